What follows belongs to an exercise in optimizing a design on an open flow for a short achievable clock period and few clock cycles; a production flow would make more cautious choices. Only simulation tests tie the RTL to the original design; equivalence was not proved. Order is by start time. A run may have started before the one above it ended, and the first run may already hold edits. The series may have gaps, and a smaller design here may also do less where the tests do not look. Power figures rest on the tool's default switching activity, not on a simulated workload.

**design/flow/design.v**
```verilog
`timescale 1ns / 1ps
module alu(
    input [31:0] alu_a,
    input [31:0] alu_b,
    input [3:0] alu_op,
    output reg [31:0] alu_out,
    output beq_sig,
    output bgez_sig,
    output bgtz_sig,
    output blez_sig,
    output bltz_sig,
    output bne_sig
);
    parameter A_NOP = 4'd00;
    parameter A_ADD = 4'd01;
    parameter A_SUB = 4'd02;
    parameter A_AND = 4'd03;
    parameter A_OR = 4'd04;
    parameter A_XOR = 4'd05;
    parameter A_NOR = 4'd06;
    parameter A_SLT = 4'd07;
    parameter A_SLTU = 4'd08;
    parameter A_SLL = 4'd09;
    parameter A_SRA = 4'd10;
    parameter A_SRL = 4'd11;
    parameter A_LUI = 4'd12;
    always @(*)
    begin
        case (alu_op)
            A_ADD: alu_out = alu_a + alu_b;
            A_SUB: alu_out = alu_a - alu_b;
            A_AND: alu_out = alu_a & alu_b;
            A_OR: alu_out = alu_a | alu_b;
            A_XOR: alu_out = alu_a ^ alu_b;
            A_NOR: alu_out = ~(alu_a | alu_b);
            A_SLT: alu_out = ($signed(alu_a) < $signed(alu_b)) ? 32'd1 : 32'd0;
            A_SLTU: alu_out = (alu_a < alu_b) ? 32'd1 : 32'd0;
            A_SLL: alu_out = alu_b << alu_a[4:0];
            A_SRA: alu_out = $signed(alu_b) >>> alu_a[4:0];
            A_SRL: alu_out = alu_b >> alu_a[4:0];
            A_LUI: alu_out = {alu_b[15:0], 16'b0};
            default: alu_out = 32'h0;
        endcase
    end
    assign beq_sig = alu_a == alu_b;
    assign bgez_sig = $signed(alu_a) >= 0;
    assign bgtz_sig = $signed(alu_a) > 0;
    assign blez_sig = $signed(alu_a) <= 0;
    assign bltz_sig = $signed(alu_a) < 0;
    assign bne_sig = alu_a != alu_b;
endmodule
`timescale 1ns / 1ps
module control(
    input [5:0] op,
    input [5:0] funct,
    input [4:0] rt,
    output reg branch,
    output reg mem_to_reg,
    output reg [3:0] alu_control,
    output reg mem_write,
    output reg alu_src,
    output reg alu_shift_shamt,
    output reg reg_write,
    output reg jump,
    output reg jump_reg,
    output reg reg_dst,
    output reg [2:0] branch_type,
    output reg [2:0] load_type,
    output reg [1:0] store_type
);
    parameter BRANCH_BEQ = 3'd0;
    parameter BRANCH_BGEZ = 3'd1; 
    parameter BRANCH_BGTZ = 3'd2;
    parameter BRANCH_BLEZ = 3'd3;
    parameter BRANCH_BLTZ = 3'd4;
    parameter BRANCH_BNE = 3'd5;
    parameter LOAD_LB = 3'd0;
    parameter LOAD_LBU = 3'd1;
    parameter LOAD_LH = 3'd2;
    parameter LOAD_LHU = 3'd3;
    parameter LOAD_LW = 3'd4;
    parameter STORE_SB = 2'd0;
    parameter STORE_SH = 2'd1;
    parameter STORE_SW = 2'd2;
    parameter A_NOP = 4'd00;
    parameter A_ADD = 4'd01;
    parameter A_SUB = 4'd02;
    parameter A_AND = 4'd03;
    parameter A_OR = 4'd04;
    parameter A_XOR = 4'd05;
    parameter A_NOR = 4'd06;
    parameter A_SLT = 4'd07;
    parameter A_SLTU = 4'd08;
    parameter A_SLL = 4'd09;
    parameter A_SRA = 4'd10;
    parameter A_SRL = 4'd11;
    parameter A_LUI = 4'd12;
    always @(*)
    begin
        branch = 1'b0;
        mem_to_reg = 1'b0;
        alu_control = 4'd0;
        mem_write = 1'b0;
        alu_src = 1'b0;
        alu_shift_shamt = 1'b0;
        reg_write = 1'b0;
        jump = 1'b0;
        jump_reg = 1'b0;
        reg_dst = 1'b0;
        branch_type = 3'd0;
        load_type = 3'd0;
        store_type = 2'd0;
        case(op)
            6'h0:
            begin
                reg_dst = 1'b1;
                reg_write = 1'b1;
                case(funct)
                    6'h20:  
                        alu_control = A_ADD;
                    6'h21:  
                        alu_control = A_ADD;
                    6'h24:  
                        alu_control = A_AND;
                    6'h27:  
                        alu_control = A_XOR;
                    6'h25:  
                        alu_control = A_OR;
                    6'h0:  
                    begin
                        alu_shift_shamt = 1'b1;
                        alu_control = A_SLL;
                    end
                    6'h4:  
                        alu_control = A_SLL;
                    6'h3:  
                    begin
                        alu_shift_shamt = 1'b1;
                        alu_control = A_SRA;
                    end
                    6'h7:  
                        alu_control = A_SRA;
                    6'h2:  
                    begin
                        alu_shift_shamt = 1'b1;
                        alu_control = A_SRL;
                    end 
                    6'h6:  
                        alu_control = A_SRL;
                    6'h22:  
                        alu_control = A_SUB;
                    6'h23:  
                        alu_control = A_SUB;
                    6'h26:  
                        alu_control = A_XOR;
                    6'h2a:  
                        alu_control = A_SLT;
                    6'h2b:  
                        alu_control = A_SLTU;
                    6'h8:  
                        jump_reg = 1'b1;
						  default:
								alu_control = A_NOP;
                endcase
            end
            6'h8:  
            begin
                alu_src = 1'b1;
                reg_write = 1'b1;
                alu_control = A_ADD;
            end
            6'h9:  
            begin
                alu_src = 1'b1;
                reg_write = 1'b1;
                alu_control = A_ADD;
            end
            6'hc:  
            begin
                alu_src = 1'b1;
                reg_write = 1'b1;
                alu_control = A_AND;
            end
            6'hd:  
            begin
                alu_src = 1'b1;
                reg_write = 1'b1;
                alu_control = A_OR;
            end
            6'he:  
            begin
                alu_src = 1'b1;
                reg_write = 1'b1;
                alu_control = A_XOR;
            end
            6'ha:  
            begin
                alu_src = 1'b1;
                reg_write = 1'b1;
                alu_control = A_SLT;
            end
            6'hb:  
            begin
                alu_src = 1'b1;
                reg_write = 1'b1;
                alu_control = A_SLTU;
            end
            6'h4:  
            begin
                branch = 1'b1;
                branch_type = BRANCH_BEQ;
            end
            6'h1:
            begin
                if (rt == 1)  
                begin
                    branch = 1'b1;
                    branch_type = BRANCH_BGEZ;
                end
                else if (rt == 0)  
                begin
                    branch = 1'b1;
                    branch_type = BRANCH_BLTZ;
                end
            end
            6'h7:  
            begin
                branch = 1'b1;
                branch_type = BRANCH_BGTZ;
            end
            6'h6:  
            begin
                branch = 1'b1;
                branch_type = BRANCH_BLEZ;
            end
            6'h5:  
            begin
                branch = 1'b1;
                branch_type = BRANCH_BNE;
            end
            6'h20:  
            begin
                mem_to_reg = 1'b1;
                reg_write = 1'b1;
                alu_src = 1'b1;
                alu_control = A_ADD;
                load_type = LOAD_LB;
            end
            6'h24:  
            begin
                mem_to_reg = 1'b1;
                reg_write = 1'b1;
                alu_src = 1'b1;
                alu_control = A_ADD;
                load_type = LOAD_LBU;
            end
            6'h21:  
            begin
                mem_to_reg = 1'b1;
                reg_write = 1'b1;
                alu_src = 1'b1;
                alu_control = A_ADD;
                load_type = LOAD_LH;
            end
            6'h25:  
            begin
                mem_to_reg = 1'b1;
                reg_write = 1'b1;
                alu_src = 1'b1;
                alu_control = A_ADD;
                load_type = LOAD_LHU;
            end
            6'h23:  
            begin
                mem_to_reg = 1'b1;
                reg_write = 1'b1;
                alu_src = 1'b1;
                alu_control = A_ADD;
                load_type = LOAD_LW;
            end
            6'h28:  
            begin
                mem_write = 1'b1;
                alu_control = A_ADD;
                alu_src = 1'b1;
                store_type = STORE_SB;
            end
            6'h29:  
            begin
                mem_write = 1'b1;
                alu_control = A_ADD;
                alu_src = 1'b1;
                store_type = STORE_SH;
            end
            6'h2b:  
            begin
                mem_write = 1'b1;
                alu_control = A_ADD;
                alu_src = 1'b1;
                store_type = STORE_SW;
            end
            6'h2:  
            begin
                jump = 1'b1;
            end
				default:
				begin
				end
        endcase
    end
endmodule
`timescale 1ns / 1ps
module forwarding_alu(
    input [4:0] id_ex_rs,
    input [4:0] id_ex_rt,
    input [4:0] ex_mem_rd,
    input [4:0] mem_wb_rd,
    input ex_mem_reg_write,
    input mem_wb_reg_write,
    input [31:0] reg_a_data,
    input [31:0] reg_b_data,
    input [31:0] ex_mem_alu_result,
    input [31:0] mem_wb_data,
    output reg [31:0] alu_src_a,
    output reg [31:0] alu_src_b_reg
);
    wire bypass_a_from_mem;
    wire bypass_a_from_wb;
    wire bypass_b_from_mem;
    wire bypass_b_from_wb;
    wire [1:0] forward_a;
    wire [1:0] forward_b;
    function [1:0] forward_sig;
        input ex_mem_forward_sig;
        input mem_wb_forward_sig;
        begin
            if (ex_mem_forward_sig)
                forward_sig = 2'b10;
            else if (mem_wb_forward_sig)
                forward_sig = 2'b01;
            else forward_sig = 2'b00;
        end
    endfunction
    assign bypass_a_from_mem = (id_ex_rs == ex_mem_rd) && (id_ex_rs != 5'd0) && (ex_mem_reg_write == 1'b1);
    assign bypass_b_from_mem = (id_ex_rt == ex_mem_rd) && (id_ex_rt != 5'd0) && (ex_mem_reg_write == 1'b1);
    assign bypass_a_from_wb = (id_ex_rs == mem_wb_rd) && (id_ex_rs != 5'd0) && (mem_wb_reg_write == 1'b1);
    assign bypass_b_from_wb = (id_ex_rt == mem_wb_rd) && (id_ex_rt != 5'd0) && (mem_wb_reg_write == 1'b1);
    assign forward_a = forward_sig(bypass_a_from_mem, bypass_a_from_wb);
    assign forward_b = forward_sig(bypass_b_from_mem, bypass_b_from_wb);
    always @(*)
        case (forward_a)
            2'b00: alu_src_a = reg_a_data;
            2'b01: alu_src_a = mem_wb_data;
            2'b10: alu_src_a = ex_mem_alu_result;
            default: alu_src_a = reg_a_data;
        endcase
    always @(*)
        case (forward_b)
            2'b00: alu_src_b_reg = reg_b_data;
            2'b01: alu_src_b_reg = mem_wb_data;
            2'b10: alu_src_b_reg = ex_mem_alu_result;
            default: alu_src_b_reg = reg_b_data;
        endcase
endmodule
`timescale 1ns / 1ps
module flush_control(
    input branch_taken,
    input jump_taken,
    output flush_if,
    output flush_id,
    output flush_ex
);
    assign flush_if = (jump_taken || branch_taken) ? 1'b1 : 1'b0;
    assign flush_id = (jump_taken || branch_taken) ? 1'b1 : 1'b0;
    assign flush_ex = (jump_taken || branch_taken) ? 1'b1 : 1'b0;
endmodule
`timescale 1ns / 1ps
module split_word_load(
    input [31:0] original_data,
    input [2:0] load_type,
    input [1:0] addr_low_two_bits,
    output reg [31:0] split_data
);
    parameter LOAD_LB = 3'd0;
    parameter LOAD_LBU = 3'd1;
    parameter LOAD_LH = 3'd2;
    parameter LOAD_LHU = 3'd3;
    parameter LOAD_LW = 3'd4;
    always @(*)
    begin
        case(load_type)
            LOAD_LB:
            begin
                if (addr_low_two_bits == 2'b00)
                    split_data = $signed(original_data[7:0]);
                else if (addr_low_two_bits == 2'b01)
                    split_data = $signed(original_data[15:8]);
                else if (addr_low_two_bits == 2'b10)
                    split_data = $signed(original_data[23:16]);
                else
                    split_data = $signed(original_data[31:24]);
            end    
            LOAD_LBU:
            begin
                if (addr_low_two_bits == 2'b00)
                    split_data = original_data[7:0];
                else if (addr_low_two_bits == 2'b01)
                    split_data = original_data[15:8];
                else if (addr_low_two_bits == 2'b10)
                    split_data = original_data[23:16];
                else
                    split_data = original_data[31:24];
            end
            LOAD_LH:
            begin
                if (addr_low_two_bits == 2'b00)
                    split_data = $signed(original_data[15:0]);
                else     
                    split_data = $signed(original_data[31:16]);
            end
            LOAD_LHU:
            begin
                if (addr_low_two_bits == 2'b00)
                    split_data = original_data[15:0];
                else
                    split_data = original_data[31:15];
            end
            LOAD_LW:
                split_data = original_data;
            default: split_data = 32'b0;
        endcase
    end
endmodule
`timescale 1ns / 1ps
module split_word_store(
    input [31:0] original_data,
    input [31:0] whole_piece_read,   
    input [1:0] store_type,
    input [1:0] addr_low_two_bits,
    output reg [31:0] split_data
);
    parameter STORE_SB = 2'd0;
    parameter STORE_SH = 2'd1;
    parameter STORE_SW = 2'd2;
    always @(*)
    begin
        case(store_type)
            STORE_SB:
            begin
                if (addr_low_two_bits == 2'b00)
                    split_data = {whole_piece_read[31:8], original_data[7:0]};
                else if (addr_low_two_bits == 2'b01)
                    split_data = {whole_piece_read[31:16], original_data[7:0], whole_piece_read[7:0]};
                else if (addr_low_two_bits == 2'b10)
                    split_data = {whole_piece_read[31:24], original_data[7:0], whole_piece_read[15:0]};
                else     
                    split_data = {original_data[7:0], whole_piece_read[23:0]};
            end
            STORE_SH:
            begin
                if (addr_low_two_bits == 2'b00)
                    split_data = {whole_piece_read[31:16], original_data[15:0]};
                else  
                    split_data = {original_data[15:0], whole_piece_read[31:16]};
            end
            STORE_SW:
                split_data = original_data;
            default:
                split_data = original_data;
        endcase
    end
endmodule
`timescale 1ns / 1ps
module reg_file(
	input clk,
	input rst_n,
	input [4:0] rAddr,
	output [31:0] rDout,
	input [4:0] rAddr2,
	output [31:0] rDout2,
	input [4:0] wAddr,
	input [31:0] wIn,
	input wEna
);
	reg [31:0] data [31:0];
	integer i;
	assign rDout = (rAddr)? ((wEna && rAddr == wAddr) ? wIn : data[rAddr]) : 32'b0;
	assign rDout2 = (rAddr2) ? ((wEna && rAddr2 == wAddr) ? wIn : data[rAddr2]) : 32'b0;
	always @(posedge clk or negedge rst_n)
	begin
		if (~rst_n)
		begin
			for (i = 0; i < 32; i = i + 1)
			begin
				data[i] <= 32'h00000000;
			end
		end
		else if (wEna)
		begin
			if (wAddr != 5'd0) data[wAddr] <= wIn;
		end
	end
endmodule
`timescale 1ns / 1ps
module if_stage(
    input clk,
    input rst_n,
    input jump_taken,
    input branch_taken,
    input [31:0] pc_jump,
    input [31:0] pc_branch,
	 input flush_if,
	 input stall,
    output [7:0] imem_addr,
    input [31:0] imem_rdata,
    output reg [31:0] if_id_instruction,
    output reg [31:0] if_id_pc_next
);
    reg [31:0] pc;
    wire [31:0] instruction;
    always @(posedge clk or negedge rst_n)
        if (~rst_n) pc <= 32'b0;
        else
        begin
            if (jump_taken) pc <= pc_jump;
            else if (branch_taken) pc <= pc_branch;
            else if (stall) pc <= pc;
            else pc <= pc + 32'h4;
        end
    assign imem_addr = pc[9:2];
    assign instruction = imem_rdata;
    always @(posedge clk or negedge rst_n)
    begin
        if (~rst_n)
        begin
            if_id_pc_next <= 32'b0;
            if_id_instruction <= 32'b0;
        end
        else if (flush_if)
		  begin
            if_id_pc_next <= 32'b0;
            if_id_instruction <= 32'b0;
		  end
        else if (stall)
        begin
            if_id_pc_next <= if_id_pc_next;
            if_id_instruction <= if_id_instruction;
        end
        else
        begin
            if_id_pc_next <= pc + 32'h4;
            if_id_instruction <= instruction;
        end
    end
endmodule
`timescale 1ns / 1ps
module id_stage(
    input clk,
    input rst_n,
    input [31:0] if_id_instruction,
    input [31:0] if_id_pc_next,
	 input flush_id,
    output reg [4:0] id_ex_rs,
    output reg [4:0] id_ex_rt,
    output reg [4:0] id_ex_rd,
    output reg [31:0] id_ex_imm_sign_extended,
    output reg [4:0] id_ex_shamt,
    output reg [31:0] id_ex_pc_next,
    output reg [3:0] id_ex_ctrl_alu_control,
    output reg id_ex_ctrl_alu_src,
    output reg id_ex_ctrl_alu_shift_shamt,
    output reg id_ex_ctrl_branch,
    output reg id_ex_ctrl_jump,
    output reg id_ex_ctrl_jump_reg,
    output reg [2:0] id_ex_ctrl_load_type,
    output reg [1:0] id_ex_ctrl_store_type,
    output reg [2:0] id_ex_ctrl_branch_type,
    output reg id_ex_ctrl_mem_to_reg,
    output reg id_ex_ctrl_mem_write,
    output reg id_ex_ctrl_reg_dst,
    output reg id_ex_ctrl_reg_write,
    output stall
);
    wire [4:0] rs;
    wire [4:0] rt;
    wire [4:0] rd;
    wire [5:0] op;
    wire [5:0] funct;
    wire [4:0] shamt;
    wire branch;
    wire mem_to_reg;
    wire [3:0] alu_control;
    wire mem_write;
    wire alu_src;
    wire alu_shift_shamt;
    wire reg_write;
    wire jump;
    wire jump_reg;
    wire reg_dst;
    wire [2:0] branch_type;
    wire [2:0] load_type;
    wire [1:0] store_type;
    reg [31:0] imm_sign_extended;
    assign rs = if_id_instruction[25:21];
    assign rt = if_id_instruction[20:16];
    assign rd = if_id_instruction[15:11];
    assign op = if_id_instruction[31:26];
    assign funct = if_id_instruction[5:0];
    assign shamt = if_id_instruction[10:6];
    control CPU_CONTROL(
        op,
        funct,
        rt,
        branch,
        mem_to_reg,
        alu_control,
        mem_write,
        alu_src,
        alu_shift_shamt,
        reg_write,
        jump,
        jump_reg,
        reg_dst,
        branch_type,
        load_type,
        store_type
    );
    always @(*)
        if (if_id_instruction[15] == 1'b1) imm_sign_extended = 32'hffff0000 + if_id_instruction[15:0];
        else imm_sign_extended = 32'h00000000 + if_id_instruction[15:0];
    assign stall = (id_ex_ctrl_mem_to_reg) && (id_ex_rt == rs || id_ex_rt == rt);
    always @(posedge clk or negedge rst_n)
    begin
        if (~rst_n)
        begin
            id_ex_ctrl_alu_control <= 3'b0;
            id_ex_ctrl_reg_dst <= 1'b0;
            id_ex_ctrl_alu_src <= 1'b0;
            id_ex_ctrl_reg_write <= 1'b0;
            id_ex_ctrl_mem_to_reg <= 1'b0;
            id_ex_ctrl_mem_write <= 1'b0;
            id_ex_ctrl_jump <= 1'b0;
            id_ex_ctrl_branch <= 1'b0;
            id_ex_ctrl_jump_reg <= 1'b0;
            id_ex_ctrl_alu_shift_shamt <= 1'b0;
            id_ex_ctrl_store_type <= 2'b0;
            id_ex_ctrl_load_type <= 2'b0;
            id_ex_ctrl_branch_type <= 2'b0;
            id_ex_imm_sign_extended <= 32'b0;
            id_ex_pc_next <= 32'b0;
            id_ex_rd <= 5'b0;
            id_ex_rt <= 5'b0;
            id_ex_rs <= 5'b0;
            id_ex_shamt <= 5'b0;
        end
        else if (flush_id)
        begin
            id_ex_ctrl_alu_control <= 3'b0;
            id_ex_ctrl_reg_dst <= 1'b0;
            id_ex_ctrl_alu_src <= 1'b0;
            id_ex_ctrl_reg_write <= 1'b0;
            id_ex_ctrl_mem_to_reg <= 1'b0;
            id_ex_ctrl_mem_write <= 1'b0;
            id_ex_ctrl_jump <= 1'b0;
            id_ex_ctrl_branch <= 1'b0;
            id_ex_ctrl_jump_reg <= 1'b0;
            id_ex_ctrl_alu_shift_shamt <= 1'b0;
            id_ex_ctrl_store_type <= 2'b0;
            id_ex_ctrl_load_type <= 2'b0;
            id_ex_ctrl_branch_type <= 2'b0;
            id_ex_imm_sign_extended <= 32'b0;
            id_ex_pc_next <= 32'b0;
            id_ex_rd <= 5'b0;
            id_ex_rt <= 5'b0;
            id_ex_rs <= 5'b0;
            id_ex_shamt <= 5'b0;
        end
        else if (stall)
        begin
            id_ex_ctrl_alu_control <= 3'b0;
            id_ex_ctrl_reg_dst <= 1'b0;
            id_ex_ctrl_alu_src <= 1'b0;
            id_ex_ctrl_reg_write <= 1'b0;
            id_ex_ctrl_mem_to_reg <= 1'b0;
            id_ex_ctrl_mem_write <= 1'b0;
            id_ex_ctrl_jump <= 1'b0;
            id_ex_ctrl_branch <= 1'b0;
            id_ex_ctrl_jump_reg <= 1'b0;
            id_ex_ctrl_alu_shift_shamt <= 1'b0;
            id_ex_ctrl_store_type <= 2'b0;
            id_ex_ctrl_load_type <= 2'b0;
            id_ex_ctrl_branch_type <= 2'b0;
            id_ex_imm_sign_extended <= 32'b0;
            id_ex_pc_next <= 32'b0;
            id_ex_rd <= 5'b0;
            id_ex_rt <= 5'b0;
            id_ex_rs <= 5'b0;
            id_ex_shamt <= 5'b0;
        end
        else 
        begin
            id_ex_ctrl_alu_control <= alu_control;
            id_ex_ctrl_reg_dst <= reg_dst;
            id_ex_ctrl_alu_src <= alu_src;
            id_ex_ctrl_reg_write <= reg_write;
            id_ex_ctrl_mem_to_reg <= mem_to_reg;
            id_ex_ctrl_mem_write <= mem_write;
            id_ex_ctrl_jump <= jump;
            id_ex_ctrl_branch <= branch;
            id_ex_ctrl_jump_reg <= jump_reg;
            id_ex_ctrl_alu_shift_shamt <= alu_shift_shamt;
            id_ex_ctrl_store_type <= store_type;
            id_ex_ctrl_load_type <= load_type;
            id_ex_ctrl_branch_type <= branch_type;
            id_ex_imm_sign_extended <= imm_sign_extended;
            id_ex_pc_next <= if_id_pc_next;
            id_ex_rd <= rd;
            id_ex_rt <= rt;
            id_ex_rs <= rs;
            id_ex_shamt <= shamt;
        end
    end
endmodule
`timescale 1ns / 1ps
module ex_stage(
    input clk,
    input rst_n,
    input [4:0] id_ex_rs,
    input [4:0] id_ex_rt,
    input [4:0] id_ex_rd,
    input [31:0] id_ex_imm_sign_extended,
    input [4:0] id_ex_shamt,
    input [31:0] id_ex_reg_a_data,
    input [31:0] id_ex_reg_b_data,
    input [31:0] id_ex_pc_next,
    input [3:0] id_ex_ctrl_alu_control,
    input id_ex_ctrl_alu_src,
    input id_ex_ctrl_alu_shift_shamt,
    input id_ex_ctrl_branch,
    input id_ex_ctrl_jump,
    input id_ex_ctrl_jump_reg,
    input [2:0] id_ex_ctrl_load_type,
    input [1:0] id_ex_ctrl_store_type,
    input [2:0] id_ex_ctrl_branch_type,
    input id_ex_ctrl_mem_to_reg,
    input id_ex_ctrl_mem_write,
    input id_ex_ctrl_reg_dst,
    input id_ex_ctrl_reg_write,
    input [31:0] mem_wb_data,
    input [4:0] mem_wb_rd,
    input mem_wb_ctrl_reg_write,
	 input flush_ex,
    output reg ex_mem_alu_beq_sig,
    output reg ex_mem_alu_bgez_sig,
    output reg ex_mem_alu_bgtz_sig,
    output reg ex_mem_alu_blez_sig,
    output reg ex_mem_alu_bltz_sig,
    output reg ex_mem_alu_bne_sig,
    output reg [31:0] ex_mem_alu_out,
    output reg ex_mem_ctrl_branch,
    output reg [2:0] ex_mem_ctrl_branch_type,
    output reg ex_mem_ctrl_jump,
    output reg ex_mem_ctrl_jump_reg,
    output reg [2:0] ex_mem_ctrl_load_type,
    output reg ex_mem_ctrl_mem_to_reg,
    output reg ex_mem_ctrl_mem_write,
    output reg ex_mem_ctrl_reg_write,
    output reg [1:0] ex_mem_ctrl_store_type,
    output reg [31:0] ex_mem_pc_branch,
    output reg [31:0] ex_mem_pc_jump,
    output reg [4:0] ex_mem_rd,
    output reg [31:0] ex_mem_reg_b_data
);
    wire [31:0] alu_src_a_reg;
    wire [31:0] alu_src_b_reg;
    wire [4:0] write_reg_dst;
	 wire [31:0] alu_src_a;
	 wire [31:0] alu_src_b;
	 wire [31:0] alu_out;
    forwarding_alu CPU_ALU_FORWARDING(
        id_ex_rs,
        id_ex_rt,
        ex_mem_rd,
        mem_wb_rd,
        ex_mem_ctrl_reg_write,
        mem_wb_ctrl_reg_write,
        id_ex_reg_a_data, 
        id_ex_reg_b_data, 
        ex_mem_alu_out, 
        mem_wb_data, 
        alu_src_a_reg,
        alu_src_b_reg
    );
    assign alu_src_a = (id_ex_ctrl_alu_shift_shamt) ? id_ex_shamt : alu_src_a_reg;
    assign alu_src_b = (id_ex_ctrl_alu_src) ? id_ex_imm_sign_extended : alu_src_b_reg;
    alu CPU_ALU(
        alu_src_a, 
        alu_src_b, 
        id_ex_ctrl_alu_control, 
        alu_out, 
        alu_beq_sig,
        alu_bgez_sig,
        alu_bgtz_sig,
        alu_blez_sig,
        alu_bltz_sig,
        alu_bne_sig
    );
    assign write_reg_dst = (id_ex_ctrl_reg_dst) ? id_ex_rd : id_ex_rt; 
    always @(posedge clk or negedge rst_n)
    begin
        if (~rst_n)
        begin
            ex_mem_ctrl_reg_write <= 1'b0;
            ex_mem_ctrl_mem_to_reg <= 1'b0;
            ex_mem_ctrl_mem_write <= 1'b0;
            ex_mem_ctrl_jump <= 1'b0;
            ex_mem_ctrl_jump_reg <= 1'b0;
            ex_mem_ctrl_branch <= 1'b0;
            ex_mem_ctrl_branch_type <= 3'd0;
            ex_mem_ctrl_load_type <= 3'd0;
            ex_mem_ctrl_store_type <= 2'd0;
            ex_mem_alu_out <= 32'b0;
            ex_mem_reg_b_data <= 32'b0;
            ex_mem_pc_branch <= 32'd0;
            ex_mem_pc_jump <= 32'd0;   
            ex_mem_rd <= 5'd0;
            ex_mem_alu_beq_sig <= 1'b0;
            ex_mem_alu_bgez_sig <= 1'b0;
            ex_mem_alu_bgtz_sig <= 1'b0;
            ex_mem_alu_blez_sig <= 1'b0;
            ex_mem_alu_bltz_sig <= 1'b0;
            ex_mem_alu_bne_sig <= 1'b0;
        end 
        else if (flush_ex)
        begin
            ex_mem_ctrl_reg_write <= 1'b0;
            ex_mem_ctrl_mem_to_reg <= 1'b0;
            ex_mem_ctrl_mem_write <= 1'b0;
            ex_mem_ctrl_jump <= 1'b0;
            ex_mem_ctrl_jump_reg <= 1'b0;
            ex_mem_ctrl_branch <= 1'b0;
            ex_mem_ctrl_branch_type <= 3'd0;
            ex_mem_ctrl_load_type <= 3'd0;
            ex_mem_ctrl_store_type <= 2'd0;
            ex_mem_alu_out <= 32'b0;
            ex_mem_reg_b_data <= 32'b0;
            ex_mem_pc_branch <= 32'd0;
            ex_mem_pc_jump <= 32'd0;   
            ex_mem_rd <= 5'd0;
            ex_mem_alu_beq_sig <= 1'b0;
            ex_mem_alu_bgez_sig <= 1'b0;
            ex_mem_alu_bgtz_sig <= 1'b0;
            ex_mem_alu_blez_sig <= 1'b0;
            ex_mem_alu_bltz_sig <= 1'b0;
            ex_mem_alu_bne_sig <= 1'b0;
        end
		  else
        begin
            ex_mem_ctrl_reg_write <= id_ex_ctrl_reg_write;
            ex_mem_ctrl_mem_to_reg <= id_ex_ctrl_mem_to_reg;
            ex_mem_ctrl_mem_write <= id_ex_ctrl_mem_write;
            ex_mem_ctrl_jump <= id_ex_ctrl_jump;
            ex_mem_ctrl_jump_reg <= id_ex_ctrl_jump_reg;
            ex_mem_ctrl_branch <= id_ex_ctrl_branch;
            ex_mem_ctrl_branch_type <= id_ex_ctrl_branch_type;
            ex_mem_ctrl_load_type <= id_ex_ctrl_load_type;
            ex_mem_ctrl_store_type <= id_ex_ctrl_store_type;
            ex_mem_alu_out <= alu_out;
            ex_mem_reg_b_data <= alu_src_b_reg;
            ex_mem_pc_branch <= id_ex_pc_next + (id_ex_imm_sign_extended << 2);
            ex_mem_pc_jump <= 
            (id_ex_ctrl_jump_reg) ? alu_src_a : {id_ex_pc_next[31:28], id_ex_imm_sign_extended[25:0], 2'b00};
            ex_mem_rd <= write_reg_dst;
            ex_mem_alu_beq_sig <= alu_beq_sig;
            ex_mem_alu_bgez_sig <= alu_bgez_sig;
            ex_mem_alu_bgtz_sig <= alu_bgtz_sig;
            ex_mem_alu_blez_sig <= alu_blez_sig;
            ex_mem_alu_bltz_sig <= alu_bltz_sig;
            ex_mem_alu_bne_sig <= alu_bne_sig;
        end
    end
endmodule
`timescale 1ns / 1ps
module mem_stage(
    input clk,
    input rst_n,
    input ex_mem_alu_beq_sig,
    input ex_mem_alu_bgez_sig,
    input ex_mem_alu_bgtz_sig,
    input ex_mem_alu_blez_sig,
    input ex_mem_alu_bltz_sig,
    input ex_mem_alu_bne_sig,
    input [31:0] ex_mem_alu_out,
    input ex_mem_ctrl_branch,
    input [2:0] ex_mem_ctrl_branch_type,
    input ex_mem_ctrl_jump,
    input ex_mem_ctrl_jump_reg,
    input [2:0] ex_mem_ctrl_load_type,
    input ex_mem_ctrl_mem_to_reg,
    input ex_mem_ctrl_mem_write,
    input ex_mem_ctrl_reg_write,
    input [1:0] ex_mem_ctrl_store_type,
    input [31:0] ex_mem_pc_branch,
    input [31:0] ex_mem_pc_jump,
    input [4:0] ex_mem_rd,
    input [31:0] ex_mem_reg_b_data,
    output reg branch_taken,
    output jump_taken,
    output reg [2:0] mem_wb_ctrl_load_type,
    output reg mem_wb_ctrl_reg_write,
	 output reg mem_wb_ctrl_mem_to_reg,
    output reg [31:0] mem_wb_data,
    output reg [4:0] mem_wb_rd,
    output reg [1:0] mem_wb_low_two_bits,
    output [7:0] dmem_addr,
    output [31:0] dmem_wdata,
    output dmem_we,
    input [31:0] dmem_rdata
);
    parameter BRANCH_BEQ = 3'd0;
    parameter BRANCH_BGEZ = 3'd1; 
    parameter BRANCH_BGTZ = 3'd2;
    parameter BRANCH_BLEZ = 3'd3;
    parameter BRANCH_BLTZ = 3'd4;
    parameter BRANCH_BNE = 3'd5;
    wire [31:0] data_mem_read;
    wire [31:0] split_data_write;
    split_word_store split_word_store_module(
        ex_mem_reg_b_data,
        data_mem_read,
        ex_mem_ctrl_store_type,
        ex_mem_alu_out[1:0],
        split_data_write
    );
    assign dmem_addr = ex_mem_alu_out[9:2];
    assign dmem_wdata = split_data_write;
    assign dmem_we = ex_mem_ctrl_mem_write;
    assign data_mem_read = dmem_rdata;
    always @(*)
    begin
        case(ex_mem_ctrl_branch_type)
            BRANCH_BEQ:
                branch_taken = ex_mem_ctrl_branch && ex_mem_alu_beq_sig;
            BRANCH_BGEZ:
                branch_taken = ex_mem_ctrl_branch && ex_mem_alu_bgez_sig;
            BRANCH_BGTZ:
                branch_taken = ex_mem_ctrl_branch && ex_mem_alu_bgtz_sig;
            BRANCH_BLEZ:
                branch_taken = ex_mem_ctrl_branch && ex_mem_alu_blez_sig;
            BRANCH_BLTZ:
                branch_taken = ex_mem_ctrl_branch && ex_mem_alu_bltz_sig;
            BRANCH_BNE:
                branch_taken = ex_mem_ctrl_branch && ex_mem_alu_bne_sig;
            default:
                branch_taken = 1'b0;
		  endcase
    end
    assign jump_taken = ex_mem_ctrl_jump || ex_mem_ctrl_jump_reg;
    always @(posedge clk or negedge rst_n)
    begin
        if (~rst_n)
        begin
            mem_wb_ctrl_reg_write <= 1'b0;
            mem_wb_ctrl_load_type <= 1'b0;
				mem_wb_ctrl_mem_to_reg <= 1'b0;
            mem_wb_low_two_bits <= 2'b00;
            mem_wb_data <= 32'b0;
            mem_wb_rd <= 5'b0;
        end
        else
        begin
            mem_wb_ctrl_reg_write <= ex_mem_ctrl_reg_write;
            mem_wb_ctrl_load_type <= ex_mem_ctrl_load_type;
				mem_wb_ctrl_mem_to_reg <= ex_mem_ctrl_mem_to_reg;
            mem_wb_low_two_bits <= ex_mem_alu_out[1:0];
            mem_wb_data <= (ex_mem_ctrl_mem_to_reg) ? data_mem_read : ex_mem_alu_out;
            mem_wb_rd <= ex_mem_rd;
        end
    end
endmodule
`timescale 1ns / 1ps
module wb_stage(
    input [2:0] mem_wb_ctrl_load_type,
    input mem_wb_ctrl_reg_write,
	 input mem_wb_ctrl_mem_to_reg,
    input [4:0] mem_wb_rd,
    input [31:0] mem_wb_data,
    input [1:0] mem_wb_low_two_bits,
    output final_reg_write,
    output [31:0] final_data_reg_write,
    output [4:0] final_dst_reg_write
);
	 wire [31:0] load_data_splited;
    split_word_load split_word_load_module(
        mem_wb_data,
        mem_wb_ctrl_load_type,
        mem_wb_low_two_bits,
        load_data_splited
    );
    assign final_reg_write = mem_wb_ctrl_reg_write;
	 assign final_dst_reg_write = mem_wb_rd;
	 assign final_data_reg_write = (mem_wb_ctrl_mem_to_reg) ? load_data_splited : mem_wb_data; 
endmodule
`timescale 1ns / 1ps
module CPU(
	 input clk,
	 input rst_n,
	 output [7:0] imem_addr,
	 input [31:0] imem_rdata,
	 output [7:0] dmem_addr,
	 output [31:0] dmem_wdata,
	 output dmem_we,
	 input [31:0] dmem_rdata
);
	 wire jump_taken;
	 wire branch_taken;
	 wire [31:0] if_id_instruction;
	 wire [31:0] if_id_pc_next;
	 wire [4:0] id_ex_rs;
	 wire [4:0] id_ex_rt;
	 wire [4:0] id_ex_rd;
	 wire [31:0] id_ex_imm_sign_extended;
	 wire [4:0] id_ex_shamt;
	 reg [31:0] id_ex_reg_a_data;
	 reg [31:0] id_ex_reg_b_data;
	 wire [31:0] id_ex_pc_next;
	 wire [3:0] id_ex_ctrl_alu_control;
	 wire id_ex_ctrl_alu_src;
	 wire id_ex_ctrl_alu_shift_shamt;
	 wire id_ex_ctrl_branch;
	 wire id_ex_ctrl_jump;
	 wire id_ex_ctrl_jump_reg;
	 wire [2:0] id_ex_ctrl_load_type;
	 wire [1:0] id_ex_ctrl_store_type;
	 wire [2:0] id_ex_ctrl_branch_type;
	 wire id_ex_ctrl_mem_to_reg;
	 wire id_ex_ctrl_mem_write;
	 wire id_ex_ctrl_reg_dst;
	 wire id_ex_ctrl_reg_write;
	 wire ex_mem_alu_beq_sig;
	 wire ex_mem_alu_bgez_sig;
	 wire ex_mem_alu_bgtz_sig;
	 wire ex_mem_alu_blez_sig;
	 wire ex_mem_alu_bltz_sig;
	 wire ex_mem_alu_bne_sig;
	 wire [31:0] ex_mem_alu_out;
	 wire ex_mem_ctrl_branch;
	 wire [2:0] ex_mem_ctrl_branch_type;
	 wire ex_mem_ctrl_jump;
	 wire ex_mem_ctrl_jump_reg;
	 wire [2:0] ex_mem_ctrl_load_type;
	 wire ex_mem_ctrl_mem_to_reg;
	 wire ex_mem_ctrl_mem_write;
	 wire ex_mem_ctrl_reg_write;
	 wire [1:0] ex_mem_ctrl_store_type;
	 wire [31:0] ex_mem_pc_branch;
	 wire [31:0] ex_mem_pc_jump;
	 wire [4:0] ex_mem_rd;
	 wire [31:0] ex_mem_reg_b_data;
	 wire [2:0] mem_wb_ctrl_load_type;
	 wire mem_wb_ctrl_reg_write;
	 wire mem_wb_ctrl_mem_to_reg;
	 wire [31:0] mem_wb_data;
	 wire [4:0] mem_wb_rd;
	 wire [1:0] mem_wb_low_two_bits;
	 wire final_reg_write;
	 wire [31:0] final_data_reg_write;
	 wire [4:0] final_dst_reg_write;
	 wire [31:0] regfile_reg_a_data;
	 wire [31:0] regfile_reg_b_data;
	 wire flush_if;
	 wire flush_id;
	 wire flush_ex;
	 wire stall;
	 if_stage instruction_fetch (
    .clk(clk), 
    .rst_n(rst_n), 
    .jump_taken(jump_taken), 
    .branch_taken(branch_taken), 
    .pc_jump(ex_mem_pc_jump), 
    .pc_branch(ex_mem_pc_branch), 
    .if_id_instruction(if_id_instruction), 
    .if_id_pc_next(if_id_pc_next),
	 .flush_if(flush_if),
	 .stall(stall),
	 .imem_addr(imem_addr),
	 .imem_rdata(imem_rdata)
    );
	 id_stage instruction_decode (
    .clk(clk), 
    .rst_n(rst_n), 
    .if_id_instruction(if_id_instruction), 
    .if_id_pc_next(if_id_pc_next), 
    .id_ex_rs(id_ex_rs), 
    .id_ex_rt(id_ex_rt), 
    .id_ex_rd(id_ex_rd), 
    .id_ex_imm_sign_extended(id_ex_imm_sign_extended), 
    .id_ex_shamt(id_ex_shamt), 
    .id_ex_pc_next(id_ex_pc_next), 
    .id_ex_ctrl_alu_control(id_ex_ctrl_alu_control), 
    .id_ex_ctrl_alu_src(id_ex_ctrl_alu_src), 
    .id_ex_ctrl_alu_shift_shamt(id_ex_ctrl_alu_shift_shamt), 
    .id_ex_ctrl_branch(id_ex_ctrl_branch), 
    .id_ex_ctrl_jump(id_ex_ctrl_jump), 
    .id_ex_ctrl_jump_reg(id_ex_ctrl_jump_reg), 
    .id_ex_ctrl_load_type(id_ex_ctrl_load_type), 
    .id_ex_ctrl_store_type(id_ex_ctrl_store_type), 
    .id_ex_ctrl_branch_type(id_ex_ctrl_branch_type), 
    .id_ex_ctrl_mem_to_reg(id_ex_ctrl_mem_to_reg), 
    .id_ex_ctrl_mem_write(id_ex_ctrl_mem_write), 
    .id_ex_ctrl_reg_dst(id_ex_ctrl_reg_dst), 
    .id_ex_ctrl_reg_write(id_ex_ctrl_reg_write), 
    .stall(stall),
	 .flush_id(flush_id)
    );
	 ex_stage instruction_execute (
    .clk(clk), 
    .rst_n(rst_n), 
    .id_ex_rs(id_ex_rs), 
    .id_ex_rt(id_ex_rt), 
    .id_ex_rd(id_ex_rd), 
    .id_ex_imm_sign_extended(id_ex_imm_sign_extended), 
    .id_ex_shamt(id_ex_shamt), 
    .id_ex_reg_a_data(id_ex_reg_a_data), 
    .id_ex_reg_b_data(id_ex_reg_b_data), 
    .id_ex_pc_next(id_ex_pc_next), 
    .id_ex_ctrl_alu_control(id_ex_ctrl_alu_control), 
    .id_ex_ctrl_alu_src(id_ex_ctrl_alu_src), 
    .id_ex_ctrl_alu_shift_shamt(id_ex_ctrl_alu_shift_shamt), 
    .id_ex_ctrl_branch(id_ex_ctrl_branch), 
    .id_ex_ctrl_jump(id_ex_ctrl_jump), 
    .id_ex_ctrl_jump_reg(id_ex_ctrl_jump_reg), 
    .id_ex_ctrl_load_type(id_ex_ctrl_load_type), 
    .id_ex_ctrl_store_type(id_ex_ctrl_store_type), 
    .id_ex_ctrl_branch_type(id_ex_ctrl_branch_type), 
    .id_ex_ctrl_mem_to_reg(id_ex_ctrl_mem_to_reg), 
    .id_ex_ctrl_mem_write(id_ex_ctrl_mem_write), 
    .id_ex_ctrl_reg_dst(id_ex_ctrl_reg_dst), 
    .id_ex_ctrl_reg_write(id_ex_ctrl_reg_write), 
    .mem_wb_data(final_data_reg_write), 
    .mem_wb_rd(mem_wb_rd), 
    .mem_wb_ctrl_reg_write(mem_wb_ctrl_reg_write), 
    .ex_mem_alu_beq_sig(ex_mem_alu_beq_sig), 
    .ex_mem_alu_bgez_sig(ex_mem_alu_bgez_sig), 
    .ex_mem_alu_bgtz_sig(ex_mem_alu_bgtz_sig), 
    .ex_mem_alu_blez_sig(ex_mem_alu_blez_sig), 
    .ex_mem_alu_bltz_sig(ex_mem_alu_bltz_sig), 
    .ex_mem_alu_bne_sig(ex_mem_alu_bne_sig), 
    .ex_mem_alu_out(ex_mem_alu_out), 
    .ex_mem_ctrl_branch(ex_mem_ctrl_branch), 
    .ex_mem_ctrl_branch_type(ex_mem_ctrl_branch_type), 
    .ex_mem_ctrl_jump(ex_mem_ctrl_jump), 
    .ex_mem_ctrl_jump_reg(ex_mem_ctrl_jump_reg), 
    .ex_mem_ctrl_load_type(ex_mem_ctrl_load_type), 
    .ex_mem_ctrl_mem_to_reg(ex_mem_ctrl_mem_to_reg), 
    .ex_mem_ctrl_mem_write(ex_mem_ctrl_mem_write), 
    .ex_mem_ctrl_reg_write(ex_mem_ctrl_reg_write), 
    .ex_mem_ctrl_store_type(ex_mem_ctrl_store_type), 
    .ex_mem_pc_branch(ex_mem_pc_branch), 
    .ex_mem_pc_jump(ex_mem_pc_jump), 
    .ex_mem_rd(ex_mem_rd), 
    .ex_mem_reg_b_data(ex_mem_reg_b_data),
	 .flush_ex(flush_ex)
    );
	 mem_stage instruction_mem (
    .clk(clk), 
    .rst_n(rst_n), 
    .ex_mem_alu_beq_sig(ex_mem_alu_beq_sig), 
    .ex_mem_alu_bgez_sig(ex_mem_alu_bgez_sig), 
    .ex_mem_alu_bgtz_sig(ex_mem_alu_bgtz_sig), 
    .ex_mem_alu_blez_sig(ex_mem_alu_blez_sig), 
    .ex_mem_alu_bltz_sig(ex_mem_alu_bltz_sig), 
    .ex_mem_alu_bne_sig(ex_mem_alu_bne_sig), 
    .ex_mem_alu_out(ex_mem_alu_out), 
    .ex_mem_ctrl_branch(ex_mem_ctrl_branch), 
    .ex_mem_ctrl_branch_type(ex_mem_ctrl_branch_type), 
    .ex_mem_ctrl_jump(ex_mem_ctrl_jump), 
    .ex_mem_ctrl_jump_reg(ex_mem_ctrl_jump_reg), 
    .ex_mem_ctrl_load_type(ex_mem_ctrl_load_type), 
    .ex_mem_ctrl_mem_to_reg(ex_mem_ctrl_mem_to_reg), 
    .ex_mem_ctrl_mem_write(ex_mem_ctrl_mem_write), 
    .ex_mem_ctrl_reg_write(ex_mem_ctrl_reg_write), 
    .ex_mem_ctrl_store_type(ex_mem_ctrl_store_type), 
    .ex_mem_pc_branch(ex_mem_pc_branch), 
    .ex_mem_pc_jump(ex_mem_pc_jump), 
    .ex_mem_rd(ex_mem_rd), 
    .ex_mem_reg_b_data(ex_mem_reg_b_data), 
    .branch_taken(branch_taken), 
    .jump_taken(jump_taken), 
    .mem_wb_ctrl_load_type(mem_wb_ctrl_load_type), 
    .mem_wb_ctrl_reg_write(mem_wb_ctrl_reg_write), 
    .mem_wb_data(mem_wb_data), 
    .mem_wb_rd(mem_wb_rd), 
    .mem_wb_low_two_bits(mem_wb_low_two_bits),
	 .mem_wb_ctrl_mem_to_reg(mem_wb_ctrl_mem_to_reg),
	 .dmem_addr(dmem_addr),
	 .dmem_wdata(dmem_wdata),
	 .dmem_we(dmem_we),
	 .dmem_rdata(dmem_rdata)
    );
	 wb_stage instruction_write_back (
    .mem_wb_ctrl_load_type(mem_wb_ctrl_load_type), 
    .mem_wb_ctrl_reg_write(mem_wb_ctrl_reg_write), 
    .mem_wb_rd(mem_wb_rd), 
    .mem_wb_data(mem_wb_data), 
    .mem_wb_low_two_bits(mem_wb_low_two_bits), 
    .final_reg_write(final_reg_write), 
    .final_data_reg_write(final_data_reg_write), 
    .final_dst_reg_write(final_dst_reg_write),
	 .mem_wb_ctrl_mem_to_reg(mem_wb_ctrl_mem_to_reg)
    );
	 flush_control flush_control_module (
    .branch_taken(branch_taken), 
    .jump_taken(jump_taken), 
    .flush_if(flush_if), 
    .flush_id(flush_id), 
    .flush_ex(flush_ex)
    );
	 reg_file regfile_stack (
    .clk(clk), 
    .rst_n(rst_n), 
    .rAddr(if_id_instruction[25:21]), 
    .rDout(regfile_reg_a_data), 
    .rAddr2(if_id_instruction[20:16]), 
    .rDout2(regfile_reg_b_data), 
    .wAddr(final_dst_reg_write), 
    .wIn(final_data_reg_write), 
    .wEna(final_reg_write)
    );
	 always @(posedge clk or negedge rst_n)
	 begin
	   if (~rst_n)
		begin
		  id_ex_reg_a_data <= 32'b0;
		  id_ex_reg_b_data <= 32'b0;
		end
		else
		begin
		  id_ex_reg_a_data <= regfile_reg_a_data;
		  id_ex_reg_b_data <= regfile_reg_b_data;
		end
	 end
endmodule
```
**design/flow/run.sh**
```bash
#!/bin/bash
# synth_recipe.tcl (not shown) runs the flow's synth.tcl, then flattens the netlist and writes it again
# the make line also repeats each setting of config.mk as NAME=value (left out here)
make -C /OpenROAD-flow-scripts/flow DESIGN_CONFIG=/design/flow/config.mk WORK_HOME=/design/flow/orfs CLKGATE_MAP_FILE= SYNTH_SCRIPT=/design/flow/synth_recipe.tcl finish
```
**design/flow/config.mk**
```make
export PLATFORM = sky130hd
export DESIGN_NAME = CPU
export DESIGN_NICKNAME = CPU
export VERILOG_FILES = /design/flow/design.v
export SDC_FILE = /design/flow/constraint.sdc
export NUM_CORES = 4
export LEC_CHECK = 0
export CAP_MARGIN = 20
export CORE_MARGIN = 2
export CORE_UTILIZATION = 40
export SLEW_MARGIN = 20
```
**design/flow/constraint.sdc**
```tcl
create_clock -name core_clock -period 9.0 [get_ports {clk}]
set_input_delay 1.8000 -clock core_clock [delete_from_list [all_inputs] [get_ports {clk}]]
set_output_delay 1.8000 -clock core_clock [all_outputs]
set_load 0.01 [all_outputs]
```
==> results.toml, run 1 <==
[critical_path]
path_cells = "xor2_1 -> nor4_4 -> and2_4 -> mux2i_1 -> a211oi_2 -> ha_1 -> o21ba_2 -> o21ai_0 -> a221o_1 -> and2_1 -> nand4b_1 -> o32ai_1 -> o211ai_1 -> and2_1 -> o221ai_1 -> mux2_2 -> a31o_1"
cp.required_ns = 9.67
cp.arrival_ns = 8.30
worstReg2RegEnd = "instruction_execute.ex_mem_alu_out[31]"
endpoint_kind = "register"
worstRegToRegCells = 17
worst-setup-path-type = "register to register"
cp_common_cell = "and2_1"
r2r_start = "instruction_mem.mem_wb_rd[3]"
r2r_slack_ns = 1.36
critPathMaxFanout = 48
critPathSlowestCell = "nor4_4"
cpPeakStageDelay_ns = 0.92
startpoint_type = "register"

[layout]
final_core_util_pct = 45.39
synthToLayoutAreaGrowth_pct = 12.73
largest_register = "regfile_stack.data"
fin_area_um2 = 80980
largest_reg_flops = 992
drive_gt1_share_pct = 9.892
fin_nets = 7929

[worst_hold_path]
min_delay_path_depth = 1
hp-class = "register to register"
hold_path_end = "instruction_execute.ex_mem_ctrl_store_type[1]"
min_from = "instruction_decode.id_ex_ctrl_store_type[1]"

[timing]
period_share_pct = 84.83
hold_ws_ns = 0.4324
rsz0062_at_grt = "false"
setup_viol = 0
max_freq_mhz = 131.0
slew_headroom_pct = 10.96
hold_violations = 0
period_minus_slack_ns = 7.635
fin_skew_ns = 0.08275
fin_setup_tns_ns = 0
slew_violations = 0
fin_ws_ns = 1.365
worstMarginPinSlew_ns = 1.336

[die]
dieArea_um2 = 183000
io_pins = 115
die_y_um = 427.8
core_um2 = 178400
fp.dieW_um = 427.8
start_util_pct = 40.26
num_rows = 155

[synthesis]
async_flop_share_pct = 100.0
ys.flop_type = "dfrtp_1"
syn-mean-instance-area_um2 = 8.951
synthesis.area_um2 = 71830
synth_seq_cells = 1308
yosysSeqAreaShare_pct = 45.57
synth_edf_count = 0
ys_warn_count = 18
netlist_instances = 8025
synth_nets = 8203
yosysUniqueCellTypes = 109

[clock_tree]
clock-root-buffer = "clkbuf_16"
tritoncts = "done"
cts_resized = 0
insertion_delay_ns = 0.86
cts_setup_buffers = 0
htree_levels = 4
hold_buffers = 0
cts_buffers = 147
clk_pin_slew_worst_paths_ns = 0.06
clockBufferDepth = 3
cts.sinks = 1308

[route]
avgRoutedWirePerCell_um = 38.00
via_per_inst = 7.107
route.detailed.drc = 0
drtAntennaViolNets = 0
dr.first_iter.drc_count = 13150
routed_wl_um = 388900
firstDrtPassIters = 13
vias = 72740

[placement]
placed_area_um2 = 75690
gp_congestion = 1.057
portBuffers = 114
dp_hpwl_um = 237700
place_ws_ns = 1.584

[pwr]
p_per_area_nw_per_um2 = 183.1
leakage_nw = 34.10
irDropWorstVdd_v = 0.0001775

[status]
status = "timing/DRC/antenna clean"

[grt]
grt_max_degree = 177
overflow = 0
grt_util_all_layers_pct = 41.47
grt_pass1_wl_um = 537200
grt_pass1_vias = 68250
antenna_found_initial = 32

[job]
maxCapViolations = 0
## synth_stat cells (all sizes together), types with 126 or more instances
cell / n / area, um^2
nand3: 175 / 875.8
a22oi: 320 / 2412
inv: 129 / 486.7
a21oi: 233 / 1189
nor3: 126 / 635.6
o21ai: 1162 / 5838
a22o: 308 / 2698
a221oi: 373 / 3386
clkbuf: 645 / 2421
dfrtp: 1308 / 32730
mux2i: 179 / 1810
nand2: 1287 / 4843
nor2: 466 / 1752
## worst max path at each step
stage                                                   endpoint  slack, ns                            from  depth (start not counted)
final                     instruction_execute.ex_mem_alu_out[31]       1.36    instruction_mem.mem_wb_rd[3]                         17
after global routing      instruction_execute.ex_mem_alu_out[31]       1.00    instruction_mem.mem_wb_rd[3]                         17
after CTS                 instruction_execute.ex_mem_alu_out[31]       1.51    instruction_mem.mem_wb_rd[3]                         17
after detailed placement  instruction_execute.ex_mem_alu_out[31]       1.58    instruction_mem.mem_wb_rd[3]                         17
after global placement    instruction_execute.ex_mem_alu_out[31]       1.62    instruction_mem.mem_wb_rd[3]                         17
after floorplan           instruction_execute.ex_mem_alu_out[31]       3.45  instruction_decode.id_ex_rs[1]                         24
## metal layers
| layer | vias to the layer above | part of all wire (%) | track usage, % |
|---|---|---|---|
| li1 | 29170 | - | - |
| met1 | 35340 | 36 | 50.86 |
| met2 | 6156 | 41 | 59.21 |
| met3 | 2034 | 14 | 15.56 |
| met4 | 34 | 9.4 | 30.87 |
| met5 | - | 0.071 | 0.2604 |
## cell usage in the layout, fill, tap and decap left out, types with 59 or more instances in the layout
| cell | n |
|---|---|
| mux2i_1 | 174 |
| clkbuf_16 | 147 |
| a22o_1 | 308 |
| a222oi_1 | 65 |
| clkdlybuf4s50_1 | 113 |
| ha_1 | 109 |
| nand4_1 | 88 |
| inv_1 | 122 |
| nor3_1 | 110 |
| o22ai_1 | 67 |
| o21ai_0 | 1141 |
| dfrtp_1 | 1307 |
| a22oi_1 | 318 |
| nor2_1 | 397 |
| a21oi_1 | 214 |
| a221oi_1 | 363 |
| a211oi_1 | 99 |
| mux2_2 | 71 |
| buf_4 | 212 |
| nand3_1 | 165 |
| nand2_1 | 1257 |
| nor2_4 | 65 |
| and3_1 | 59 |
## worst max-delay path, delay by kind of cell, from the launching register on
| family | cells | cell delay [ns] |
|---|---|---|
| compound gates | 8 | 3.13 |
| xor+xnor | 1 | 0.21 |
| fa+ha+maj | 1 | 0.38 |
| flops | 1 | 0.89 |
| mux | 2 | 0.59 |
| simple gates | 5 | 2.24 |
## where the power goes
group,switching (mW),internal [mW]
sequential,0.270,6.12
combinational,1.35,0.590
clock,2.78,3.72
total,4.40,10.4
## layout make-up
type	count	area [um^2]
Fill cell	17300	97440
Clock buffer	205	4207
Tap cell	2355	2947
Antenna cell	14	35.03
Clock inverter	58	959.7
Multi-Input combinational cell	5828	36650
Timing Repair Buffer	335	2953
Sequential cell	1308	32730
Inverter	131	494.2
## through the flow
stage	power [mW]	cells
after floorplan	7.400	8025
after global placement	8.320	9954
after detailed placement	8.337	9955
after CTS	14.75	10220
after global routing	15.19	10220
final	14.83	10230
## logic make-up (layout without fill, tap and decap cells)
logic type,count (synthesis),in the layout,synth area share [%]
AND/OR/NAND/NOR,2391,2391,14.37
XOR/XNOR,67,67,0.8170
AO/OA/AOI/OAI,2998,2998,28.49
multiplexers,259,259,3.832
adder cells (fa/ha/maj),113,113,1.996
buffers and inverters,889,729,4.928
other,0,14,0
flip-flops,1308,1308,45.57
Testbench counts, summed over its fixed seeds: cycles 128,965.
==> run 2, diff against run 1 <==
==> design/flow/design.v (replaced) <==
`timescale 1ns / 1ps
module CPU(
    input clk,
    input rst_n,
    output [7:0] imem_addr,
    input [31:0] imem_rdata,
    output [7:0] dmem_addr,
    output [31:0] dmem_wdata,
    output dmem_we,
    input [31:0] dmem_rdata
);
    localparam OP_ADD = 0, OP_SUB = 1, OP_AND = 2, OP_OR = 3, OP_XOR = 4,
               OP_SLT = 5, OP_SLTU = 6, OP_SLL = 7, OP_SRL = 8, OP_SRA = 9;
    localparam L_LB = 3'd0, L_LBU = 3'd1, L_LH = 3'd2, L_LHU = 3'd3, L_LW = 3'd4;
    localparam S_SB = 2'd0, S_SH = 2'd1, S_SW = 2'd2;
    localparam B_BEQ = 3'd0, B_BNE = 3'd1, B_BLEZ = 3'd2, B_BGTZ = 3'd3,
               B_BGEZ = 3'd4, B_BLTZ = 3'd5;
    reg  [7:0]  pc;
    reg         d_v;
    reg  [31:0] d_ins;
    reg  [7:0]  d_pc1;
    reg         d_pt;
    reg  [31:0] e_a;         
    reg  [31:0] e_b;         
    reg  [31:0] e_bx;        
    reg         e_fa;        
    reg         e_fb;        
    reg         e_fbx;       
    reg  [3:0]  e_sadd;      
    reg  [3:0]  e_ssub;      
    reg  [3:0]  e_sslt;      
    reg  [3:0]  e_ssltu;     
    reg  [9:0]  e_op;        
    reg  [4:0]  e_sh;
    reg         e_shv;
    reg         e_rw;
    reg  [4:0]  e_dst;
    reg         e_load;
    reg  [2:0]  e_ltype;
    reg         e_store;
    reg  [1:0]  e_stype;
    reg         e_br;
    reg  [2:0]  e_btype;
    reg         e_pt;
    reg  [7:0]  e_alt;
    reg         e_fast;      
    reg  [31:0] m_res, m_sd;
    reg         m_rw;
    reg  [4:0]  m_dst;
    reg         m_load;
    reg  [2:0]  m_ltype;
    reg         m_store;
    reg  [1:0]  m_stype;
    reg         w_rw;
    reg  [4:0]  w_dst;
    reg  [31:0] w_data;
    reg         sb_v;
    reg  [7:0]  da_r;
    reg         we_r;
    reg  [31:0] wd_r;
    reg  [31:0] rf [1:31];
    wire m_sbsh = m_store & (m_stype != S_SW);
    wire m_sw   = m_store & (m_stype == S_SW);
    wire mem_stall = sb_v & (m_store | m_load);
    assign dmem_addr  = da_r;
    assign dmem_we    = we_r;
    assign dmem_wdata = wd_r;
    wire [31:0] w = dmem_rdata;
    wire [1:0]  a2 = m_res[1:0];
    reg  [31:0] ld;
    always @(*) begin
        case (m_ltype)
            L_LB:  case (a2)
                       2'd0: ld = {{24{w[7]}},  w[7:0]};
                       2'd1: ld = {{24{w[15]}}, w[15:8]};
                       2'd2: ld = {{24{w[23]}}, w[23:16]};
                       default: ld = {{24{w[31]}}, w[31:24]};
                   endcase
            L_LBU: case (a2)
                       2'd0: ld = {24'b0, w[7:0]};
                       2'd1: ld = {24'b0, w[15:8]};
                       2'd2: ld = {24'b0, w[23:16]};
                       default: ld = {24'b0, w[31:24]};
                   endcase
            L_LH:  ld = (a2 == 2'd0) ? {{16{w[15]}}, w[15:0]} : {{16{w[31]}}, w[31:16]};
            L_LHU: ld = (a2 == 2'd0) ? {16'b0, w[15:0]} : {15'b0, w[31:15]};
            default: ld = w;
        endcase
    end
    wire [31:0] m_wb = m_load ? ld : m_res;
    reg [31:0] merged;
    always @(*) begin
        if (m_stype == S_SB)
            case (a2)
                2'd0: merged = {w[31:8], m_sd[7:0]};
                2'd1: merged = {w[31:16], m_sd[7:0], w[7:0]};
                2'd2: merged = {w[31:24], m_sd[7:0], w[15:0]};
                default: merged = {m_sd[7:0], w[23:0]};
            endcase
        else
            merged = (a2 == 2'd0) ? {w[31:16], m_sd[15:0]} : {m_sd[15:0], w[31:16]};
    end
    wire [31:0] a   = e_fa  ? m_res : e_a;
    wire [31:0] rtv = e_fb  ? m_res : e_b;
    wire [31:0] b   = e_fbx ? m_res : e_bx;
    wire [31:0] s0 = e_a + e_bx;
    wire [31:0] s1 = e_a + m_res;
    wire [31:0] s2 = m_res + e_bx;
    wire [31:0] s3 = {m_res[30:0], 1'b0};
    wire [31:0] d0 = e_a - e_bx;
    wire [31:0] d1 = e_a - m_res;
    wire [31:0] d2 = m_res - e_bx;
    wire [31:0] xa = {~e_a[31],   e_a[30:0]};
    wire [31:0] xb = {~e_bx[31],  e_bx[30:0]};
    wire [31:0] xm = {~m_res[31], m_res[30:0]};
    wire lt0 = xa < xb;
    wire lt1 = xa < xm;
    wire lt2 = xm < xb;
    wire ltu0 = $signed(xa) < $signed(xb);
    wire ltu1 = $signed(xa) < $signed(xm);
    wire ltu2 = $signed(xm) < $signed(xb);
    wire [31:0] sum = ({32{e_sadd[0]}} & s0) | ({32{e_sadd[1]}} & s1) |
                      ({32{e_sadd[2]}} & s2) | ({32{e_sadd[3]}} & s3);
    wire [31:0] dif = ({32{e_ssub[0]}} & d0) | ({32{e_ssub[1]}} & d1) |
                      ({32{e_ssub[2]}} & d2);
    wire slt  = (e_sslt[0] & lt0) | (e_sslt[1] & lt1) | (e_sslt[2] & lt2);
    wire sltu = (e_ssltu[0] & ltu0) | (e_ssltu[1] & ltu1) | (e_ssltu[2] & ltu2);
    wire [4:0]  shamt = e_shv ? a[4:0] : e_sh;
    wire [31:0] shl = rtv << shamt;
    wire [31:0] shr = rtv >> shamt;
    wire [31:0] sra = $signed(rtv) >>> shamt;
    wire [31:0] lgc = ({32{e_op[OP_AND]}} & (a & b)) |
                      ({32{e_op[OP_OR]}}  & (a | b)) |
                      ({32{e_op[OP_XOR]}} & (a ^ b));
    wire [31:0] res = sum | dif | lgc | {31'b0, slt | sltu} |
                      ({32{e_op[OP_SLL]}} & shl) |
                      ({32{e_op[OP_SRL]}} & shr) |
                      ({32{e_op[OP_SRA]}} & sra);
    wire [9:0] res_lo = sum[9:0] | dif[9:0] | lgc[9:0];
    wire eq = e_fa ? (e_fb | (m_res == e_b)) : (e_fb ? (e_a == m_res) : (e_a == e_b));
    wire az = e_fa ? (m_res == 32'b0) : (e_a == 32'b0);
    reg taken;
    always @(*)
        case (e_btype)
            B_BEQ:  taken = eq;
            B_BNE:  taken = ~eq;
            B_BLEZ: taken = a[31] | az;
            B_BGTZ: taken = ~a[31] & ~az;
            B_BGEZ: taken = ~a[31];
            default: taken = a[31];
        endcase
    wire redirect = ~mem_stall & e_br & (taken ^ e_pt);
    wire [7:0]  pc1 = pc + 8'd1;
    wire [31:0] fi = imem_rdata;
    wire [5:0]  f_op = fi[31:26];
    wire f_j  = f_op == 6'h02;
    wire f_br = (f_op == 6'h01) | (f_op[5:2] == 4'b0001);
    wire f_pt = f_br & (fi[15] | ~((f_op == 6'h04) | ((f_op == 6'h01) & ~fi[16])));
    wire [7:0] f_tgt = pc1 + fi[7:0];
    wire [7:0] f_next = f_j ? fi[7:0] : (f_pt ? f_tgt : pc1);
    assign imem_addr = pc;
    wire [5:0]  op = d_ins[31:26];
    wire [4:0]  rs = d_ins[25:21];
    wire [4:0]  rt = d_ins[20:16];
    wire [4:0]  rd = d_ins[15:11];
    wire [4:0]  sh = d_ins[10:6];
    wire [5:0]  fn = d_ins[5:0];
    wire [31:0] imm = {{16{d_ins[15]}}, d_ins[15:0]};
    reg  [9:0] i_op;
    reg  i_rw, i_rdst, i_bimm, i_shv, i_load, i_store, i_br, i_jr, i_urs, i_urt;
    reg  [2:0] i_ltype, i_btype;
    reg  [1:0] i_stype;
    always @(*) begin
        i_op = 10'b0; i_rw = 1'b0; i_rdst = 1'b0; i_bimm = 1'b0; i_shv = 1'b0;
        i_load = 1'b0; i_store = 1'b0; i_br = 1'b0; i_jr = 1'b0;
        i_urs = 1'b0; i_urt = 1'b0;
        i_ltype = L_LW; i_btype = B_BEQ; i_stype = S_SW;
        case (op)
            6'h00: begin
                i_rw = 1'b1; i_rdst = 1'b1; i_urs = 1'b1; i_urt = 1'b1;
                case (fn)
                    6'h20, 6'h21: i_op[OP_ADD] = 1'b1;
                    6'h22, 6'h23: i_op[OP_SUB] = 1'b1;
                    6'h24: i_op[OP_AND] = 1'b1;
                    6'h25: i_op[OP_OR] = 1'b1;
                    6'h26, 6'h27: i_op[OP_XOR] = 1'b1;
                    6'h2a: i_op[OP_SLT] = 1'b1;
                    6'h2b: i_op[OP_SLTU] = 1'b1;
                    6'h00: begin i_op[OP_SLL] = 1'b1; i_urs = 1'b0; end
                    6'h02: begin i_op[OP_SRL] = 1'b1; i_urs = 1'b0; end
                    6'h03: begin i_op[OP_SRA] = 1'b1; i_urs = 1'b0; end
                    6'h04: begin i_op[OP_SLL] = 1'b1; i_shv = 1'b1; end
                    6'h06: begin i_op[OP_SRL] = 1'b1; i_shv = 1'b1; end
                    6'h07: begin i_op[OP_SRA] = 1'b1; i_shv = 1'b1; end
                    6'h08: begin i_jr = 1'b1; i_rw = 1'b0; i_urt = 1'b0; end
                    default: ;
                endcase
            end
            6'h08, 6'h09: begin i_rw = 1'b1; i_bimm = 1'b1; i_urs = 1'b1; i_op[OP_ADD] = 1'b1; end
            6'h0a: begin i_rw = 1'b1; i_bimm = 1'b1; i_urs = 1'b1; i_op[OP_SLT] = 1'b1; end
            6'h0b: begin i_rw = 1'b1; i_bimm = 1'b1; i_urs = 1'b1; i_op[OP_SLTU] = 1'b1; end
            6'h0c: begin i_rw = 1'b1; i_bimm = 1'b1; i_urs = 1'b1; i_op[OP_AND] = 1'b1; end
            6'h0d: begin i_rw = 1'b1; i_bimm = 1'b1; i_urs = 1'b1; i_op[OP_OR] = 1'b1; end
            6'h0e: begin i_rw = 1'b1; i_bimm = 1'b1; i_urs = 1'b1; i_op[OP_XOR] = 1'b1; end
            6'h04: begin i_br = 1'b1; i_btype = B_BEQ;  i_urs = 1'b1; i_urt = 1'b1; end
            6'h05: begin i_br = 1'b1; i_btype = B_BNE;  i_urs = 1'b1; i_urt = 1'b1; end
            6'h06: begin i_br = 1'b1; i_btype = B_BLEZ; i_urs = 1'b1; end
            6'h07: begin i_br = 1'b1; i_btype = B_BGTZ; i_urs = 1'b1; end
            6'h01: begin
                i_urs = 1'b1;
                if (rt == 5'd1) begin i_br = 1'b1; i_btype = B_BGEZ; end
                else if (rt == 5'd0) begin i_br = 1'b1; i_btype = B_BLTZ; end
            end
            6'h20: begin i_rw = 1'b1; i_load = 1'b1; i_ltype = L_LB;  i_bimm = 1'b1; i_urs = 1'b1; i_op[OP_ADD] = 1'b1; end
            6'h24: begin i_rw = 1'b1; i_load = 1'b1; i_ltype = L_LBU; i_bimm = 1'b1; i_urs = 1'b1; i_op[OP_ADD] = 1'b1; end
            6'h21: begin i_rw = 1'b1; i_load = 1'b1; i_ltype = L_LH;  i_bimm = 1'b1; i_urs = 1'b1; i_op[OP_ADD] = 1'b1; end
            6'h25: begin i_rw = 1'b1; i_load = 1'b1; i_ltype = L_LHU; i_bimm = 1'b1; i_urs = 1'b1; i_op[OP_ADD] = 1'b1; end
            6'h23: begin i_rw = 1'b1; i_load = 1'b1; i_ltype = L_LW;  i_bimm = 1'b1; i_urs = 1'b1; i_op[OP_ADD] = 1'b1; end
            6'h28: begin i_store = 1'b1; i_stype = S_SB; i_bimm = 1'b1; i_urs = 1'b1; i_urt = 1'b1; i_op[OP_ADD] = 1'b1; end
            6'h29: begin i_store = 1'b1; i_stype = S_SH; i_bimm = 1'b1; i_urs = 1'b1; i_urt = 1'b1; i_op[OP_ADD] = 1'b1; end
            6'h2b: begin i_store = 1'b1; i_stype = S_SW; i_bimm = 1'b1; i_urs = 1'b1; i_urt = 1'b1; i_op[OP_ADD] = 1'b1; end
            default: ;
        endcase
    end
    wire [4:0] i_dst = i_rdst ? rd : rt;
    wire i_rw_nz = i_rw & (i_dst != 5'd0);
    wire m_hit_rs = m_rw & (m_dst == rs);
    wire m_hit_rt = m_rw & (m_dst == rt);
    wire w_hit_rs = w_rw & (w_dst == rs);
    wire w_hit_rt = w_rw & (w_dst == rt);
    wire [31:0] rf_rs = (rs == 5'd0) ? 32'b0 : rf[rs];
    wire [31:0] rf_rt = (rt == 5'd0) ? 32'b0 : rf[rt];
    wire [31:0] i_a = m_hit_rs ? m_wb : (w_hit_rs ? w_data : rf_rs);
    wire [31:0] i_b = m_hit_rt ? m_wb : (w_hit_rt ? w_data : rf_rt);
    wire i_fa = e_rw & (e_dst == rs);
    wire i_fb = e_rw & (e_dst == rt);
    wire i_fbx = i_fb & ~i_bimm;
    wire [3:0] i_src = {i_fa & i_fbx, i_fa & ~i_fbx, ~i_fa & i_fbx, ~i_fa & ~i_fbx};
    wire ld_stall = d_v & e_load & e_rw &
                    (((e_dst == rs) & i_urs) | ((e_dst == rt) & i_urt));
    wire [7:0] d_tgt = d_pc1 + d_ins[7:0];
    wire i_isjr = d_v & i_jr;
    wire jr_stall = i_isjr & ((i_fa & ~e_fast) | (m_hit_rs & m_load));
    wire [7:0] jr_tgt = i_fa ? res_lo[9:2] :
                        m_hit_rs ? m_res[9:2] :
                        w_hit_rs ? w_data[9:2] : rf_rs[9:2];
    wire id_redirect = i_isjr & ~jr_stall;
    wire hz_stall = ld_stall | jr_stall;
    wire n_sbv = ~sb_v & m_sbsh;
    wire e_sw  = e_store & (e_stype == S_SW);
    always @(posedge clk or negedge rst_n)
        if (~rst_n) begin
            sb_v <= 1'b0;
            da_r <= 8'b0;
            we_r <= 1'b0;
            wd_r <= 32'b0;
        end else begin
            sb_v <= n_sbv;
            da_r <= (n_sbv | mem_stall) ? m_res[9:2] : sum[9:2];
            we_r <= n_sbv | (mem_stall ? m_sw : e_sw);
            wd_r <= n_sbv ? merged : (mem_stall ? m_sd : rtv);
        end
    always @(posedge clk or negedge rst_n)
        if (~rst_n) begin
            pc <= 8'b0;
            d_v <= 1'b0;
            d_ins <= 32'b0;
            d_pc1 <= 8'b0;
            d_pt <= 1'b0;
        end else if (~mem_stall) begin
            if (redirect) begin
                pc <= e_alt;
                d_v <= 1'b0;
            end else if (id_redirect) begin
                pc <= jr_tgt;
                d_v <= 1'b0;
            end else if (~hz_stall) begin
                pc <= f_next;
                d_v <= 1'b1;
            end
            if (~hz_stall) begin
                d_ins <= fi;
                d_pc1 <= pc1;
                d_pt <= f_pt;
            end
        end
    wire i_go = d_v & ~redirect & ~hz_stall;
    always @(posedge clk or negedge rst_n)
        if (~rst_n) begin
            e_a <= 32'b0; e_b <= 32'b0; e_bx <= 32'b0;
            e_fa <= 1'b0; e_fb <= 1'b0; e_fbx <= 1'b0;
            e_sadd <= 4'b0; e_ssub <= 4'b0; e_sslt <= 4'b0; e_ssltu <= 4'b0;
            e_op <= 10'b0; e_sh <= 5'b0; e_shv <= 1'b0;
            e_rw <= 1'b0; e_dst <= 5'b0;
            e_load <= 1'b0; e_ltype <= 3'b0; e_store <= 1'b0; e_stype <= 2'b0;
            e_br <= 1'b0; e_btype <= 3'b0; e_pt <= 1'b0; e_alt <= 8'b0; e_fast <= 1'b0;
        end else if (~mem_stall) begin
            e_a <= i_a; e_b <= i_b; e_bx <= i_bimm ? imm : i_b;
            e_fa <= i_fa; e_fb <= i_fb; e_fbx <= i_fbx;
            e_sadd  <= {4{i_op[OP_ADD]}}  & i_src;
            e_ssub  <= {4{i_op[OP_SUB]}}  & i_src;
            e_sslt  <= {4{i_op[OP_SLT]}}  & i_src;
            e_ssltu <= {4{i_op[OP_SLTU]}} & i_src;
            e_op <= i_op; e_sh <= sh; e_shv <= i_shv;
            e_dst <= i_dst;
            e_ltype <= i_ltype; e_stype <= i_stype;
            e_btype <= i_btype; e_pt <= d_pt; e_alt <= d_pt ? d_pc1 : d_tgt;
            e_fast <= ~i_load & (i_op[OP_ADD] | i_op[OP_SUB] | i_op[OP_AND] | i_op[OP_OR] | i_op[OP_XOR]);
            e_rw <= i_go & i_rw_nz;
            e_load <= i_go & i_load;
            e_store <= i_go & i_store;
            e_br <= i_go & i_br;
        end
    always @(posedge clk or negedge rst_n)
        if (~rst_n) begin
            m_res <= 32'b0; m_sd <= 32'b0; m_rw <= 1'b0; m_dst <= 5'b0;
            m_load <= 1'b0; m_ltype <= 3'b0; m_store <= 1'b0; m_stype <= 2'b0;
        end else if (~mem_stall) begin
            m_res <= res; m_sd <= rtv; m_rw <= e_rw; m_dst <= e_dst;
            m_load <= e_load; m_ltype <= e_ltype; m_store <= e_store; m_stype <= e_stype;
        end
    always @(posedge clk or negedge rst_n)
        if (~rst_n) begin
            w_rw <= 1'b0; w_dst <= 5'b0; w_data <= 32'b0;
        end else if (~mem_stall) begin
            w_rw <= m_rw; w_dst <= m_dst; w_data <= m_wb;
        end
    integer i;
    always @(posedge clk or negedge rst_n)
        if (~rst_n) begin
            for (i = 1; i < 32; i = i + 1) rf[i] <= 32'b0;
        end else if (w_rw)
            rf[w_dst] <= w_data;
endmodule
--- a/design/flow/config.mk
+++ b/design/flow/config.mk
@@ -9,3 +9,4 @@
 export CORE_MARGIN = 2
 export CORE_UTILIZATION = 40
+export SETUP_SLACK_MARGIN = 5
 export SLEW_MARGIN = 20
==> results.toml, run 2 <==
[timing]
slew_violations = 0
period_share_pct = 46.27
worstMarginPinSlew_ns = 1.288
fin_skew_ns = 0.04128
period_minus_slack_ns = 4.164
hold_violations = 0
rsz0062_at_grt = "true"
slew_headroom_pct = 14.17
fin_setup_tns_ns = 0
setup_viol = 0
max_freq_mhz = 240.1

[layout]
synthToLayoutAreaGrowth_pct = 14.51
mostFrequentLayoutCells = "dfrtp_1, mux2_2, a22oi_1, nand2_1, a21oi_1"
drive_gt1_share_pct = 23.95
stdcell_count = 11840
fin_nets = 9210
largest_register = "rf"
largest_reg_flops = 992
final_common_cell = "dfrtp_1"
final_core_util_pct = 46.01
fin_area_um2 = 98640

[synthesis]
synth_area_leaders = "dfrtp_1, mux2_2, a22oi_1"
yosysSeqAreaShare_pct = 39.22
synth_top_area_share_pct = 39.22
yosysUniqueCellTypes = 94
synthesis.area_um2 = 86140
synth_seq_cells = 1350
netlist_instances = 8986
synth_common_cells = "dfrtp_1, mux2_2, a22oi_1"
synth_edf_count = 0
ys.flop_type = "dfrtp_1"
synth_nets = 9328
yosysMostFrequentCell = "dfrtp_1"
ys_warn_count = 2
syn-mean-instance-area_um2 = 9.586
async_flop_share_pct = 100.0
yosysTopAreaCell = "dfrtp_1"

[status]
status = "timing/DRC/antenna clean"

[critical_path]
worstReg2RegEnd = "e_a[28]"
cp.required_ns = 9.74
worst-setup-path-type = "register to register"
path_cells = "or3b_2 -> nor2_4 -> buf_6 -> a22oi_1 -> nand2_1 -> nor3_1 -> a21oi_1 -> mux2i_1 -> nor2_1 -> a21oi_1 -> o21ai_2"
endpoint_kind = "register"
r2r_start = "d_ins[23]"
critPathMaxFanout = 26
cpPeakStageDelay_ns = 0.64
startpoint_type = "register"
cp_common_cell = "a21oi_1"
cp.arrival_ns = 4.90
worstRegToRegCells = 11
r2r_slack_ns = 4.84
critPathLaunch = "d_ins[23]"
critPathSlowestCell = "or3b_2"

[route]
via_per_inst = 7.088
wl_met3_um = 58860
dr.first_iter.drc_count = 15550
routed_wl_um = 451800
route.detailed.drc = 0
avgRoutedWirePerCell_um = 38.16
vias = 83920
topRoutingLayerUsed = "met5"
firstDrtPassIters = 12
route.met2.wl_um = 185800
drtAntennaViolNets = 0
wl_met1_um = 161400

[pwr]
irDropWorstVdd_v = 0.0002086
total_power_mw = 17.05
p_per_area_nw_per_um2 = 172.9
leakage_nw = 44.17

[worst_hold_path]
min_delay_path_depth = 2
hp-class = "register to register"
hold_path_end = "e_alt[7]"
min_from = "e_alt[7]"

[placement]
dp_hpwl_um = 284100
placed_area_um2 = 90690
dp_cells = 11430
portBuffers = 114
gp_congestion = 1.094

[grt]
grt_pass1_wl_um = 626100
grt_max_degree = 178
grt_util_all_layers_pct = 40.02
grt_pass1_vias = 80260
overflow = 0
antenna_found_initial = 17

[die]
start_util_pct = 40.18
die_y_um = 468.1
dieArea_um2 = 219100
core_um2 = 214400
fp.dieW_um = 468.1
num_rows = 170
io_pins = 115

[clock_tree]
tritoncts = "done"
cts.sinks = 1350
htree_levels = 4
hold_buffers = 0
clockBufferDepth = 3
insertion_delay_ns = 0.86
clk_pin_slew_worst_paths_ns = 0.06
cts_buffers = 152
clock-root-buffer = "clkbuf_16"

[job]
maxCapViolations = 0
## run 2: worst max-delay path by stage
stage,slack [ns],end
after floorplan,5.02,pc[7]
after global placement,3.73,e_bx[6]
after detailed placement,3.97,e_bx[15]
after CTS,4.82,m_res[26]
after global routing,4.86,m_res[31]
final,4.84,e_a[28]
## run 2: critical path: cells and delay by family, from the launching register on
family | cells | cell delay, ns
simple gates | 5 | 1.51
compound gates | 4 | 1.11
buf+inv | 1 | 0.55
mux | 1 | 0.30
flops | 1 | 0.52
## run 2: cell type report
cell class	count	area (um^2)
Clock inverter	67	875.8
Inverter	260	991.0
Multi-Input combinational cell	6591	50220
Tap cell	2838	3551
Antenna cell	12	30.03
Fill cell	20180	115800
Timing Repair Buffer	513	4730
Clock buffer	208	4377
Sequential cell	1350	33870
## run 2: where the power goes
group | switching (mW) | internal [mW]
combinational | 2.14 | 1.26
sequential | 0.522 | 6.44
clock | 2.85 | 3.84
total | 5.52 | 11.5
## run 2: timing repair
action,CTS,global route
buffers inserted,75,42
setup endpoints to repair,180,108
pin swaps,41,37
resized for setup,211,165
cloned,4,0
## run 2: kinds of logic after synthesis
logic type	share of synthesized area (%)
compound gates	20.21
xor+xnor	2.593
fa+ha+maj	4.079
buf+inv	4.694
flops	39.22
mux	17.59
simple gates	11.62
## run 2: layer usage
layer	track usage, %	vias to the layer above
li1	-	33160
met1	48.50	41300
met5	0	-
met3	14.06	2317
met4	31.08	20
met2	57.83	7124
## run 2: stage by stage
| step | setup slack [ns] | hold WS (ns) |
|---|---|---|
| 6_report | 4.836 | 0.4868 |
| 5_1_grt | 4.858 | 0.5130 |
| 4_1_cts | 4.821 | 0.4879 |
| 3_5_place_dp | 3.971 | 0.4743 |
| 3_3_place_gp | 3.733 | 0.4713 |
| 2_1_floorplan | 5.022 | 0.4386 |
Testbench counts for the RTL of run 2, summed over its fixed seeds: cycles 98,336.
==> run 3, diff against run 2 <==
--- a/design/flow/design.v
+++ b/design/flow/design.v
@@ -32,6 +32,7 @@
     reg  [3:0]  e_ssltu;     
     reg  [9:0]  e_op;        
-    reg  [4:0]  e_sh;
-    reg         e_shv;
+    reg  [3:0]  e_slo;       
+    reg  [7:0]  e_shi;       
+    reg         e_samr;      
     reg         e_rw;
     reg  [4:0]  e_dst;
@@ -126,15 +127,36 @@
     wire slt  = (e_sslt[0] & lt0) | (e_sslt[1] & lt1) | (e_sslt[2] & lt2);
     wire sltu = (e_ssltu[0] & ltu0) | (e_ssltu[1] & ltu1) | (e_ssltu[2] & ltu2);
-    wire [4:0]  shamt = e_shv ? a[4:0] : e_sh;
-    wire [31:0] shl = rtv << shamt;
-    wire [31:0] shr = rtv >> shamt;
-    wire [31:0] sra = $signed(rtv) >>> shamt;
+    wire [3:0] slo = e_samr ? (4'b1 << m_res[1:0]) : e_slo;
+    wire [7:0] shi = e_samr ? (8'b1 << m_res[4:2]) : e_shi;
+    wire [7:0] shl_sel = shi & {8{e_op[OP_SLL]}};
+    wire [7:0] shr_sel = shi & {8{e_op[OP_SRL] | e_op[OP_SRA]}};
+    wire fill = e_op[OP_SRA] & rtv[31];
+    reg [31:0] tl, tr, shl, shr;
+    integer k, j;
+    always @(*) begin
+        for (k = 0; k < 32; k = k + 1) begin
+            tl[k] = (slo[0] & rtv[k]) |
+                    (slo[1] & ((k >= 1) ? rtv[(k >= 1) ? k - 1 : 0] : 1'b0)) |
+                    (slo[2] & ((k >= 2) ? rtv[(k >= 2) ? k - 2 : 0] : 1'b0)) |
+                    (slo[3] & ((k >= 3) ? rtv[(k >= 3) ? k - 3 : 0] : 1'b0));
+            tr[k] = (slo[0] & rtv[k]) |
+                    (slo[1] & ((k + 1 < 32) ? rtv[(k + 1 < 32) ? k + 1 : 0] : fill)) |
+                    (slo[2] & ((k + 2 < 32) ? rtv[(k + 2 < 32) ? k + 2 : 0] : fill)) |
+                    (slo[3] & ((k + 3 < 32) ? rtv[(k + 3 < 32) ? k + 3 : 0] : fill));
+        end
+        for (k = 0; k < 32; k = k + 1) begin
+            shl[k] = 1'b0;
+            shr[k] = 1'b0;
+            for (j = 0; j < 8; j = j + 1) begin
+                if (k >= 4 * j) shl[k] = shl[k] | (shl_sel[j] & tl[(k >= 4 * j) ? k - 4 * j : 0]);
+                shr[k] = shr[k] | (shr_sel[j] & ((k + 4 * j < 32) ? tr[(k + 4 * j < 32) ? k + 4 * j : 0] : fill));
+            end
+        end
+    end
     wire [31:0] lgc = ({32{e_op[OP_AND]}} & (a & b)) |
                       ({32{e_op[OP_OR]}}  & (a | b)) |
                       ({32{e_op[OP_XOR]}} & (a ^ b));
     wire [31:0] res = sum | dif | lgc | {31'b0, slt | sltu} |
-                      ({32{e_op[OP_SLL]}} & shl) |
-                      ({32{e_op[OP_SRL]}} & shr) |
-                      ({32{e_op[OP_SRA]}} & sra);
+                      shl | shr;
     wire [9:0] res_lo = sum[9:0] | dif[9:0] | lgc[9:0];
     wire eq = e_fa ? (e_fb | (m_res == e_b)) : (e_fb ? (e_a == m_res) : (e_a == e_b));
@@ -237,4 +259,5 @@
     wire i_fbx = i_fb & ~i_bimm;
     wire [3:0] i_src = {i_fa & i_fbx, i_fa & ~i_fbx, ~i_fa & i_fbx, ~i_fa & ~i_fbx};
+    wire [4:0] i_amt = i_shv ? i_a[4:0] : sh;
     wire ld_stall = d_v & e_load & e_rw &
                     (((e_dst == rs) & i_urs) | ((e_dst == rt) & i_urt));
@@ -291,5 +314,5 @@
             e_fa <= 1'b0; e_fb <= 1'b0; e_fbx <= 1'b0;
             e_sadd <= 4'b0; e_ssub <= 4'b0; e_sslt <= 4'b0; e_ssltu <= 4'b0;
-            e_op <= 10'b0; e_sh <= 5'b0; e_shv <= 1'b0;
+            e_op <= 10'b0; e_slo <= 4'b0; e_shi <= 8'b0; e_samr <= 1'b0;
             e_rw <= 1'b0; e_dst <= 5'b0;
             e_load <= 1'b0; e_ltype <= 3'b0; e_store <= 1'b0; e_stype <= 2'b0;
@@ -302,5 +325,5 @@
             e_sslt  <= {4{i_op[OP_SLT]}}  & i_src;
             e_ssltu <= {4{i_op[OP_SLTU]}} & i_src;
-            e_op <= i_op; e_sh <= sh; e_shv <= i_shv;
+            e_op <= i_op; e_slo <= 4'b1 << i_amt[1:0]; e_shi <= 8'b1 << i_amt[4:2]; e_samr <= i_shv & i_fa;
             e_dst <= i_dst;
             e_ltype <= i_ltype; e_stype <= i_stype;
==> design/flow/flow/run.sh (new file) <==
#!/bin/bash
# Own flow: the standard layout (standard.sh: the standard synthesis,
# floorplan, placement, CTS and routing, all unchanged) with one difference:
# repair_timing aims for a larger setup margin (SETUP_SLACK_MARGIN), so it
# keeps sizing and buffering the critical paths after the 9 ns clock is met.
# The make output goes to layout.log; ORFS keeps each step's log under orfs/logs.
set -euo pipefail
sed 's/"\${@:-finish}"/SETUP_SLACK_MARGIN=8 "${@:-finish}"/' standard.sh > standard_margin.sh
grep -q 'SETUP_SLACK_MARGIN=8 ' standard_margin.sh
bash standard_margin.sh finish > layout.log 2>&1
test -s out/final.def
==> design/flow/standard.sh (new file) <==
#!/bin/bash
# synth_recipe.tcl (not shown) runs the flow's synth.tcl, then flattens the netlist and writes it again
# the make line also repeats each setting of config.mk as NAME=value (left out here)
make -C /OpenROAD-flow-scripts/flow DESIGN_CONFIG=/design/flow/config.mk WORK_HOME=/design/flow/orfs CLKGATE_MAP_FILE= SYNTH_SCRIPT=/design/flow/synth_recipe.tcl "${@:-finish}"
--- a/design/flow/config.mk
+++ b/design/flow/config.mk
@@ -9,4 +9,3 @@
 export CORE_MARGIN = 2
 export CORE_UTILIZATION = 40
-export SETUP_SLACK_MARGIN = 5
 export SLEW_MARGIN = 20
removed: design/flow/run.sh
==> results.toml, run 3 <==
[synthesis]
synth_nets = 9303
ys.flop_type = "dfrtp_1"
yosysTopAreaCell = "dfrtp_1"
netlist_instances = 8961
yosysSeqAreaShare_pct = 39.68
synth_seq_cells = 1357
synthesis.area_um2 = 85570
ys_warn_count = 2
synth_common_cells = "dfrtp_1, mux2_2, nand2_1"
async_flop_share_pct = 100.0
yosysUniqueCellTypes = 101
synth_edf_count = 0
yosysMostFrequentCell = "dfrtp_1"
synth_top_area_share_pct = 39.68
synth_area_leaders = "dfrtp_1, mux2_2, a22oi_1"
syn-mean-instance-area_um2 = 9.549

[grt]
grt_max_degree = 64
overflow = 1
grt_util_all_layers_pct = 61.18

[clock_tree]
hold_buffers = 0
htree_levels = 4
clock-root-buffer = "clkbuf_16"
cts_buffers = 153
cts.sinks = 1357
clockBufferDepth = 3

[placement]
portBuffers = 114
dp_cells = 11410
placed_area_um2 = 94020
dp_hpwl_um = 292300
place_ws_ns = 3.983
gp_congestion = 1.075

[status]
haltStage = "5_1_grt"
status = "stopped before the end"
firstError = "[ERROR GRT-0232] Routing congestion too high. Check the congestion heatmap in the GUI."

[die]
num_rows = 169
fp.dieW_um = 466.5
start_util_pct = 40.31
io_pins = 115
die_y_um = 466.5
-- run 3: worst min path at each step --
| stage | cells past startpoint | endpoint | slack (ns) |
|---|---|---|---|
| after floorplan | 2 | e_shi[1] | 0.44 |
| after global placement | 2 | m_ltype[0] | 0.46 |
| after detailed placement | 2 | e_ltype[0] | 0.47 |
| after CTS | 2 | m_ltype[0] | 0.48 |
-- run 3: power by group through the flow --
stage               Clock, mW  Sequential [mW]  Combinational, mW
detailed placement          0             7.07               3.43
global placement            0             7.06               3.40
floorplan                   0             6.86               2.22
CTS                      6.81             6.95               4.78
-- run 3: logic make-up after synthesis --
group | Yosys count | synth area share (%)
DFF | 1357 | 39.68
AOI/OAI and AO/OA | 2493 | 20.09
and+or+nand+nor | 2364 | 13.11
muxes | 1212 | 15.91
adders and majority gates | 276 | 4.106
buffers and inverters | 1011 | 4.565
xor gates and xnor gates | 248 | 2.538
-- run 3: repair_timing --
action / 4_1_cts
endpoints found under the setup margin: 2762
pin swaps: 457
buffers inserted: 977
cloned: 371
gates resized for setup: 2746
-- run 3: metal layers --
layer	overflow	global-route usage, %
met2	0	74.30
met1	0	59.59
met5	0	32.06
met3	1	50.86
met4	0	60.26
-- run 3: metrics by stage --
stage / util (%) / power (mW)
floorplan: - / 9.084
global placement: 44.24 / 10.46
detailed placement: 44.29 / 10.51
CTS: 60.32 / 18.54
Testbench counts for the RTL of run 3, summed over its fixed seeds: cycles 98,336.
==> run 4, diff against run 3 <==
--- a/design/flow/design.v
+++ b/design/flow/design.v
@@ -19,6 +19,9 @@
     reg         d_v;
     reg  [31:0] d_ins;
+    reg  [7:0]  d_pc;
     reg  [7:0]  d_pc1;
     reg         d_pt;
+    reg         d_jp;        
+    reg  [7:0]  d_jt;        
     reg  [31:0] e_a;         
     reg  [31:0] e_b;         
@@ -28,5 +31,7 @@
     reg         e_fbx;       
     reg  [3:0]  e_sadd;      
-    reg  [3:0]  e_ssub;      
+    reg  [31:0] e_bxs;       
+    reg         e_ci;        
+    reg         e_s1s;       
     reg  [3:0]  e_sslt;      
     reg  [3:0]  e_ssltu;     
@@ -44,4 +49,8 @@
     reg  [2:0]  e_btype;
     reg         e_pt;
+    reg         e_back;      
+    reg         e_jrp;       
+    reg  [7:0]  e_jt;        
+    reg  [7:0]  e_pc;
     reg  [7:0]  e_alt;
     reg         e_fast;      
@@ -61,4 +70,13 @@
     reg  [31:0] wd_r;
     reg  [31:0] rf [1:31];
+    reg  [3:0]  lp_v, lp_lv;
+    reg  [7:0]  lp_tag [0:3];
+    reg  [3:0]  lp_cnt [0:3];
+    reg  [3:0]  lp_lim [0:3];
+    reg  [1:0]  lp_ptr;
+    reg  [1:0]  bt_v;
+    reg  [7:0]  bt_tag [0:1];
+    reg  [7:0]  bt_tgt [0:1];
+    reg         bt_ptr;
     wire m_sbsh = m_store & (m_stype != S_SW);
     wire m_sw   = m_store & (m_stype == S_SW);
@@ -105,11 +123,11 @@
     wire [31:0] rtv = e_fb  ? m_res : e_b;
     wire [31:0] b   = e_fbx ? m_res : e_bx;
-    wire [31:0] s0 = e_a + e_bx;
+    wire [32:0] t0 = {e_a, 1'b1} + {e_bxs, e_ci};
+    wire [32:0] t2 = {m_res, 1'b1} + {e_bxs, e_ci};
+    wire [31:0] s0 = t0[32:1];
     wire [31:0] s1 = e_a + m_res;
-    wire [31:0] s2 = m_res + e_bx;
-    wire [31:0] s3 = {m_res[30:0], 1'b0};
-    wire [31:0] d0 = e_a - e_bx;
     wire [31:0] d1 = e_a - m_res;
-    wire [31:0] d2 = m_res - e_bx;
+    wire [31:0] s2 = t2[32:1];
+    wire [31:0] s3 = {m_res[30:0], 1'b0};
     wire [31:0] xa = {~e_a[31],   e_a[30:0]};
     wire [31:0] xb = {~e_bx[31],  e_bx[30:0]};
@@ -122,7 +140,6 @@
     wire ltu2 = $signed(xm) < $signed(xb);
     wire [31:0] sum = ({32{e_sadd[0]}} & s0) | ({32{e_sadd[1]}} & s1) |
+                      ({32{e_s1s}} & d1) |
                       ({32{e_sadd[2]}} & s2) | ({32{e_sadd[3]}} & s3);
-    wire [31:0] dif = ({32{e_ssub[0]}} & d0) | ({32{e_ssub[1]}} & d1) |
-                      ({32{e_ssub[2]}} & d2);
     wire slt  = (e_sslt[0] & lt0) | (e_sslt[1] & lt1) | (e_sslt[2] & lt2);
     wire sltu = (e_ssltu[0] & ltu0) | (e_ssltu[1] & ltu1) | (e_ssltu[2] & ltu2);
@@ -157,7 +174,7 @@
                       ({32{e_op[OP_OR]}}  & (a | b)) |
                       ({32{e_op[OP_XOR]}} & (a ^ b));
-    wire [31:0] res = sum | dif | lgc | {31'b0, slt | sltu} |
+    wire [31:0] res = sum | lgc | {31'b0, slt | sltu} |
                       shl | shr;
-    wire [9:0] res_lo = sum[9:0] | dif[9:0] | lgc[9:0];
+    wire [9:0] res_lo = e_a[9:0] + e_bx[9:0];
     wire eq = e_fa ? (e_fb | (m_res == e_b)) : (e_fb ? (e_a == m_res) : (e_a == e_b));
     wire az = e_fa ? (m_res == 32'b0) : (e_a == 32'b0);
@@ -172,5 +189,8 @@
             default: taken = a[31];
         endcase
-    wire redirect = ~mem_stall & e_br & (taken ^ e_pt);
+    wire [7:0] jr_ex = e_fa ? m_res[9:2] : e_a[9:2];
+    wire jr_bad = e_jrp & (jr_ex != e_jt);
+    wire redirect = ~mem_stall & ((e_br & (taken ^ e_pt)) | jr_bad);
+    wire [7:0] r_tgt = e_jrp ? jr_ex : e_alt;
     wire [7:0]  pc1 = pc + 8'd1;
     wire [31:0] fi = imem_rdata;
@@ -178,7 +198,20 @@
     wire f_j  = f_op == 6'h02;
     wire f_br = (f_op == 6'h01) | (f_op[5:2] == 4'b0001);
-    wire f_pt = f_br & (fi[15] | ~((f_op == 6'h04) | ((f_op == 6'h01) & ~fi[16])));
+    wire f_jr = (f_op == 6'h00) & (fi[5:0] == 6'h08);
+    reg lp_exit;
+    integer q;
+    always @(*) begin
+        lp_exit = 1'b0;
+        for (q = 0; q < 4; q = q + 1)
+            if (lp_v[q] & lp_lv[q] & (lp_tag[q] == pc) & (lp_cnt[q] == lp_lim[q])) lp_exit = 1'b1;
+    end
+    wire bt_hit0 = bt_v[0] & (bt_tag[0] == pc);
+    wire bt_hit1 = bt_v[1] & (bt_tag[1] == pc);
+    wire bt_hit = bt_hit0 | bt_hit1;
+    wire [7:0] bt_t = bt_hit0 ? bt_tgt[0] : bt_tgt[1];
+    wire f_jp = f_jr & bt_hit;
+    wire f_pt = f_br & (fi[15] ? ~lp_exit : ~((f_op == 6'h04) | ((f_op == 6'h01) & ~fi[16])));
     wire [7:0] f_tgt = pc1 + fi[7:0];
-    wire [7:0] f_next = f_j ? fi[7:0] : (f_pt ? f_tgt : pc1);
+    wire [7:0] f_next = f_j ? fi[7:0] : (f_jp ? bt_t : (f_pt ? f_tgt : pc1));
     assign imem_addr = pc;
     wire [5:0]  op = d_ins[31:26];
@@ -264,9 +297,10 @@
     wire [7:0] d_tgt = d_pc1 + d_ins[7:0];
     wire i_isjr = d_v & i_jr;
-    wire jr_stall = i_isjr & ((i_fa & ~e_fast) | (m_hit_rs & m_load));
+    wire jr_stall = i_isjr & ~d_jp & ((i_fa & ~e_fast) | (m_hit_rs & m_load));
     wire [7:0] jr_tgt = i_fa ? res_lo[9:2] :
                         m_hit_rs ? m_res[9:2] :
                         w_hit_rs ? w_data[9:2] : rf_rs[9:2];
-    wire id_redirect = i_isjr & ~jr_stall;
+    wire jr_ok = i_isjr & ~d_jp & ~jr_stall;
+    wire id_redirect = jr_ok;
     wire hz_stall = ld_stall | jr_stall;
     wire n_sbv = ~sb_v & m_sbsh;
@@ -289,9 +323,12 @@
             d_v <= 1'b0;
             d_ins <= 32'b0;
+            d_pc <= 8'b0;
             d_pc1 <= 8'b0;
             d_pt <= 1'b0;
+            d_jp <= 1'b0;
+            d_jt <= 8'b0;
         end else if (~mem_stall) begin
             if (redirect) begin
-                pc <= e_alt;
+                pc <= r_tgt;
                 d_v <= 1'b0;
             end else if (id_redirect) begin
@@ -304,6 +341,9 @@
             if (~hz_stall) begin
                 d_ins <= fi;
+                d_pc <= pc;
                 d_pc1 <= pc1;
                 d_pt <= f_pt;
+                d_jp <= f_jp;
+                d_jt <= bt_t;
             end
         end
@@ -313,14 +353,16 @@
             e_a <= 32'b0; e_b <= 32'b0; e_bx <= 32'b0;
             e_fa <= 1'b0; e_fb <= 1'b0; e_fbx <= 1'b0;
-            e_sadd <= 4'b0; e_ssub <= 4'b0; e_sslt <= 4'b0; e_ssltu <= 4'b0;
+            e_sadd <= 4'b0; e_bxs <= 32'b0; e_ci <= 1'b0; e_s1s <= 1'b0; e_sslt <= 4'b0; e_ssltu <= 4'b0;
             e_op <= 10'b0; e_slo <= 4'b0; e_shi <= 8'b0; e_samr <= 1'b0;
             e_rw <= 1'b0; e_dst <= 5'b0;
             e_load <= 1'b0; e_ltype <= 3'b0; e_store <= 1'b0; e_stype <= 2'b0;
-            e_br <= 1'b0; e_btype <= 3'b0; e_pt <= 1'b0; e_alt <= 8'b0; e_fast <= 1'b0;
+            e_br <= 1'b0; e_btype <= 3'b0; e_pt <= 1'b0; e_back <= 1'b0; e_pc <= 8'b0; e_alt <= 8'b0; e_fast <= 1'b0; e_jrp <= 1'b0; e_jt <= 8'b0;
         end else if (~mem_stall) begin
             e_a <= i_a; e_b <= i_b; e_bx <= i_bimm ? imm : i_b;
             e_fa <= i_fa; e_fb <= i_fb; e_fbx <= i_fbx;
-            e_sadd  <= {4{i_op[OP_ADD]}}  & i_src;
-            e_ssub  <= {4{i_op[OP_SUB]}}  & i_src;
+            e_sadd  <= ({4{i_op[OP_ADD]}} & i_src) | ({4{i_op[OP_SUB]}} & i_src & 4'b0101);
+            e_s1s <= i_op[OP_SUB] & i_src[1];
+            e_bxs <= {32{i_op[OP_SUB]}} ^ (i_bimm ? imm : i_b);
+            e_ci <= i_op[OP_SUB];
             e_sslt  <= {4{i_op[OP_SLT]}}  & i_src;
             e_ssltu <= {4{i_op[OP_SLTU]}} & i_src;
@@ -328,6 +370,8 @@
             e_dst <= i_dst;
             e_ltype <= i_ltype; e_stype <= i_stype;
-            e_btype <= i_btype; e_pt <= d_pt; e_alt <= d_pt ? d_pc1 : d_tgt;
-            e_fast <= ~i_load & (i_op[OP_ADD] | i_op[OP_SUB] | i_op[OP_AND] | i_op[OP_OR] | i_op[OP_XOR]);
+            e_btype <= i_btype; e_pt <= d_pt; e_back <= d_ins[15]; e_pc <= d_pc; e_alt <= d_pt ? d_pc1 : d_tgt;
+            e_fast <= ~i_load & i_op[OP_ADD] & i_src[0];
+            e_jrp <= i_go & i_jr & d_jp;
+            e_jt <= d_jt;
             e_rw <= i_go & i_rw_nz;
             e_load <= i_go & i_load;
@@ -349,4 +393,63 @@
             w_rw <= m_rw; w_dst <= m_dst; w_data <= m_wb;
         end
+    wire lp_upd = ~mem_stall & e_br & e_back;
+    reg [3:0] lp_eh;
+    integer q2;
+    always @(*)
+        for (q2 = 0; q2 < 4; q2 = q2 + 1) lp_eh[q2] = lp_v[q2] & (lp_tag[q2] == e_pc);
+    integer n;
+    always @(posedge clk or negedge rst_n)
+        if (~rst_n) begin
+            lp_v <= 4'b0; lp_lv <= 4'b0; lp_ptr <= 2'b0;
+            for (n = 0; n < 4; n = n + 1) begin
+                lp_tag[n] <= 8'b0; lp_cnt[n] <= 4'b0; lp_lim[n] <= 4'b0;
+            end
+        end else if (lp_upd) begin
+            if (lp_eh == 4'b0) begin
+                lp_v[lp_ptr] <= 1'b1;
+                lp_tag[lp_ptr] <= e_pc;
+                lp_cnt[lp_ptr] <= taken ? 4'd1 : 4'd0;
+                lp_lim[lp_ptr] <= 4'd0;
+                lp_lv[lp_ptr] <= ~taken;
+                lp_ptr <= lp_ptr + 2'd1;
+            end else
+                for (n = 0; n < 4; n = n + 1)
+                    if (lp_eh[n]) begin
+                        if (taken) begin
+                            if (lp_cnt[n] == 4'd15) lp_lv[n] <= 1'b0;
+                            else lp_cnt[n] <= lp_cnt[n] + 4'd1;
+                        end else begin
+                            lp_lim[n] <= lp_cnt[n];
+                            lp_lv[n] <= lp_cnt[n] != 4'd15;
+                            lp_cnt[n] <= 4'd0;
+                        end
+                    end
+        end
+    wire bt_fix = ~mem_stall & jr_bad;
+    wire bt_new = bt_fix | (~mem_stall & ~redirect & jr_ok);
+    reg        bt_upd;
+    reg  [7:0] bt_pc, bt_nt;
+    always @(posedge clk or negedge rst_n)
+        if (~rst_n) begin
+            bt_upd <= 1'b0; bt_pc <= 8'b0; bt_nt <= 8'b0;
+        end else begin
+            bt_upd <= bt_new;
+            bt_pc <= bt_fix ? e_pc : d_pc;
+            bt_nt <= bt_fix ? jr_ex : jr_tgt;
+        end
+    wire bt_eh0 = bt_v[0] & (bt_tag[0] == bt_pc);
+    wire bt_eh1 = bt_v[1] & (bt_tag[1] == bt_pc);
+    wire bt_w = bt_eh0 ? 1'b0 : (bt_eh1 ? 1'b1 : bt_ptr);
+    always @(posedge clk or negedge rst_n)
+        if (~rst_n) begin
+            bt_v <= 2'b0; bt_ptr <= 1'b0;
+            bt_tag[0] <= 8'b0; bt_tag[1] <= 8'b0;
+            bt_tgt[0] <= 8'b0; bt_tgt[1] <= 8'b0;
+        end else if (bt_upd) begin
+            bt_v[bt_w] <= 1'b1;
+            bt_tag[bt_w] <= bt_pc;
+            bt_tgt[bt_w] <= bt_nt;
+            if (~bt_eh0 & ~bt_eh1) bt_ptr <= ~bt_ptr;
+        end
     integer i;
     always @(posedge clk or negedge rst_n)
--- a/design/flow/flow/run.sh
+++ b/design/flow/flow/run.sh
@@ -6,6 +6,6 @@
 # The make output goes to layout.log; ORFS keeps each step's log under orfs/logs.
 set -euo pipefail
-sed 's/"\${@:-finish}"/SETUP_SLACK_MARGIN=8 "${@:-finish}"/' standard.sh > standard_margin.sh
-grep -q 'SETUP_SLACK_MARGIN=8 ' standard_margin.sh
+sed 's/"\${@:-finish}"/SETUP_SLACK_MARGIN=7 "${@:-finish}"/' standard.sh > standard_margin.sh
+grep -q 'SETUP_SLACK_MARGIN=7 ' standard_margin.sh
 bash standard_margin.sh finish > layout.log 2>&1
 test -s out/final.def
--- a/design/flow/config.mk
+++ b/design/flow/config.mk
@@ -8,4 +8,4 @@
 export CAP_MARGIN = 20
 export CORE_MARGIN = 2
-export CORE_UTILIZATION = 40
+export CORE_UTILIZATION = 35
 export SLEW_MARGIN = 20
==> results.toml, run 4 <==
[placement]
dp_hpwl_um = 312000
gp_congestion = 1.013
portBuffers = 114

[clock_tree]
cts_buffers = 182
clockBufferDepth = 4
htree_levels = 4
clock-root-buffer = "clkbuf_16"
hold_buffers = 0
cts.sinks = 1549

[synthesis]
yosysTopAreaCell = "dfrtp_1"
synthesis.area_um2 = 93840
ys.flop_type = "dfrtp_1"
synth_common_cells = "dfrtp_1, mux2_2, nand2_1"
async_flop_share_pct = 100.0
ys_warn_count = 7
yosysUniqueCellTypes = 117
yosysSeqAreaShare_pct = 41.31
syn-mean-instance-area_um2 = 9.996
yosysMostFrequentCell = "dfrtp_1"
synth_seq_cells = 1549
synth_top_area_share_pct = 41.31
synth_area_leaders = "dfrtp_1, mux2_2, a22oi_1"
synth_nets = 9742
synth_edf_count = 0
netlist_instances = 9388

[die]
start_util_pct = 35.12
num_rows = 190
io_pins = 115
die_y_um = 521.8
fp.dieW_um = 521.8

[status]
haltStage = "5_1_grt"
status = "stopped before the end"
firstError = "[ERROR GRT-0232] Routing congestion too high. Check the congestion heatmap in the GUI."

[grt]
grt_util_all_layers_pct = 45.83
grt_max_degree = 139
overflow = 1
==> run 4: cell count changes after synthesis, sizes merged, moves of 39 or more <==
| cell | previous run | this run |
|---|---|---|
| a21oi | 500 | 450 |
| and3 | 61 | 128 |
| buf | 132 | 307 |
| clkbuf | 628 | 465 |
| dfrtp | 1357 | 1549 |
| mux2 | 1070 | 1170 |
| nand4 | 151 | 190 |
| nor2 | 550 | 478 |
| nor3 | 174 | 134 |
| o21ai | 296 | 372 |
| xnor2 | 143 | 259 |
| xor2 | 105 | 53 |
==> run 4: power by group through the flow <==
stage	combinational, mW	sequential (mW)	clock [mW]
CTS	6.86	8.64	7.76
detailed placement	5.04	8.89	0
floorplan	3.47	8.31	0
global placement	4.97	8.87	0
==> run 4: logic make-up after synthesis <==
kind of cell,share of synthesized area (%)
and+or+nand+nor,12.42
xor gates and xnor gates,2.912
AOI/OAI and AO/OA,18.81
muxes,16.11
DFF,41.31
adders and majority gates,3.888
buffers and inverters,4.548
==> run 4: worst min-delay path by stage <==
| stage | end | start | slack [ns] | cells past startpoint |
|---|---|---|---|---|
| CTS | bt_tgt[0][0] | bt_nt[0] | 0.46 | 1 |
| detailed placement | e_jt[4] | d_jt[4] | 0.47 | 2 |
| global placement | e_jt[6] | d_jt[6] | 0.45 | 2 |
| floorplan | e_ltype[0] | e_ltype[0] | 0.44 | 2 |
==> run 4: what timing repair did <==
action / in CTS
endpoints found under the setup margin: 3004
hold endpoints to repair: 0
cloned: 163
buffers inserted: 1015
resized for setup: 2679
pin swaps: 562
==> run 4: per-layer routing <==
metal	GRT overflow	track usage [%]
met5	0	18.23
met4	0	42.86
met3	0	31.74
met2	1	58.28
met1	0	47.88
==> run 4: stage by stage <==
step                      instance area (um^2)  instances  setup slack [ns]  total power [mW]
after floorplan                          96080       9388             5.302             11.78
after global placement                  100500      12580             3.898             13.84
after detailed placement                100600      12580             3.942             13.94
after CTS                               129500      14080             5.452             23.26
Testbench counts for the RTL of run 4, summed over its fixed seeds: cycles 93,936.
==> run 5, diff against run 4 <==
--- a/design/flow/design.v
+++ b/design/flow/design.v
@@ -22,4 +22,6 @@
     reg  [7:0]  d_pc1;
     reg         d_pt;
+    reg  [31:1] d_rs_oh;     
+    reg  [31:1] d_rt_oh;
     reg         d_jp;        
     reg  [7:0]  d_jt;        
@@ -215,4 +217,6 @@
     wire [7:0] f_next = f_j ? fi[7:0] : (f_jp ? bt_t : (f_pt ? f_tgt : pc1));
     assign imem_addr = pc;
+    wire [31:0] f_rs_oh = 32'b1 << fi[25:21];
+    wire [31:0] f_rt_oh = 32'b1 << fi[20:16];
     wire [5:0]  op = d_ins[31:26];
     wire [4:0]  rs = d_ins[25:21];
@@ -284,6 +288,14 @@
     wire w_hit_rs = w_rw & (w_dst == rs);
     wire w_hit_rt = w_rw & (w_dst == rt);
-    wire [31:0] rf_rs = (rs == 5'd0) ? 32'b0 : rf[rs];
-    wire [31:0] rf_rt = (rt == 5'd0) ? 32'b0 : rf[rt];
+    reg  [31:0] rf_rs, rf_rt;
+    integer r;
+    always @(*) begin
+        rf_rs = 32'b0;
+        rf_rt = 32'b0;
+        for (r = 1; r < 32; r = r + 1) begin
+            rf_rs = rf_rs | ({32{d_rs_oh[r]}} & rf[r]);
+            rf_rt = rf_rt | ({32{d_rt_oh[r]}} & rf[r]);
+        end
+    end
     wire [31:0] i_a = m_hit_rs ? m_wb : (w_hit_rs ? w_data : rf_rs);
     wire [31:0] i_b = m_hit_rt ? m_wb : (w_hit_rt ? w_data : rf_rt);
@@ -323,4 +335,6 @@
             d_v <= 1'b0;
             d_ins <= 32'b0;
+            d_rs_oh <= 31'b0;
+            d_rt_oh <= 31'b0;
             d_pc <= 8'b0;
             d_pc1 <= 8'b0;
@@ -341,4 +355,6 @@
             if (~hz_stall) begin
                 d_ins <= fi;
+                d_rs_oh <= f_rs_oh[31:1];
+                d_rt_oh <= f_rt_oh[31:1];
                 d_pc <= pc;
                 d_pc1 <= pc1;
==> design/flow/run.sh (new file) <==
#!/bin/bash
# synth_recipe.tcl (not shown) runs the flow's synth.tcl, then flattens the netlist and writes it again
# the make line also repeats each setting of config.mk as NAME=value (left out here)
make -C /OpenROAD-flow-scripts/flow DESIGN_CONFIG=/design/flow/config.mk WORK_HOME=/design/flow/orfs CLKGATE_MAP_FILE= SYNTH_SCRIPT=/design/flow/synth_recipe.tcl finish
--- a/design/flow/config.mk
+++ b/design/flow/config.mk
@@ -8,4 +8,5 @@
 export CAP_MARGIN = 20
 export CORE_MARGIN = 2
-export CORE_UTILIZATION = 35
+export CORE_UTILIZATION = 40
+export SETUP_SLACK_MARGIN = 5
 export SLEW_MARGIN = 20
removed: design/flow/flow/run.sh
removed: design/flow/standard.sh
==> results.toml, run 5 <==
[status]
status = "timing/DRC/antenna clean"

[timing]
rsz0062_at_grt = "true"
hold_violations = 0
slew_violations = 0
worstMarginPinSlew_ns = 1.416
setup_viol = 0
max_freq_mhz = 251.7
slew_headroom_pct = 4.902
fin_setup_tns_ns = 0
fin_skew_ns = 0.06130
period_share_pct = 44.15
period_minus_slack_ns = 3.973

[layout]
fin_nets = 9269
largest_register = "rf"
mostFrequentLayoutCells = "dfrtp_1, mux2_2, nand2_1, nor2_1, a21oi_1"
stdcell_count = 12100
fin_area_um2 = 105500
synthToLayoutAreaGrowth_pct = 13.65
drive_gt1_share_pct = 23.77
largest_reg_flops = 992
final_common_cell = "dfrtp_1"

[synthesis]
ys.flop_type = "dfrtp_1"
synth_top_area_share_pct = 43.43
yosysMostFrequentCell = "dfrtp_1"
synth_nets = 9403
async_flop_share_pct = 100.0
yosysTopAreaCell = "dfrtp_1"
yosysSeqAreaShare_pct = 43.43
netlist_instances = 9049
ys_warn_count = 7
synth_area_leaders = "dfrtp_1, mux2_2, ha_1"
synth_edf_count = 0
yosysUniqueCellTypes = 91
synthesis.area_um2 = 92820
syn-mean-instance-area_um2 = 10.26
synth_seq_cells = 1611
synth_common_cells = "dfrtp_1, mux2_2, nand2_1"

[pwr]
power.net_switching_mw = 7.705
internal-power_mw = 14.79
p_comb_share_pct = 23.5
p_per_area_nw_per_um2 = 213.2
sw_frac_of_total_pct = 34.26
clkPwrFrac_pct = 35.3
irDropWorstVdd_v = 0.0001730
seqPwrFrac_pct = 41.2
leakage_nw = 47.60

[clock_tree]
clk_pin_slew_worst_paths_ns = 0.06
tritoncts = "done"
cts_buffers = 177
cts.sinks = 1611
insertion_delay_ns = 0.88
htree_levels = 4
hold_buffers = 0
clock-root-buffer = "clkbuf_16"
clockBufferDepth = 3

[placement]
placed_area_um2 = 97410
gp_congestion = 1.043
portBuffers = 114
dp_hpwl_um = 271400
dp_cells = 11710

[grt]
grt_pass1_vias = 81310
antenna_found_initial = 25
grt_pass1_wl_um = 617400
grt_util_all_layers_pct = 36.16
overflow = 0
grt_max_degree = 172

[job]
maxCapViolations = 0

[critical_path]
cp.required_ns = 9.77
worstReg2RegEnd = "m_res[17]"
critPathSlowestCell = "clkdlybuf4s50_1"
worstRegToRegCells = 8
cpPeakStageDelay_ns = 0.54
cp_common_cell = "nor2_1"
critPathMaxFanout = 6
r2r_slack_ns = 5.03
cp.arrival_ns = 4.74
worst-setup-path-type = "input port to register"
startpoint_type = "input port"
r2r_start = "e_fb"
endpoint_kind = "register"
path_cells = "clkdlybuf4s50_1 -> mux4_2 -> nor2_1 -> a31oi_1 -> o221ai_4 -> o21ai_1 -> a21boi_0 -> nor2_1 -> a21oi_1 -> nand2_1 -> inv_1 -> a32o_1"

[route]
routed_wl_um = 443600
drtAntennaViolNets = 0
route.detailed.drc = 0
vias = 85100
avgRoutedWirePerCell_um = 36.67
dr.first_iter.drc_count = 14100
firstDrtPassIters = 14
via_per_inst = 7.034

[worst_hold_path]
min_from = "d_jt[0]"
hp-class = "register to register"
hold_path_end = "e_jt[0]"
min_delay_path_depth = 2

[die]
start_util_pct = 40.29
fp.dieW_um = 485.7
num_rows = 176
io_pins = 115
die_y_um = 485.7
core_um2 = 230300
dieArea_um2 = 235900
run 5: cell types whose count changed after synthesis, sizes merged, moves of 57 or more:
| cell | delta |
|---|---|
| a22o | +262 |
| and3 | -88 |
| a221oi | +258 |
| o21ai | -77 |
| dfrtp | +62 |
| clkbuf | +127 |
| buf | -142 |
| nor2 | +75 |
| xor2 | +57 |
| nand2 | -156 |
| xnor2 | -58 |
| a22oi | -424 |
run 5: logic make-up after synthesis:
logic type               after synthesis  share of synthesized area [%]
buffers and inverters                986                          4.117
XOR/XNOR                             311                          2.935
flip-flops                          1611                          43.43
adder cells (fa/ha/maj)              288                          3.931
multiplexers                        1293                          15.65
AO/OA/AOI/OAI                       2556                          19.92
AND/OR/NAND/NOR                     2004                          10.02
run 5: worst max-delay path, delay by kind of cell:
kind | cells | cell delay (ns)
and+or+nand+nor | 3 | 0.29
AOI/OAI and AO/OA | 6 | 1.44
buffers and inverters | 2 | 0.69
muxes | 1 | 0.51
run 5: cell type report:
| class | instances | area [um^2] |
|---|---|---|
| Antenna cell | 11 | 27.53 |
| Multi-Input combinational cell | 6456 | 50210 |
| Inverter | 229 | 895.9 |
| Clock buffer | 262 | 5294 |
| Tap cell | 3026 | 3786 |
| Timing Repair Buffer | 440 | 3822 |
| Sequential cell | 1611 | 40470 |
| Clock inverter | 62 | 970.9 |
| Fill cell | 21450 | 124900 |
run 5: worst max-delay path by stage:
stage	start	end	slack [ns]	depth (start not counted)
after floorplan	dmem_rdata[31]	e_bx[21]	5.06	9
after global placement	dmem_rdata[27]	e_shi[2]	3.45	11
after detailed placement	dmem_rdata[27]	e_shi[2]	3.42	11
after CTS	dmem_rdata[27]	e_shi[2]	4.97	11
after global routing	m_res[2]	m_res[30]	4.94	14
final	dmem_rdata[26]	e_shi[0]	5.03	12
run 5: metal layers:
layer  part of all wire, %  wire length, um  vias up  global-route usage (%)
met4                   8.8            39060       30                   24.87
met3                    14            60470     2149                   13.80
li1                      -                -    33750                       -
met5                  0.10              455        -                  0.7144
met2                    41           180400     6899                   51.49
met1                    37           163200    42260                   45.00
run 5: power by group through the flow:
stage	registers, mW	clock network [mW]	logic [mW]
2_1_floorplan	8.71	0	3.36
3_3_place_gp	9.30	0	4.76
3_5_place_dp	9.34	0	4.84
4_1_cts	9.21	7.95	5.00
5_1_grt	9.34	8.25	5.62
6_report	9.27	7.93	5.29
run 5: per-stage QoR:
| step | setup slack, ns | hold slack (ns) | utilization (%) | total power [mW] |
|---|---|---|---|---|
| 2_1_floorplan | 5.058 | 0.4386 | - | 12.06 |
| 3_3_place_gp | 3.446 | 0.4534 | 42.27 | 14.06 |
| 3_5_place_dp | 3.421 | 0.4597 | 42.29 | 14.18 |
| 4_1_cts | 4.967 | 0.4748 | 45.41 | 22.16 |
| 5_1_grt | 4.943 | 0.4893 | 45.78 | 23.21 |
| 6_report | 5.027 | 0.4730 | 45.79 | 22.49 |
run 5: what timing repair did:
| item | CTS | global route |
|---|---|---|
| pin swaps | 9 | 16 |
| endpoints found under the setup margin | 236 | 173 |
| setup buffers | 23 | 28 |
| gates cloned | 2 | 2 |
| resized for setup | 159 | 104 |
Testbench counts for the RTL of run 5, summed over its fixed seeds: cycles 93,936.

## port drivers added, routing unchanged
In the flow no input, the clock included, has a driving cell. The finished layouts below were timed again as built, in two steps.
Step 1, drivers: a clkbuf_16 drives clk and a buf_2 each remaining input, both assumed.
Step 2 moves the port delays by t, midway between the first and last clock arrival at a register: inputs arrive t later, outputs are due t later. That takes back most of the time a late clock gives input paths.
Three values: no drivers, after step 1, after step 2; two values: the first two.
| run | t (ns) | slack for setup (ns) | hold WS [ns] | worst setup path at the end | clock arrival spread, ns |
|---|---|---|---|---|---|
| run 1 | 0.919 | 1.365 / 1.365 / 1.365 | 0.432 / 0.432 / 0.432 | register to register | 0.086 / 0.086 |
| run 2 | 0.921 | 4.836 / 4.836 / 4.129 | 0.487 / 0.487 / 0.487 | input to register | 0.042 / 0.042 |
| run 5 | 0.941 | 5.027 / 4.960 / 4.158 | 0.473 / 0.473 / 0.473 | input to register | 0.062 / 0.062 |
After both steps setup and hold are still met in every run listed. The setup slack of run 5, which loses most, moves by -0.067 ns with the drivers and by -0.869 ns with both steps.
